Background: an optimization exercise with open tools, aiming at small area. Do not read the settings as production practice. Where RTL was checked, it was by simulation tests only, not by an equivalence proof against the original. The runs stand in the order in which they began. Some may have run side by side, so a run need not build on the results above it, and the first need not be the original design. The series may have gaps, and a smaller design here may also do less where the tests do not look. For runs 3 to 5, only the layout was checked, not whether the RTL still works. No activity file was given, so power comes from the tool's default toggle rates.

==> design/flow/design.v <==
module vga_sync(
   input iCLK,  
   input iRST,  
   input [9:0] iRed,
   input [9:0] iGreen,
   input [9:0] iBlue,
   output [9:0] px,
   output [9:0] py,
   output  [9:0] VGA_R,
   output  [9:0] VGA_G,
   output  [9:0] VGA_B,
   output reg VGA_H_SYNC,
   output reg VGA_V_SYNC,
   output VGA_BLANK
);
assign	VGA_BLANK	=	VGA_H_SYNC & VGA_V_SYNC;
reg [9:0] h_count, v_count;
assign px = h_count;
assign py = v_count;
parameter H_SYNC_TOTAL = 800;
parameter H_PIXELS =     640;
parameter H_SYNC_START = 659;
parameter H_SYNC_WIDTH =  96;
always@(posedge iCLK)
begin
   if(iRST)
   begin
      h_count <= 10'h000;
      VGA_H_SYNC <= 1'b0;
   end
   else
   begin
      if (h_count < H_SYNC_TOTAL-1) h_count <= h_count + 1'b1;
      else h_count <= 10'h0000;
      if (h_count >= H_SYNC_START && 
	h_count < H_SYNC_START+H_SYNC_WIDTH) VGA_H_SYNC <= 1'b0;
      else VGA_H_SYNC <= 1'b1;
   end
end
parameter V_SYNC_TOTAL = 525;
parameter V_PIXELS     = 480;
parameter V_SYNC_START = 493;
parameter V_SYNC_WIDTH =   2;
parameter H_START = 699;
always @(posedge iCLK)
begin
   if (iRST)
   begin
      v_count <= 10'h0000;
      VGA_V_SYNC <= 1'b0;
   end
   else if (h_count == H_START)
   begin
      if (v_count < V_SYNC_TOTAL-1) v_count <= v_count + 1'b1;
      else v_count <= 10'h0000;
      if (v_count >= V_SYNC_START && 
		v_count < V_SYNC_START+V_SYNC_WIDTH) VGA_V_SYNC <= 1'b0;
      else VGA_V_SYNC <= 1'b1;
   end
end
wire video_h_on = (h_count<H_PIXELS);
wire video_v_on = (v_count<V_PIXELS);
wire video_on = video_h_on & video_v_on;
assign VGA_R = (video_on? iRed: 10'h000);
assign VGA_G = (video_on? iGreen: 10'h000);
assign VGA_B = (video_on? iBlue: 10'h000);
endmodule
module Spaceship(
input clk,
input [9:0] px,
input [9:0] py,
input clk_60hz,  
input left, 
input right,
input reset,
input [3:0] bullets,
output reg pixel,
output [9:0]shipXOut);
reg [9:0] shipX;
wire [9:0] shipY = 10'd240;
assign shipXOut = shipX + 10'd16;
always @(posedge clk) begin
	if(reset)begin
		shipX <= 10'd320;
	end else if (clk_60hz) begin
		if(left && (shipX > 10'd30)) begin
			shipX <= shipX - 10'd3;
		end
		else if(right && (shipX < 10'd628)) begin
			shipX <= shipX + 10'd3;
		end
	end
end
always @(*) begin
	if( (py==shipY) && px>=(shipX+10) && px<=(shipX+22))
		pixel=1'b1;
	else if( (py == (shipY+1)) && px>=(shipX+6) && px<=(shipX+26) )
		pixel=1'b1;
	else if( (py == (shipY+2)) && px>=(shipX+4) && px<=(shipX+28))
		pixel=1'b1;
	else if( (py == (shipY+3)) && px>=(shipX+2) && px<=(shipX+30))
		pixel=1'b1;
	else if( (py == (shipY+4)) && px>=(shipX+2) && px<=(shipX+30))
		pixel=1'b1;
	else if( (py == (shipY+5)) && px>=(shipX+2) && px<=(shipX+30))
		pixel=1'b1;
	else if( (py == (shipY+6)) && px>=(shipX+2) && px<=(shipX+30))
		pixel=1'b1;
	else if( (py == (shipY+7)) && px>=(shipX+2) && px<=(shipX+30))
		pixel=1'b1;
	else if( (py == (shipY+8)) && px>=(shipX+2) && px<=(shipX+30))
		pixel=1'b1;
	else if( (py == (shipY+9)) && px>=(shipX+4) && px<=(shipX+28))
		pixel=1'b1;
	else if( (py == (shipY+10)) && px>=(shipX+6) && px<=(shipX+26))
		pixel=1'b1;
	else if( (py == (shipY+11)) && px>=(shipX+10) && px<=(shipX+22))
		pixel=1'b1;
	else
		pixel=1'b0;
	if( py>=(shipY+4) && py<=(shipY+8) && px>=(shipX+11) && px<=(shipX+12) )
		pixel = ~bullets[0];
	if( py>=(shipY+4) && py<=(shipY+8) && px>=(shipX+14) && px<=(shipX+15) )
		pixel = ~bullets[1];	
	if( py>=(shipY+4) && py<=(shipY+8) && px>=(shipX+17) && px<=(shipX+18) )
		pixel = ~bullets[2];
	if( py>=(shipY+4) && py<=(shipY+8) && px>=(shipX+20) && px<=(shipX+21) )
		pixel = ~bullets[3];
end
endmodule
module Bullet(
input clk,
input [9:0] px,
input [9:0] py,
input clk_60hz,  
input start_bullet,
input direction,  
input reset,
input [9:0]shipX,
output reg pixel,
output reg inUse
); 
reg [9:0] bulletX;
reg [9:0] bulletY;
reg bullet_direction;
always @(posedge clk) begin
	if (reset) begin
		inUse <= 1'b0;
	end else if (clk_60hz) begin
		if (~inUse && start_bullet) begin
			inUse <= 1'b1;
			bullet_direction <= direction;
			bulletX <= shipX;
			bulletY <= 10'd240;
		end else if (inUse) begin
			if(bullet_direction == 1'b1)
				bulletY <= bulletY - 10'd6;
			else if (bullet_direction == 1'b0)
				bulletY <= bulletY + 10'd6;
		end
	end	
end
always @(*) begin
	pixel = 1'b0;
	if (inUse) begin
		if((px-2)<bulletX && (px+2)>bulletX && (py-6)<bulletY && (py+6)>bulletY ) begin
				pixel = 1'b1;
		end
	end
end
endmodule
module Bullet_Man(
input clk,
input rst,
input [9:0] px,
input [9:0] py,
input clk_60hz,  
input [9:0]shipX,
input shootUp,
input shootDown,
input [3:0]reset,
output [3:0] inUse,
output [3:0]pixel
);
wire direction;
assign direction = shootUp;
wire shoot = (shootUp || shootDown);
reg [3:0] fire;
reg prvCycleShoot;
Bullet B0(
	.clk(clk),
	.px(px),
	.py(py),
	.clk_60hz(clk_60hz),
	.direction(direction),
	.start_bullet(fire[0]),
	.reset(reset[0]),
	.shipX(shipX),
	.pixel(pixel[0]),
	.inUse(inUse[0])
);
Bullet B1(
	.clk(clk),
	.px(px),
	.py(py),
	.clk_60hz(clk_60hz),
	.direction(direction),
	.start_bullet(fire[1]),
	.reset(reset[1]),
	.shipX(shipX),
	.pixel(pixel[1]),
	.inUse(inUse[1])
);
Bullet B2(
	.clk(clk),
	.px(px),
	.py(py),
	.clk_60hz(clk_60hz),
	.direction(direction),
	.start_bullet(fire[2]),
	.reset(reset[2]),
	.shipX(shipX),
	.pixel(pixel[2]),
	.inUse(inUse[2])
);
Bullet B3(
	.clk(clk),
	.px(px),
	.py(py),
	.clk_60hz(clk_60hz),
	.direction(direction),
	.start_bullet(fire[3]),
	.reset(reset[3]),
	.shipX(shipX),
	.pixel(pixel[3]),
	.inUse(inUse[3])
);
always @ (posedge clk) begin
	if (rst) begin
		fire <= 4'b0000;
		prvCycleShoot <= 1'b0;
	end else if (clk_60hz) begin
		fire <= 4'b0000;
		if (~prvCycleShoot) begin
			if (shoot) begin
				prvCycleShoot <= 1'b1;
				if (~inUse[0])
					fire[0] <= 1'b1;
				else if (~inUse[1])
					fire[1] <= 1'b1;
				else if (~inUse[2])
					fire[2] <= 1'b1;
				else if (~inUse[3])
					fire[3] <= 1'b1;
			end
		end else if (~shoot)
			prvCycleShoot <= 1'b0;
	end
end
endmodule
module Rocks(
input clk,
input [9:0] px,
input [9:0] py,
input [9:0] initialX,
input [9:0] initialY,
input [2:0] dirX,
input [2:0] dirY,
input start,
input reset,
input clk60hz,
output reg pixel,
output reg inUse);
reg [9:0] rockX, rockY;
reg [2:0] rockDirX, rockDirY;
always @ (posedge clk) begin
	if (reset) begin
		inUse <= 1'b0;
	end else if (clk60hz) begin
		if (~inUse) begin
			if (start) begin
				inUse <= 1'b1;
				rockX <= initialX;
				rockY <= initialY;
				rockDirX <= dirX;
				rockDirY <= dirY;
			end
		end else begin
			if (rockDirX[2] == 1'b0) begin
					rockX <= rockX + rockDirX[1:0];
			end else begin
					rockX <= rockX - rockDirX[1:0];
			end
			if (rockDirY[2] == 1'b0) begin
				rockY <= rockY + rockDirY[1:0];
			end else begin
				rockY <= rockY - rockDirY[1:0];
			end
		end
	end
end
always @(*) begin
	pixel = 1'b0;
	if (inUse) begin
		if((px-12)<rockX && (px+12)>rockX && (py-10)<rockY&& (py+10)>rockY )
			pixel=1'b1;
		else if((px-10)<rockX && (px+10)>rockX && (py-12)<rockY&& (py+12)>rockY )
			pixel=1'b1;
	end
end
endmodule
module fib_16bit (clk, rst, en, Q);
	 input clk, rst, en;
	 output [15:0] Q;
	 reg [15:0]SEED;
	 always @(posedge clk) begin
	  if (rst)
	   SEED <= 16'b0011010100101001;
	  else if (en)
	   SEED<={SEED[14:0],SEED[10]^ (SEED[12]^  (SEED[13]^SEED[15]))};
	 end
	 assign Q = SEED;
endmodule
module randomDir(in, out);
	input [15:0] in;
	output [2:0] out;
	assign out[0] = ~in[1] | in[0];
	assign out[1] = in[1];
	assign out[2] = in[2];
endmodule
module Clk2sec( input clk, input rst, input clk60hz, output reg q);
	reg [6:0] counter;
	always @ (posedge clk) begin
		if (rst) begin
			counter <= 7'b0000000;
			q <= 1'b0;
		end else if (clk60hz) begin
			counter <= counter + 1;
			if (counter == 120) begin
				q <= 1;
				counter <=0;
			end
			else q <= 0;
		end
	end
endmodule
module rand_coordinates(A, B, X, Y);
	input [15:0] A, B;
	output [9:0] X, Y;
	wire [9:0] Xedge, Yedge;
	assign Xedge = (A[10]? 10'd0 : 10'd640);
	assign Yedge = (A[10]? 10'd0 : 10'd480);
	assign X = (A[11]? A[9:0] : Xedge);
	assign Y = (A[11]? Yedge : B[9:0]);
endmodule
module Rocks_Man(
input clk,
input rst,
input [9:0] px,
input [9:0] py,
input clk60hz,  
input [3:0] reset,
output [3:0] pixel
);
	wire [3:0] rocks_in_use;
	wire [15:0] randomA, randomB;
	fib_16bit ra(clk, rst, clk60hz, randomA);
	fib_16bit rb(clk, rst, clk60hz, randomB);
	wire [9:0] randomX, randomY;
	rand_coordinates rc(randomA, randomB, randomX, randomY);
	wire [2:0] ranDirX;
	wire [2:0] ranDirY;
	randomDir rdx({6'd0, randomX}, ranDirX);
	randomDir rdy({6'd0, randomY}, ranDirY);
	wire spawn;
	reg spawn_d;
	reg [3:0] fire;
	Clk2sec c2s(clk, rst, clk60hz, spawn);
	always @ (posedge clk) begin
		if (rst) begin
			spawn_d <= 1'b0;
			fire <= 4'd0;
		end else begin
			spawn_d <= spawn;
			if (spawn & ~spawn_d) begin
				fire <= 4'd0;
				if (rocks_in_use[0] == 1'b0)
					fire[0] <= 1'b1;
				else if (rocks_in_use[1] == 1'b0)
					fire[1] <= 1'b1;
				else if (rocks_in_use[2] == 1'b0)
					fire[2] <= 1'b1;
				else if (rocks_in_use[3] == 1'b0)
					fire[3] <= 1'b1;
			end
		end
	end
	Rocks r0(
	.clk(clk),
	.px(px),
	.py(py),
	.initialX(randomX),
	.initialY(randomY),
	.dirX(ranDirX),
	.dirY(ranDirY),
	.start(fire[0]),
	.reset(reset[0]),
	.clk60hz(clk60hz),
	.pixel(pixel[0]),
	.inUse(rocks_in_use[0]));
	Rocks r1(
	.clk(clk),
	.px(px),
	.py(py),
	.initialX(randomX),
	.initialY(randomY),
	.dirX(ranDirX),
	.dirY(ranDirY),
	.start(fire[1]),
	.reset(reset[1]),
	.clk60hz(clk60hz),
	.pixel(pixel[1]),
	.inUse(rocks_in_use[1]));
	Rocks r2(
	.clk(clk),
	.px(px),
	.py(py),
	.initialX(randomX),
	.initialY(randomY),
	.dirX(ranDirX),
	.dirY(ranDirY),
	.start(fire[2]),
	.reset(reset[2]),
	.clk60hz(clk60hz),
	.pixel(pixel[2]),
	.inUse(rocks_in_use[2]));
	Rocks r3(
	.clk(clk),
	.px(px),
	.py(py),
	.initialX(randomX),
	.initialY(randomY),
	.dirX(ranDirX),
	.dirY(ranDirY),
	.start(fire[3]),
	.reset(reset[3]),
	.clk60hz(clk60hz),
	.pixel(pixel[3]),
	.inUse(rocks_in_use[3]));
endmodule
module collision_detector(
	input clk,
	input rst,
	input [9:0] px,
	input [9:0] py,
	input [8:0] pixels,  
	input reset_game,
	output reg [8:0]reset,  
	output reg game_over,  
	output reg [15:0] score,
	output reg [1:0] lives
	);
	wire space_ship = pixels[0];
	wire bullets = |pixels[4:1];
	wire rocks = |pixels[8:5];
	always @ (posedge clk) begin
		if (rst || reset_game) begin
			game_over <= 1'b0;
			reset <= 9'b111111111;  
			score <= 16'b0;
			lives <= 2'd3;
		end else if (px[0]) begin
			reset <= 9'b0; 
			if ((px > 10'd660) || (py > 10'd500)) begin
				reset <= pixels;
			end else begin
				if (bullets && rocks) begin
					score <= score + 16'b1;
					reset <= pixels;
				end else if (space_ship && rocks) begin
					lives <= lives - 2'b1;
					reset <= pixels;
					if (lives == 2'd0) begin
						game_over <= 1'b1;
						end
				end
			end
		end
	end
endmodule
module Astroids(
  input clk,             
  input rst,             
  input tick,            
  input [3:0] KEY,       
  input reset_game,      
  output VGA_HS,							 
  output VGA_VS,							 
  output VGA_BLANK,						 
  output [9:0] VGA_R,   						 
  output [9:0] VGA_G,	 						 
  output [9:0] VGA_B,   						 
  output [15:0] score,
  output reg [15:0] high_score,
  output [1:0] lives,
  output game_over
);
wire [9:0]	mVGA_R;
wire [9:0]	mVGA_G;
wire [9:0]	mVGA_B;
wire [9:0]	mCoord_X;
wire [9:0]	mCoord_Y;
wire [9:0]shipX;
wire [8:0]BW;
wire sample_clk = tick;
wire [8:0] reset;
wire [15:0] current_score;
wire [3:0] bullets;  
reg game_over_d;
assign score = current_score;
always @ (posedge clk) begin
	if (rst) begin
		high_score <= 16'd0;
		game_over_d <= 1'b0;
	end else begin
		game_over_d <= game_over;
		if (game_over && !game_over_d && (high_score < current_score))
			high_score <= current_score;
	end
end
Spaceship c1(
	.clk(clk),
	.px(mCoord_X),
	.py(mCoord_Y),
	.clk_60hz(sample_clk),
	.left(~KEY[3]),
	.right(~KEY[2]),
	.reset(reset[0]),
	.bullets(bullets),
	.pixel(BW[0]),
	.shipXOut(shipX)
);
Bullet_Man Bm1(
	.clk(clk),
	.rst(rst),
	.px(mCoord_X),
	.py(mCoord_Y),
	.clk_60hz(sample_clk),
	.shipX(shipX),
	.shootUp(~KEY[1]),
	.shootDown(~KEY[0]),
	.reset(reset[4:1]),
	.inUse(bullets),
	.pixel(BW[4:1])
);
Rocks_Man Rm1(
	.clk(clk),
	.rst(rst),
	.px(mCoord_X),
	.py(mCoord_Y),
	.clk60hz(sample_clk),
	.reset(reset[8:5]),
	.pixel(BW[8:5])
);
collision_detector cd1(
	.clk(clk),
	.rst(rst),
	.px(mCoord_X),
	.py(mCoord_Y),
	.pixels(BW),  
	.reset_game(reset_game),
	.reset(reset),  
	.game_over(game_over),  
	.score(current_score),
	.lives(lives)
);
wire pixel = |BW;
assign mVGA_R = (game_over?  10'h3ff :(pixel? 10'h3ff : 10'h000));
assign mVGA_G = (game_over?  10'h300 :(pixel? 10'h3ff : 10'h000));
assign mVGA_B = (game_over?  10'h300 :(pixel? 10'h3ff : 10'h000));
vga_sync u1(
   .iCLK(clk),
   .iRST(rst),	
   .iRed(mVGA_R),
   .iGreen(mVGA_G),
   .iBlue(mVGA_B),
   .px(mCoord_X),
   .py(mCoord_Y),
   .VGA_R(VGA_R),
   .VGA_G(VGA_G),
   .VGA_B(VGA_B),
   .VGA_H_SYNC(VGA_HS),
   .VGA_V_SYNC(VGA_VS),
   .VGA_BLANK(VGA_BLANK)
);
endmodule
==> design/flow/run.sh <==
#!/bin/bash
# synth_recipe.tcl (not shown) runs the flow's synth.tcl, then flattens the netlist and writes it again
# the make line also repeats each setting of config.mk as NAME=value (left out here)
make -C /OpenROAD-flow-scripts/flow DESIGN_CONFIG=/design/flow/config.mk WORK_HOME=/design/flow/orfs CLKGATE_MAP_FILE= SYNTH_SCRIPT=/design/flow/synth_recipe.tcl finish
==> design/flow/config.mk <==
export PLATFORM = sky130hd
export DESIGN_NAME = Astroids
export DESIGN_NICKNAME = Astroids
export VERILOG_FILES = /design/flow/design.v
export SDC_FILE = /design/flow/constraint.sdc
export NUM_CORES = 4
export LEC_CHECK = 0
export CAP_MARGIN = 20
export CORE_MARGIN = 2
export CORE_UTILIZATION = 40
export PLACE_DENSITY = 0.6
export SLEW_MARGIN = 20
==> design/flow/constraint.sdc <==
create_clock -name core_clock -period 12.0 [get_ports {clk}]
set_input_delay 2.4000 -clock core_clock [delete_from_list [all_inputs] [get_ports {clk}]]
set_output_delay 2.4000 -clock core_clock [all_outputs]
set_load 0.01 [all_outputs]
==> metrics.cfg, run 1 <==
[grt]
grt_use_total_pct = 23.5
grt_first_pass_wirelength_um = 157000
antenna_found_initial = 2
grt_max_degree = 53
grt-ovfl-total = 0
grt_pass1_vias = 26900

[sta]
rsz0062_at_grt = false
setup_viol = 0
fin_skew_ns = 0.0218
min_period_ns = 9.50
setup_tns_ns = 0
setup_ws_ns = 2.50
worst_slew_pin_slew_ns = 1.12
hold_violations = 0
final_max_slew_viol_count = 0
min_period_over_period_pct = 79.2
fmax_mhz = 105
slew_headroom_pct = 24.6

[synth]
synth-edff-count = 184
yosys-top-cells-count = ha_1 (704), inv_1 (337), nor2_1 (312)
async_flop_share_pct = 0
syn-cell-area_sq_um = 33200
synth_top_area_share_pct = 26.6
ys_seq_elements = 319
synth_ff_type = edfxtp_1
yosysMostFrequentCell = ha_1
synth_top_area_cell = ha_1
syn_inst = 3777
synth_cell_types = 92
synth-seq-area-share_pct = 24.8
ys_warn_count = 10
avgSynthCellArea_sq_um = 8.78
netlist_top_cells_area = ha_1 (27%), edfxtp_1 (17%), dfxtp_1 (8.1%)
synth_nets = 4502

[drt]
wl_per_cell_um = 20.8
routed_wirelength_um = 102000
ant_nets = 0
vias = 27900
viasPerCell = 5.69
drc = 0
first_iter_violations = 2143
drt_pass1_iterations = 5

[cts]
clkLatencyLatePin_ns = 0.58
ctsResizeCount = 0
clock_sinks = 319
post_cts_buffers = 0
htree_levels = 2
cts_hold_buf = 0
cts_buffer_depth = 3
cts_root_buf = clkbuf_16
cts_tree = built
clk_pin_slew_worst_paths_ns = 0.06
numCtsBuffers = 39

[placement]
place.gp.congestion = 0.957
dp_cells = 4832
hpwl_um = 78600
portBuffers = 75
dp_slack_ns = 3.22

[flow_run]
drv_cap = 0

[floorplanning]
start_util_pct = 40.4
die_area_sq_um = 85200
core_sq_um = 82100
die_h_um = 292
rows = 105
die_width_um = 292
pin_count = 76

[final_layout]
nets = 4528
finalNonFillerCells = 4905
area_growth_pct = 9.55
fin_util_pct = 44.2
layout-drive-gt1-share_pct = 4.28

[critical_path]
crit_type = reg -> out
crit_fanout = 17
cp.arrival_ns = 7.10
r2r_setup_slack_ns = 5.80
start_kind = flip-flop
cp.required_ns = 9.60
cp-end-kind = output pin

[power_and_ir_drop]
p_clk_share_pct = 47.2
p_leak_nw = 15.9
ir_drop_mv = 0.0875
switching_share_pct = 25.1
totalPowerFinal_mw = 2.72
combPwrFrac_pct = 9.2
p_int_mw = 2.04
pwr-share-seq_pct = 43.6
power_density_nw_per_um2 = 74.8
p_sw_mw = 0.682

[run_status]
outcome = complete, no violations

[worst_hold_path]
holdCritPathClass = reg -> reg

-- path summary, 6_finish.rpt --
path	from	depth (start not counted)	to
worst max-delay path	u1.v_count[3]	16	VGA_G[3]
worst min-delay path	cd1.reset[3]	1	Bm1.B2.inUse
worst max register to register	u1.v_count[3]	15	cd1.reset[0]
worst min register to register	cd1.reset[3]	1	Bm1.B2.inUse
-- cells by family after synthesis --
logic type / after synthesis / synth area share (%)
DFF: 319 / 24.8
and+or+nand+nor: 1040 / 15.7
xor gates and xnor gates: 282 / 7.45
AOI/OAI and AO/OA: 870 / 16.7
muxes: 73 / 2.21
adders and majority gates: 717 / 27.3
buffers and inverters: 476 / 5.85
-- power by group through the flow --
stage	Combinational (mW)	Clock [mW]	Sequential [mW]
floorplan	0.173	0	1.20
global placement	0.244	0	1.21
detailed placement	0.247	0	1.21
CTS	0.248	1.31	1.18
global route	0.279	1.35	1.19
finish	0.250	1.28	1.18
-- cells in the final DEF, fill, tap and decap left out, drive strengths merged, types with 14 or more instances in the layout --
cell type,instances
o21ai,228
a2111oi,20
nand4,75
a21oi,255
nor4,28
a211oi,37
nand2,248
ha,704
nor3,48
xnor2,182
mux2i,72
a21o,64
nand3b,25
edfxtp,184
nor2b,45
o21a,47
nand3,95
o211ai,33
and3,19
clkdlybuf4s50,73
or3,25
a31oi,17
dfxtp,135
o2111ai,15
o21bai,30
buf,45
nor2,313
clkbuf,52
inv,345
nand2b,38
a22oi,14
xor2,100
-- worst max-delay path: stages, from the launching register on --
cell,delay [ns]
dfxtp_1,0.77
inv_1,0.27
ha_1,0.34
a21oi_2,0.33
xor2_1,0.59
inv_1,0.28
ha_1,0.36
a21o_1,0.16
a221o_1,0.28
a2111oi_0,0.92
a21oi_1,0.08
a22o_1,0.25
nand4bb_4,0.23
or2_1,0.30
or3_1,0.46
and3b_1,0.35
clkdlybuf4s50_1,0.55
-- layer usage --
metal / vias up / GRT usage [%] / routed length (um)
met5: - / 0 / 0
met4: 0 / 7.00 / 3050
met3: 187 / 3.54 / 6810
met2: 883 / 38.1 / 45400
met1: 13100 / 32.2 / 46500
li1: 13700 / - / -
-- flip-flops by register name, summed over array words and instances, names as in the netlist, 16 cells and up --
| register | cells |
|---|---|
| Rm1.ra.SEED | 16 |
| Rm1.rb.SEED | 16 |
| cd1.score | 16 |
| high_score | 16 |
-- area by class of cell --
cell class | instances | area, sq um
Antenna cell | 1 | 2.50
Timing Repair Buffer | 118 | 1070
Sequential cell | 319 | 8230
Inverter | 343 | 1290
Multi-Input combinational cell | 2982 | 23000
Clock buffer | 52 | 1130
Tap cell | 1070 | 1340
Clock inverter | 20 | 250
Fill cell | 8003 | 45800
-- per-stage QoR --
step / hold WS (ns) / area (sq um)
finish: 0.411 / 36300
global route: 0.424 / 36300
CTS: 0.415 / 36300
detailed placement: 0.406 / 34900
global placement: 0.395 / 34900
floorplan: 0.393 / 33200
==> run 2: changes to the inputs <==
==> design/flow/design.v (replaced) <==
module vga_sync(
   input iCLK,  
   input iRST,  
   input iPix,   
   input iOver,  
   output [9:0] px,
   output [9:0] py,
   output  [9:0] VGA_R,
   output  [9:0] VGA_G,
   output  [9:0] VGA_B,
   output reg VGA_H_SYNC,
   output reg VGA_V_SYNC,
   output VGA_BLANK
);
assign	VGA_BLANK	=	VGA_H_SYNC & VGA_V_SYNC;
reg [9:0] h_count, v_count;
assign px = h_count;
assign py = v_count;
wire h_end = (h_count == 10'd799);
wire v_step = (h_count == 10'd699);
always @(posedge iCLK) begin
   if (iRST) begin
      h_count <= 10'd0;
      VGA_H_SYNC <= 1'b0;
   end else begin
      h_count <= h_end ? 10'd0 : h_count + 1'b1;
      VGA_H_SYNC <= ~(h_count >= 10'd659 && h_count <= 10'd754);
   end
end
always @(posedge iCLK) begin
   if (iRST) begin
      v_count <= 10'd0;
      VGA_V_SYNC <= 1'b0;
   end else if (v_step) begin
      v_count <= (v_count == 10'd524) ? 10'd0 : v_count + 1'b1;
      VGA_V_SYNC <= ~(v_count == 10'd493 || v_count == 10'd494);
   end
end
wire video_on = (h_count < 10'd640) & (v_count < 10'd480);
wire hi = video_on & (iOver | iPix);
wire lo = video_on & ~iOver & iPix;
assign VGA_R = {10{hi}};
assign VGA_G = {{2{hi}}, {8{lo}}};
assign VGA_B = {{2{hi}}, {8{lo}}};
endmodule
module Spaceship(
input clk,
input [9:0] px,
input [9:0] py,
input clk_60hz,  
input left,
input right,
input reset,
input [3:0] bullets,
output reg pixel,
output [9:0] shipXOut);
function [9:0] add10;
	input [9:0] a, b;
	input cin;
	integer i;
	reg c;
	begin
		c = cin;
		for (i = 0; i < 10; i = i + 1) begin
			add10[i] = a[i] ^ b[i] ^ c;
			c = (a[i] & b[i]) | (c & (a[i] ^ b[i]));
		end
	end
endfunction
reg [9:0] shipX;
assign shipXOut = shipX;
always @(posedge clk) begin
	if (reset)
		shipX <= 10'd320;
	else if (clk_60hz) begin
		if (left && (shipX != 10'd29))
			shipX <= add10(shipX, 10'h3fc, 1'b1);
		else if (right && (shipX != 10'd629))
			shipX <= add10(shipX, 10'd3, 1'b0);
	end
end
wire [9:0] dx = add10(px, ~shipX, 1'b1);
wire [4:0] x = dx[4:0];
wire in_x = (dx[9:5] == 5'd0);
wire in_y = (py[9:4] == 6'd15) && (py[3:0] <= 4'd11);
wire [3:0] y = py[3:0];
always @(*) begin
	case (y)
	4'd0, 4'd11: pixel = (x >= 5'd10) && (x <= 5'd22);
	4'd1, 4'd10: pixel = (x >= 5'd6) && (x <= 5'd26);
	4'd2, 4'd9:  pixel = (x >= 5'd4) && (x <= 5'd28);
	default:     pixel = (x >= 5'd2) && (x <= 5'd30);
	endcase
	if (y >= 4'd4 && y <= 4'd8) begin
		if (x == 5'd11 || x == 5'd12) pixel = ~bullets[0];
		if (x == 5'd14 || x == 5'd15) pixel = ~bullets[1];
		if (x == 5'd17 || x == 5'd18) pixel = ~bullets[2];
		if (x == 5'd20 || x == 5'd21) pixel = ~bullets[3];
	end
	pixel = pixel & in_x & in_y;
end
endmodule
module Bullet(
input clk,
input [9:0] pxb,  
input [9:0] pyb,  
input py_ge6,
input clk_60hz,  
input start_bullet,
input direction,  
input reset,
input [9:0] shipX,
output pixel,
output reg inUse
);
function [9:0] add10;
	input [9:0] a, b;
	input cin;
	integer i;
	reg c;
	begin
		c = cin;
		for (i = 0; i < 10; i = i + 1) begin
			add10[i] = a[i] ^ b[i] ^ c;
			c = (a[i] & b[i]) | (c & (a[i] ^ b[i]));
		end
	end
endfunction
reg [9:0] bx;
reg [8:0] by;
reg bullet_direction;
always @(posedge clk) begin
	if (reset)
		inUse <= 1'b0;
	else if (clk_60hz && ~inUse && start_bullet)
		inUse <= 1'b1;
end
always @(posedge clk) begin
	if (clk_60hz) begin
		if (inUse)
			by <= bnext;
		else begin
			bullet_direction <= direction;
			bx <= shipX;
			by <= 9'd120;
		end
	end
end
wire [9:0] ex = add10(pxb, ~bx, 1'b1);                
wire [9:0] ey = add10(pyb, ~{by, 1'b0}, 1'b1);
wire [9:0] bsum = add10({1'b0, by}, bullet_direction ? 10'h3fc : 10'd3, bullet_direction);
wire [8:0] bnext = bsum[8:0];        
assign pixel = inUse & py_ge6 & (ex <= 10'd2) & (ey <= 10'd10);
endmodule
module Bullet_Man(
input clk,
input rst,
input [9:0] px,
input [9:0] py,
input clk_60hz,  
input [9:0]shipX,
input shootUp,
input shootDown,
input [3:0]reset,
output [3:0] inUse,
output [3:0]pixel
);
wire direction = shootUp;
wire shoot = (shootUp || shootDown);
reg [3:0] fire;
reg prvCycleShoot;
wire [9:0] pxb = px - 10'd15;
wire [9:0] pyb = py + 10'd5;
wire py_ge6 = (py >= 10'd6);
Bullet B0(.clk(clk), .pxb(pxb), .pyb(pyb), .py_ge6(py_ge6), .clk_60hz(clk_60hz),
	.direction(direction), .start_bullet(fire[0]), .reset(reset[0]), .shipX(shipX),
	.pixel(pixel[0]), .inUse(inUse[0]));
Bullet B1(.clk(clk), .pxb(pxb), .pyb(pyb), .py_ge6(py_ge6), .clk_60hz(clk_60hz),
	.direction(direction), .start_bullet(fire[1]), .reset(reset[1]), .shipX(shipX),
	.pixel(pixel[1]), .inUse(inUse[1]));
Bullet B2(.clk(clk), .pxb(pxb), .pyb(pyb), .py_ge6(py_ge6), .clk_60hz(clk_60hz),
	.direction(direction), .start_bullet(fire[2]), .reset(reset[2]), .shipX(shipX),
	.pixel(pixel[2]), .inUse(inUse[2]));
Bullet B3(.clk(clk), .pxb(pxb), .pyb(pyb), .py_ge6(py_ge6), .clk_60hz(clk_60hz),
	.direction(direction), .start_bullet(fire[3]), .reset(reset[3]), .shipX(shipX),
	.pixel(pixel[3]), .inUse(inUse[3]));
always @ (posedge clk) begin
	if (rst) begin
		fire <= 4'b0000;
		prvCycleShoot <= 1'b0;
	end else if (clk_60hz) begin
		fire <= 4'b0000;
		if (~prvCycleShoot) begin
			if (shoot) begin
				prvCycleShoot <= 1'b1;
				if (~inUse[0])
					fire[0] <= 1'b1;
				else if (~inUse[1])
					fire[1] <= 1'b1;
				else if (~inUse[2])
					fire[2] <= 1'b1;
				else if (~inUse[3])
					fire[3] <= 1'b1;
			end
		end else if (~shoot)
			prvCycleShoot <= 1'b0;
	end
end
endmodule
module Rocks(
input clk,
input [9:0] pxr,  
input [9:0] pyr,  
input px_ge10, px_ge12, py_ge10, py_ge12,
input [9:0] initialX,
input [9:0] initialY,
input [2:0] dirX,
input [2:0] dirY,
input start,
input reset,
input clk60hz,
output pixel,
output reg inUse);
function [9:0] add10;
	input [9:0] a, b;
	input cin;
	integer i;
	reg c;
	begin
		c = cin;
		for (i = 0; i < 10; i = i + 1) begin
			add10[i] = a[i] ^ b[i] ^ c;
			c = (a[i] & b[i]) | (c & (a[i] ^ b[i]));
		end
	end
endfunction
reg [9:0] rockX, rockY;
reg [2:0] rockDirX, rockDirY;
always @(posedge clk) begin
	if (reset)
		inUse <= 1'b0;
	else if (clk60hz && start)
		inUse <= 1'b1;
end
always @(posedge clk) begin
	if (clk60hz) begin
		if (inUse) begin
			rockX <= add10(rockX, {{7{rockDirX[2]}}, rockDirX}, 1'b0);
			rockY <= add10(rockY, {{7{rockDirY[2]}}, rockDirY}, 1'b0);
		end else begin
			rockX <= initialX;
			rockY <= initialY;
			rockDirX <= dirX;
			rockDirY <= dirY;
		end
	end
end
wire [9:0] ex = add10(pxr, ~rockX, 1'b1);
wire [9:0] ey = add10(pyr, ~rockY, 1'b1);
wire ex_hi = (ex[9:5] == 5'd0);
wire ey_hi = (ey[9:5] == 5'd0);
wire box1 = px_ge12 & py_ge10 & ex_hi & ey_hi & (ex[4:0] <= 5'd22) & (ey[4:0] >= 5'd2) & (ey[4:0] <= 5'd20);
wire box2 = px_ge10 & py_ge12 & ex_hi & ey_hi & (ey[4:0] <= 5'd22) & (ex[4:0] >= 5'd2) & (ex[4:0] <= 5'd20);
assign pixel = inUse & (box1 | box2);
endmodule
module fib_16bit (clk, rst, en, Q);
	input clk, rst, en;
	output [15:0] Q;
	reg [15:0]SEED;
	always @(posedge clk) begin
		if (rst)
			SEED <= 16'b0011010100101001;
		else if (en)
			SEED<={SEED[14:0],SEED[10]^ (SEED[12]^  (SEED[13]^SEED[15]))};
	end
	assign Q = SEED;
endmodule
module randomDir(in, out);
	input [2:0] in;
	output [2:0] out;
	wire [1:0] mag = {in[1], ~in[1] | in[0]};
	assign out = in[2] ? (3'd0 - {1'b0, mag}) : {1'b0, mag};
endmodule
module Clk2sec( input clk, input rst, input clk60hz, output reg q);
	reg [6:0] counter;
	always @ (posedge clk) begin
		if (rst) begin
			counter <= 7'd0;
			q <= 1'b0;
		end else begin
			q <= clk60hz && (counter == 7'd120);
			if (clk60hz)
				counter <= (counter == 7'd120) ? 7'd0 : counter + 1'b1;
		end
	end
endmodule
module Rocks_Man(
input clk,
input rst,
input [9:0] px,
input [9:0] py,
input clk60hz,  
input [3:0] reset,
output [3:0] pixel
);
	wire [3:0] rocks_in_use;
	wire [15:0] randomA;
	fib_16bit ra(clk, rst, clk60hz, randomA);
	wire [9:0] randomX = randomA[11] ? randomA[9:0] : (randomA[10] ? 10'd0 : 10'd640);
	wire [9:0] randomY = randomA[11] ? (randomA[10] ? 10'd0 : 10'd480) : randomA[9:0];
	wire [2:0] ranDirX;
	wire [2:0] ranDirY;
	randomDir rdx(randomX[2:0], ranDirX);
	randomDir rdy(randomY[2:0], ranDirY);
	wire spawn;
	reg [3:0] fire;
	Clk2sec c2s(clk, rst, clk60hz, spawn);
	always @ (posedge clk) begin
		if (rst)
			fire <= 4'd0;
		else if (spawn) begin
			fire <= 4'd0;
			if (rocks_in_use[0] == 1'b0)
				fire[0] <= 1'b1;
			else if (rocks_in_use[1] == 1'b0)
				fire[1] <= 1'b1;
			else if (rocks_in_use[2] == 1'b0)
				fire[2] <= 1'b1;
			else if (rocks_in_use[3] == 1'b0)
				fire[3] <= 1'b1;
		end
	end
	wire [9:0] pxr = px + 10'd11;
	wire [9:0] pyr = py + 10'd11;
	wire px_ge10 = (px >= 10'd10);
	wire px_ge12 = (px >= 10'd12);
	wire py_ge10 = (py >= 10'd10);
	wire py_ge12 = (py >= 10'd12);
	Rocks r0(.clk(clk), .pxr(pxr), .pyr(pyr), .px_ge10(px_ge10), .px_ge12(px_ge12),
		.py_ge10(py_ge10), .py_ge12(py_ge12), .initialX(randomX), .initialY(randomY),
		.dirX(ranDirX), .dirY(ranDirY), .start(fire[0]), .reset(reset[0]),
		.clk60hz(clk60hz), .pixel(pixel[0]), .inUse(rocks_in_use[0]));
	Rocks r1(.clk(clk), .pxr(pxr), .pyr(pyr), .px_ge10(px_ge10), .px_ge12(px_ge12),
		.py_ge10(py_ge10), .py_ge12(py_ge12), .initialX(randomX), .initialY(randomY),
		.dirX(ranDirX), .dirY(ranDirY), .start(fire[1]), .reset(reset[1]),
		.clk60hz(clk60hz), .pixel(pixel[1]), .inUse(rocks_in_use[1]));
	Rocks r2(.clk(clk), .pxr(pxr), .pyr(pyr), .px_ge10(px_ge10), .px_ge12(px_ge12),
		.py_ge10(py_ge10), .py_ge12(py_ge12), .initialX(randomX), .initialY(randomY),
		.dirX(ranDirX), .dirY(ranDirY), .start(fire[2]), .reset(reset[2]),
		.clk60hz(clk60hz), .pixel(pixel[2]), .inUse(rocks_in_use[2]));
	Rocks r3(.clk(clk), .pxr(pxr), .pyr(pyr), .px_ge10(px_ge10), .px_ge12(px_ge12),
		.py_ge10(py_ge10), .py_ge12(py_ge12), .initialX(randomX), .initialY(randomY),
		.dirX(ranDirX), .dirY(ranDirY), .start(fire[3]), .reset(reset[3]),
		.clk60hz(clk60hz), .pixel(pixel[3]), .inUse(rocks_in_use[3]));
endmodule
module collision_detector(
	input clk,
	input rst,
	input [9:0] px,
	input [9:0] py,
	input [8:0] pixels,  
	input reset_game,
	output reg [8:0]reset,  
	output reg game_over,  
	output reg [15:0] score,
	output reg [1:0] lives
	);
	wire space_ship = pixels[0];
	wire bullets = |pixels[4:1];
	wire rocks = |pixels[8:5];
	always @ (posedge clk) begin
		if (rst || reset_game) begin
			game_over <= 1'b0;
			reset <= 9'b111111111;  
			score <= 16'b0;
			lives <= 2'd3;
		end else if (px[0]) begin
			reset <= 9'b0; 
			if ((px > 10'd660) || (py > 10'd500)) begin
				reset <= pixels;
			end else begin
				if (bullets && rocks) begin
					score <= score + 16'b1;
					reset <= pixels;
				end else if (space_ship && rocks) begin
					lives <= lives - 2'b1;
					reset <= pixels;
					if (lives == 2'd0) begin
						game_over <= 1'b1;
						end
				end
			end
		end
	end
endmodule
module Astroids(
  input clk,             
  input rst,             
  input tick,            
  input [3:0] KEY,       
  input reset_game,      
  output VGA_HS,							 
  output VGA_VS,							 
  output VGA_BLANK,						 
  output [9:0] VGA_R,   						 
  output [9:0] VGA_G,	 						 
  output [9:0] VGA_B,   						 
  output [15:0] score,
  output reg [15:0] high_score,
  output [1:0] lives,
  output game_over
);
wire [9:0]	mCoord_X;
wire [9:0]	mCoord_Y;
wire [9:0] shipX;
wire [8:0] BW;
wire [8:0] reset;
wire [15:0] current_score;
wire [3:0] bullets;
reg game_over_d;
assign score = current_score;
always @ (posedge clk) begin
	if (rst) begin
		high_score <= 16'd0;
		game_over_d <= 1'b0;
	end else begin
		game_over_d <= game_over;
		if (game_over && !game_over_d && (high_score < current_score))
			high_score <= current_score;
	end
end
Spaceship c1(
	.clk(clk),
	.px(mCoord_X),
	.py(mCoord_Y),
	.clk_60hz(tick),
	.left(~KEY[3]),
	.right(~KEY[2]),
	.reset(reset[0]),
	.bullets(bullets),
	.pixel(BW[0]),
	.shipXOut(shipX)
);
Bullet_Man Bm1(
	.clk(clk),
	.rst(rst),
	.px(mCoord_X),
	.py(mCoord_Y),
	.clk_60hz(tick),
	.shipX(shipX),
	.shootUp(~KEY[1]),
	.shootDown(~KEY[0]),
	.reset(reset[4:1]),
	.inUse(bullets),
	.pixel(BW[4:1])
);
Rocks_Man Rm1(
	.clk(clk),
	.rst(rst),
	.px(mCoord_X),
	.py(mCoord_Y),
	.clk60hz(tick),
	.reset(reset[8:5]),
	.pixel(BW[8:5])
);
collision_detector cd1(
	.clk(clk),
	.rst(rst),
	.px(mCoord_X),
	.py(mCoord_Y),
	.pixels(BW),
	.reset_game(reset_game),
	.reset(reset),
	.game_over(game_over),
	.score(current_score),
	.lives(lives)
);
vga_sync u1(
   .iCLK(clk),
   .iRST(rst),
   .iPix(|BW),
   .iOver(game_over),
   .px(mCoord_X),
   .py(mCoord_Y),
   .VGA_R(VGA_R),
   .VGA_G(VGA_G),
   .VGA_B(VGA_B),
   .VGA_H_SYNC(VGA_HS),
   .VGA_V_SYNC(VGA_VS),
   .VGA_BLANK(VGA_BLANK)
);
endmodule
==> metrics.cfg, run 2 <==
[run_status]
outcome = complete, no violations

[synth]
synth_top_area_cell = edfxtp_1
synth_nets = 2175
yosys-top-cells-count = inv_1 (230), fa_1 (224), edfxtp_1 (184)
async_flop_share_pct = 0
netlist_top_cells_area = edfxtp_1 (27%), fa_1 (22%), dfxtp_1 (12%)
synth_top_area_share_pct = 27.2
synth-edff-count = 184
synth-seq-area-share_pct = 38.8
ys_seq_elements = 302
synth_ff_type = edfxtp_1
avgSynthCellArea_sq_um = 10.9
ys_warn_count = 10
synth_cell_types = 71
syn_inst = 1874
yosysMostFrequentCell = inv_1
syn-cell-area_sq_um = 20300

[drt]
viasPerCell = 5.16
first_iter_violations = 976
drt_pass1_iterations = 5
vias = 13400
ant_nets = 0
wl_per_cell_um = 18.9
drc = 0
routed_wirelength_um = 49100

[final_layout]
layout-drive-gt1-share_pct = 4.63
final_cell_mix = inv_1 (230), fa_1 (224), edfxtp_1 (184)
fin_util_pct = 45.3
finish.instance_area_sq_um = 22700
reg.largest.list = Rm1.ra.SEED x16, cd1.score x16, high_score x16
area_growth_pct = 11.6
final_common_cell = inv_1
nets = 2197
diodes = 0

[sta]
min_period_ns = 10.85
setup_tns_ns = 0
min_period_over_period_pct = 90.5
setup_ws_ns = 1.15
hold_violations = 0
slew_headroom_pct = 30.3
final_max_slew_viol_count = 0
fin_skew_ns = 0.0233
setup_viol = 0
worst_slew_pin_slew_ns = 1.04
fmax_mhz = 92.1
rsz0062_at_grt = false

[flow_run]
drv_cap = 0

[worst_hold_path]
min_delay_path_depth = 1
holdCritPathClass = reg -> reg

[floorplanning]
rows = 82
core_sq_um = 50200
pin_count = 76
start_util_pct = 40.5
die_area_sq_um = 52700
die_width_um = 230
die_h_um = 230

[placement]
dpl_cell_area_sq_um = 21500
portBuffers = 75
place.gp.congestion = 0.877
dp_slack_ns = 1.29
hpwl_um = 37500

[cts]
numCtsBuffers = 35
htree_levels = 2
clk_pin_slew_worst_paths_ns = 0.06
cts_tree = built
clock_sinks = 302
post_cts_buffers = 0
cts_root_buf = clkbuf_16
cts_buffer_depth = 3
ctsResizeCount = 0
cts_hold_buf = 0
clkLatencyLatePin_ns = 0.54

[grt]
antenna_found_initial = 0
grt_use_total_pct = 19.2
grt_pass1_vias = 13800
grt_max_degree = 68
grt_first_pass_wirelength_um = 79300
grt-ovfl-total = 0

[power_and_ir_drop]
ir_drop_mv = 0.0915
totalPowerFinal_mw = 2.66
p_leak_nw = 8.77
power_density_nw_per_um2 = 117

[critical_path]
start_kind = flip-flop
cp.required_ns = 9.60
cp-end-kind = output pin
crit_fanout = 17
cp.arrival_ns = 8.45
ff2ff_path_depth = 22
crit_type = reg -> out

[run 2: changes by cell type in the layout (fill, tap and decap cells not counted), sizes merged, moves of 63 or more]
cell,change
fa,+211
xor2,-66
a21oi,-210
ha,-635
inv,-115
nand2,-77
nor2,-182
o21ai,-117
xnor2,-104
nand3,-63
[run 2: kinds of logic (layout without fill, tap and decap cells)]
group                    after synthesis  count (layout)  synth area share, %
AO/OA/AOI/OAI                        246             246                 7.26
XOR/XNOR                             116             116                 5.27
adder cells (fa/ha/maj)              293             293                 26.3
buffers and inverters                334             382                 6.86
flip-flops                           302             302                 38.8
multiplexers                          55              55                 2.71
AND/OR/NAND/NOR                      528             528                 12.8
[run 2: layout make-up]
type                       instances  area, sq um
fill                            4660        27500
multi-input combinational       1238        11100
sequential                       302         7890
clock buffer                      53         1040
inverter                         231          867
timing repair buffer              88          845
tap                              672          841
clock inverter                    10          131
[run 2: stage by stage]
step / hold slack (ns) / std cells
4_1_cts: 0.425 / 2594
3_3_place_gp: 0.416 / 2531
2_1_floorplan: 0.393 / 1874
5_1_grt: 0.425 / 2594
6_report: 0.427 / 2594
3_5_place_dp: 0.415 / 2531
[run 2: per-layer routing]
| layer | global-route usage, % | routed length [um] |
|---|---|---|
| met1 | 26.2 | 21400 |
| met3 | 2.37 | 2280 |
| met5 | 0 | 0 |
| met4 | 5.07 | 1220 |
| met2 | 32.3 | 24200 |
[run 2: worst max-delay path, cell delays in order (launching register included)]
cell,delay (ns)
dfxtp_1,0.80
inv_1,0.44
ha_1,0.84
inv_1,0.18
fa_1,0.45
fa_1,0.39
fa_1,0.38
inv_1,0.09
fa_1,0.16
inv_1,0.05
fa_1,0.38
fa_1,0.39
fa_1,0.36
inv_1,0.08
fa_1,0.39
nand4bb_1,0.18
nor4_1,0.33
o211ai_1,0.15
nor3_1,0.17
or4_1,0.19
nor3_1,0.15
a211oi_2,0.66
clkdlybuf4s50_1,0.68
[run 2: where the power goes]
part | internal (mW) | switching (mW)
Clock | 0.662 | 0.441
Combinational | 0.151 | 0.207
Sequential | 1.15 | 0.0510
[run 2: final timing paths]
path	end	slack (ns)	startpoint
worst max-delay path	VGA_B[8]	1.15	u1.h_count[0]
worst min-delay path	Bm1.B1.inUse	0.43	cd1.reset[2]
worst max register to register	cd1.score[11]	4.37	u1.h_count[0]
worst min register to register	Bm1.B1.inUse	0.43	cd1.reset[2]
==> run 3: changes to the inputs <==
==> design/flow/design.v (replaced) <==
module vga_sync(
   input iCLK,  
   input iRST,  
   input iPix,   
   input iOver,  
   output [9:0] px,
   output [9:0] py,
   output [9:0] px_next,  
   output [9:0] py_next,
   output h_end, v_step, v_wrap,
   output reg [8:0] cx,  
   output reg [1:0] rx,
   output  [9:0] VGA_R,
   output  [9:0] VGA_G,
   output  [9:0] VGA_B,
   output reg VGA_H_SYNC,
   output reg VGA_V_SYNC,
   output VGA_BLANK
);
assign	VGA_BLANK	=	VGA_H_SYNC & VGA_V_SYNC;
reg [9:0] h_count, v_count;
assign px = h_count;
assign py = v_count;
assign h_end = (h_count >= 10'd799);
assign v_step = (h_count == 10'd699);
assign v_wrap = v_step & (v_count >= 10'd524);
assign px_next = h_end ? 10'd0 : add10(h_count, 10'd1, 1'b0);
assign py_next = v_step ? (v_wrap ? 10'd0 : add10(v_count, 10'd1, 1'b0)) : v_count;
always @(posedge iCLK) begin
   if (iRST) begin
      h_count <= 10'd0;
      VGA_H_SYNC <= 1'b0;
   end else begin
      h_count <= px_next;
      VGA_H_SYNC <= ~(h_count >= 10'd659 && h_count <= 10'd754);
   end
end
always @(posedge iCLK) begin
   if (iRST || h_end) begin
      cx <= 9'd0;
      rx <= 2'd1;
   end else if (rx == 2'd2) begin
      cx <= cx_inc[8:0];
      rx <= 2'd0;
   end else
      rx <= {rx[0], ~rx[0]};
end
wire [9:0] cx_inc = add10({1'b0, cx}, 10'd1, 1'b0);
always @(posedge iCLK) begin
   if (iRST) begin
      v_count <= 10'd0;
      VGA_V_SYNC <= 1'b0;
   end else if (v_step) begin
      v_count <= py_next;
      VGA_V_SYNC <= ~(v_count == 10'd493 || v_count == 10'd494);
   end
end
function [9:0] add10;
	input [9:0] a, b;
	input cin;
	integer i;
	reg c;
	begin
		c = cin;
		for (i = 0; i < 10; i = i + 1) begin
			add10[i] = a[i] ^ b[i] ^ c;
			c = (a[i] & b[i]) | (c & (a[i] ^ b[i]));
		end
	end
endfunction
wire video_on = (h_count < 10'd640) & (v_count < 10'd480);
wire hi = video_on & (iOver | iPix);
wire lo = video_on & ~iOver & iPix;
assign VGA_R = {10{hi}};
assign VGA_G = {{2{hi}}, {8{lo}}};
assign VGA_B = {{2{hi}}, {8{lo}}};
endmodule
module Spaceship(
input clk,
input [8:0] cx,  
input [1:0] rx,
input [9:0] py,
input clk_60hz,  
input left,
input right,
input reset,
input [3:0] bullets,
output reg pixel,
output reg [7:0] shipK);
function [8:0] add9;
	input [8:0] a, b;
	input cin;
	integer i;
	reg c;
	begin
		c = cin;
		for (i = 0; i < 9; i = i + 1) begin
			add9[i] = a[i] ^ b[i] ^ c;
			c = (a[i] & b[i]) | (c & (a[i] ^ b[i]));
		end
	end
endfunction
function [7:0] updn8;
	input [7:0] a;
	input dn;
	integer i;
	reg c;
	begin
		c = 1'b1;
		for (i = 0; i < 8; i = i + 1) begin
			updn8[i] = a[i] ^ c;
			c = c & (a[i] ^ dn);
		end
	end
endfunction
wire go_left = left && (shipK != 8'd15);
wire go_right = right && (shipK != 8'd215);
always @(posedge clk) begin
	if (reset)
		shipK <= 8'd112;
	else if (clk_60hz && (go_left || go_right))
		shipK <= updn8(shipK, go_left);
end
wire [8:0] d = add9(cx, ~{1'b0, shipK}, 1'b1);
wire in_x = ((d[8:3] == 6'd0) && (d[2:0] <= 3'd5)) || ((d[8:3] == 6'h3f) && (d[2:0] >= 3'd3));
wire [5:0] idx = {d[3:0], rx};
wire [63:0] T0 = 64'h7600000000000377;
wire [63:0] T1 = 64'h7770000000007777;
wire [63:0] T2 = 64'h7776000000037777;
wire [63:0] T3 = 64'h7777400000177777;
wire [63:0] H0 = 64'h1400000000000000;
wire [63:0] H1 = 64'h4000000000000001;
wire [63:0] H2 = 64'h0000000000000014;
wire [63:0] H3 = 64'h0000000000000140;
wire in_y = (py[9:4] == 6'd15) && (py[3:0] <= 4'd11);
wire [3:0] y = py[3:0];
always @(*) begin
	case (y)
	4'd0, 4'd11: pixel = T0[idx];
	4'd1, 4'd10: pixel = T1[idx];
	4'd2, 4'd9:  pixel = T2[idx];
	default:     pixel = T3[idx];
	endcase
	if (y >= 4'd4 && y <= 4'd8) begin
		if (H0[idx]) pixel = ~bullets[0];
		if (H1[idx]) pixel = ~bullets[1];
		if (H2[idx]) pixel = ~bullets[2];
		if (H3[idx]) pixel = ~bullets[3];
	end
	pixel = pixel & in_x & in_y;
end
endmodule
module Bullet(
input clk,
input [8:0] cx,  
input [9:0] pyb,  
input py_ge6,
input clk_60hz,  
input start_bullet,
input direction,  
input reset,
input [7:0] shipK,
output pixel,
output reg inUse
);
function [9:0] add10;
	input [9:0] a, b;
	input cin;
	integer i;
	reg c;
	begin
		c = cin;
		for (i = 0; i < 10; i = i + 1) begin
			add10[i] = a[i] ^ b[i] ^ c;
			c = (a[i] & b[i]) | (c & (a[i] ^ b[i]));
		end
	end
endfunction
reg [7:0] bk;
reg [8:0] by;
reg bullet_direction;
always @(posedge clk) begin
	if (reset)
		inUse <= 1'b0;
	else if (clk_60hz && ~inUse && start_bullet)
		inUse <= 1'b1;
end
wire [9:0] bsum = add10({1'b0, by}, bullet_direction ? 10'h3fc : 10'd3, bullet_direction);
always @(posedge clk) begin
	if (clk_60hz) begin
		if (inUse)
			by <= bsum[8:0];
		else begin
			bullet_direction <= direction;
			bk <= shipK;
			by <= 9'd120;
		end
	end
end
wire [9:0] ey = add10(pyb, ~{by, 1'b0}, 1'b1);
assign pixel = inUse & py_ge6 & (cx == {1'b0, bk}) & (ey <= 10'd10);
endmodule
module Bullet_Man(
input clk,
input rst,
input [8:0] cx,  
input [9:0] py,
input clk_60hz,  
input [7:0] shipK,
input shootUp,
input shootDown,
input [3:0]reset,
output [3:0] inUse,
output [3:0]pixel
);
wire direction = shootUp;
wire shoot = (shootUp || shootDown);
reg [3:0] fire;
reg prvCycleShoot;
wire [9:0] pyb = py + 10'd5;
wire py_ge6 = (py >= 10'd6);
Bullet B0(.clk(clk), .cx(cx), .pyb(pyb), .py_ge6(py_ge6), .clk_60hz(clk_60hz),
	.direction(direction), .start_bullet(fire[0]), .reset(reset[0]), .shipK(shipK),
	.pixel(pixel[0]), .inUse(inUse[0]));
Bullet B1(.clk(clk), .cx(cx), .pyb(pyb), .py_ge6(py_ge6), .clk_60hz(clk_60hz),
	.direction(direction), .start_bullet(fire[1]), .reset(reset[1]), .shipK(shipK),
	.pixel(pixel[1]), .inUse(inUse[1]));
Bullet B2(.clk(clk), .cx(cx), .pyb(pyb), .py_ge6(py_ge6), .clk_60hz(clk_60hz),
	.direction(direction), .start_bullet(fire[2]), .reset(reset[2]), .shipK(shipK),
	.pixel(pixel[2]), .inUse(inUse[2]));
Bullet B3(.clk(clk), .cx(cx), .pyb(pyb), .py_ge6(py_ge6), .clk_60hz(clk_60hz),
	.direction(direction), .start_bullet(fire[3]), .reset(reset[3]), .shipK(shipK),
	.pixel(pixel[3]), .inUse(inUse[3]));
always @ (posedge clk) begin
	if (rst) begin
		fire <= 4'b0000;
		prvCycleShoot <= 1'b0;
	end else if (clk_60hz) begin
		fire <= 4'b0000;
		if (~prvCycleShoot) begin
			if (shoot) begin
				prvCycleShoot <= 1'b1;
				if (~inUse[0])
					fire[0] <= 1'b1;
				else if (~inUse[1])
					fire[1] <= 1'b1;
				else if (~inUse[2])
					fire[2] <= 1'b1;
				else if (~inUse[3])
					fire[3] <= 1'b1;
			end
		end else if (~shoot)
			prvCycleShoot <= 1'b0;
	end
end
endmodule
module Rocks(
input clk,
input [9:0] initialX,
input [9:0] initialY,
input [2:0] dirX,
input [2:0] dirY,
input start,
input reset,
input clk60hz,
input hwrap, vstep, vwrap,
input px_ge10, px_ge12, py_ge10, py_ge12,
output pixel,
output reg inUse);
function [9:0] add10;
	input [9:0] a, b;
	integer i;
	reg c;
	begin
		c = 1'b0;
		for (i = 0; i < 10; i = i + 1) begin
			add10[i] = a[i] ^ b[i] ^ c;
			c = (a[i] & b[i]) | (c & (a[i] ^ b[i]));
		end
	end
endfunction
reg [9:0] relX, relY;
reg [2:0] stepX, stepY;
always @(posedge clk) begin
	if (reset)
		inUse <= 1'b0;
	else if (clk60hz && start)
		inUse <= 1'b1;
end
wire [2:0] kx = clk60hz ? stepX : 3'b111;
wire [9:0] bx = {hwrap ? {4'b1100, ~kx[2]} : {5{kx[2]}}, {2{kx[2]}}, kx};
wire [2:0] sy = clk60hz ? stepY : 3'b000;
wire [2:0] sym = sy - 3'd1;
wire [3:0] syw = {sy[2], sy} + 4'd12;
wire [9:0] by = vwrap ? {6'b100000, syw} :
                vstep ? {{7{sym[2]}}, sym} : {{7{sy[2]}}, sy};
always @(posedge clk) begin
	if (inUse) begin
		relX <= add10(relX, bx);
		relY <= add10(relY, by);
	end else begin
		relX <= initialX;
		relY <= initialY;
	end
	if (clk60hz && !inUse) begin
		stepX <= dirX;
		stepY <= dirY;
	end
end
wire x_hi = (relX[9:5] == 5'd0);
wire y_hi = (relY[9:5] == 5'd0);
wire x_a = x_hi & (relX[4:0] <= 5'd22);
wire x_b = x_hi & (relX[4:0] >= 5'd2) & (relX[4:0] <= 5'd20);
wire y_a = y_hi & (relY[4:0] <= 5'd22);
wire y_b = y_hi & (relY[4:0] >= 5'd2) & (relY[4:0] <= 5'd20);
assign pixel = inUse & ((px_ge12 & py_ge10 & x_a & y_b) | (px_ge10 & py_ge12 & x_b & y_a));
endmodule
module fib_16bit (clk, rst, en, Q);
	input clk, rst, en;
	output [15:0] Q;
	reg [15:0]SEED;
	always @(posedge clk) begin
		if (rst)
			SEED <= 16'b0011010100101001;
		else if (en)
			SEED<={SEED[14:0],SEED[10]^ (SEED[12]^  (SEED[13]^SEED[15]))};
	end
	assign Q = SEED;
endmodule
module randomDir(in, out);
	input [2:0] in;
	output [2:0] out;
	wire [1:0] mag = {in[1], ~in[1] | in[0]};
	assign out = in[2] ? (3'd0 - {1'b0, mag}) : {1'b0, mag};
endmodule
module Clk2sec( input clk, input rst, input clk60hz, output reg q);
	reg [6:0] counter;
	always @ (posedge clk) begin
		if (rst) begin
			counter <= 7'd0;
			q <= 1'b0;
		end else begin
			q <= clk60hz && (counter == 7'd120);
			if (clk60hz)
				counter <= (counter == 7'd120) ? 7'd0 : counter + 1'b1;
		end
	end
endmodule
module Rocks_Man(
input clk,
input rst,
input [9:0] px,
input [9:0] py,
input [9:0] px_next,  
input [9:0] py_next,
input hwrap, vstep, vwrap,
input clk60hz,  
input [3:0] reset,
output [3:0] pixel
);
function [9:0] add10;
	input [9:0] a, b;
	input cin;
	integer i;
	reg c;
	begin
		c = cin;
		for (i = 0; i < 10; i = i + 1) begin
			add10[i] = a[i] ^ b[i] ^ c;
			c = (a[i] & b[i]) | (c & (a[i] ^ b[i]));
		end
	end
endfunction
	wire [3:0] rocks_in_use;
	wire [15:0] randomA;
	fib_16bit ra(clk, rst, clk60hz, randomA);
	wire [9:0] randomX = randomA[11] ? randomA[9:0] : (randomA[10] ? 10'd0 : 10'd640);
	wire [9:0] randomY = randomA[11] ? (randomA[10] ? 10'd0 : 10'd480) : randomA[9:0];
	wire [2:0] ranDirX;
	wire [2:0] ranDirY;
	randomDir rdx(randomX[2:0], ranDirX);
	randomDir rdy(randomY[2:0], ranDirY);
	wire [2:0] ranDirXm = ranDirX - 3'd1;
	wire [9:0] relX0 = add10(add10(randomX, 10'd12, 1'b0), ~px_next, 1'b0);
	wire [9:0] relY0 = add10(add10(randomY, 10'd12, 1'b0), ~py_next, 1'b0);
	wire spawn;
	reg [3:0] fire;
	Clk2sec c2s(clk, rst, clk60hz, spawn);
	always @ (posedge clk) begin
		if (rst)
			fire <= 4'd0;
		else if (spawn) begin
			fire <= 4'd0;
			if (rocks_in_use[0] == 1'b0)
				fire[0] <= 1'b1;
			else if (rocks_in_use[1] == 1'b0)
				fire[1] <= 1'b1;
			else if (rocks_in_use[2] == 1'b0)
				fire[2] <= 1'b1;
			else if (rocks_in_use[3] == 1'b0)
				fire[3] <= 1'b1;
		end
	end
	wire px_ge10 = (px >= 10'd10);
	wire px_ge12 = (px >= 10'd12);
	wire py_ge10 = (py >= 10'd10);
	wire py_ge12 = (py >= 10'd12);
	genvar gi;
	generate
		for (gi = 0; gi < 4; gi = gi + 1) begin : rk
			Rocks r(.clk(clk), .initialX(relX0), .initialY(relY0),
				.dirX(ranDirXm), .dirY(ranDirY), .start(fire[gi]), .reset(reset[gi]),
				.clk60hz(clk60hz), .hwrap(hwrap), .vstep(vstep), .vwrap(vwrap),
				.px_ge10(px_ge10), .px_ge12(px_ge12), .py_ge10(py_ge10), .py_ge12(py_ge12),
				.pixel(pixel[gi]), .inUse(rocks_in_use[gi]));
		end
	endgenerate
endmodule
module collision_detector(
	input clk,
	input rst,
	input [9:0] px,
	input [9:0] py,
	input [8:0] pixels,  
	input reset_game,
	output reg [8:0]reset,  
	output reg game_over,  
	output reg [15:0] score,
	output reg [1:0] lives
	);
	wire space_ship = pixels[0];
	wire bullets = |pixels[4:1];
	wire rocks = |pixels[8:5];
	always @ (posedge clk) begin
		if (rst || reset_game) begin
			game_over <= 1'b0;
			reset <= 9'b111111111;  
			score <= 16'b0;
			lives <= 2'd3;
		end else if (px[0]) begin
			reset <= 9'b0; 
			if ((px > 10'd660) || (py > 10'd500)) begin
				reset <= pixels;
			end else begin
				if (bullets && rocks) begin
					score <= score + 16'b1;
					reset <= pixels;
				end else if (space_ship && rocks) begin
					lives <= lives - 2'b1;
					reset <= pixels;
					if (lives == 2'd0) begin
						game_over <= 1'b1;
						end
				end
			end
		end
	end
endmodule
module Astroids(
  input clk,             
  input rst,             
  input tick,            
  input [3:0] KEY,       
  input reset_game,      
  output VGA_HS,							 
  output VGA_VS,							 
  output VGA_BLANK,						 
  output [9:0] VGA_R,   						 
  output [9:0] VGA_G,	 						 
  output [9:0] VGA_B,   						 
  output [15:0] score,
  output reg [15:0] high_score,
  output [1:0] lives,
  output game_over
);
wire [9:0]	mCoord_X;
wire [9:0]	mCoord_Y;
wire [7:0] shipK;
wire [8:0] cx;
wire [1:0] rx;
wire [9:0] px_next, py_next;
wire hwrap, vstep, vwrap;
wire [8:0] BW;
wire [8:0] reset;
wire [15:0] current_score;
wire [3:0] bullets;
reg game_over_d;
assign score = current_score;
always @ (posedge clk) begin
	if (rst) begin
		high_score <= 16'd0;
		game_over_d <= 1'b0;
	end else begin
		game_over_d <= game_over;
		if (game_over && !game_over_d && (high_score < current_score))
			high_score <= current_score;
	end
end
Spaceship c1(
	.clk(clk),
	.cx(cx),
	.rx(rx),
	.py(mCoord_Y),
	.clk_60hz(tick),
	.left(~KEY[3]),
	.right(~KEY[2]),
	.reset(reset[0]),
	.bullets(bullets),
	.pixel(BW[0]),
	.shipK(shipK)
);
Bullet_Man Bm1(
	.clk(clk),
	.rst(rst),
	.cx(cx),
	.py(mCoord_Y),
	.clk_60hz(tick),
	.shipK(shipK),
	.shootUp(~KEY[1]),
	.shootDown(~KEY[0]),
	.reset(reset[4:1]),
	.inUse(bullets),
	.pixel(BW[4:1])
);
Rocks_Man Rm1(
	.clk(clk),
	.rst(rst),
	.px(mCoord_X),
	.py(mCoord_Y),
	.px_next(px_next),
	.py_next(py_next),
	.hwrap(hwrap),
	.vstep(vstep),
	.vwrap(vwrap),
	.clk60hz(tick),
	.reset(reset[8:5]),
	.pixel(BW[8:5])
);
collision_detector cd1(
	.clk(clk),
	.rst(rst),
	.px(mCoord_X),
	.py(mCoord_Y),
	.pixels(BW),
	.reset_game(reset_game),
	.reset(reset),
	.game_over(game_over),
	.score(current_score),
	.lives(lives)
);
vga_sync u1(
   .iCLK(clk),
   .iRST(rst),
   .iPix(|BW),
   .iOver(game_over),
   .px(mCoord_X),
   .py(mCoord_Y),
   .px_next(px_next),
   .py_next(py_next),
   .h_end(hwrap),
   .v_step(vstep),
   .v_wrap(vwrap),
   .cx(cx),
   .rx(rx),
   .VGA_R(VGA_R),
   .VGA_G(VGA_G),
   .VGA_B(VGA_B),
   .VGA_H_SYNC(VGA_HS),
   .VGA_V_SYNC(VGA_VS),
   .VGA_BLANK(VGA_BLANK)
);
endmodule
--- a/design/flow/config.mk
+++ b/design/flow/config.mk
@@ -7,6 +7,8 @@
 export LEC_CHECK = 0
 export CAP_MARGIN = 20
 export CORE_MARGIN = 2
-export CORE_UTILIZATION = 40
-export PLACE_DENSITY = 0.6
+export CORE_UTILIZATION = 65
+export CTS_BUF_LIST = sky130_fd_sc_hd__clkbuf_4
+export CTS_CLUSTER_SIZE = 30
+export PLACE_DENSITY = 0.8
 export SLEW_MARGIN = 20
==> metrics.cfg, run 3 <==
[power_and_ir_drop]
p_sw_mw = 0.724
power_density_nw_per_um2 = 124
combPwrFrac_pct = 15.7
pwr-share-seq_pct = 47.4
p_clk_share_pct = 36.9
ir_drop_mv = 0.106
p_leak_nw = 8.08
switching_share_pct = 28.9
p_int_mw = 1.78

[synth]
synth-edff-count = 96
synth_top_area_share_pct = 22.5
ys_warn_count = 10
synth_top_area_cell = dfxtp_1
avgSynthCellArea_sq_um = 10.2
synth_nets = 2040
syn_inst = 1799
yosys-top-cells-count = dfxtp_1 (207), inv_1 (177), nor2_1 (155)
yosysMostFrequentCell = dfxtp_1
async_flop_share_pct = 0
netlist_top_cells_area = dfxtp_1 (22%), edfxtp_1 (16%), fa_1 (16%)
synth-seq-area-share_pct = 38.1
synth_cell_types = 82
ys_seq_elements = 303
syn-cell-area_sq_um = 18400
synth_ff_type = dfxtp_1

[final_layout]
area_growth_pct = 9.68
multi_input_area_sq_um = 10200
reg.largest.list = Rm1.rk.r.relX x40, Rm1.rk.r.relY x40
fin_util_pct = 72.5
nets = 2094
nFillCells = 2032
final_cell_mix = dfxtp_1 (207), inv_1 (177), nor2_1 (154)
layout-drive-gt1-share_pct = 10.2
final_common_cell = dfxtp_1
regArea_sq_um = 7030

[grt]
grt_use_total_pct = 28.7
antenna_found_initial = 1
grt_pass1_vias = 13300
grt-ovfl-total = 0
grt_max_degree = 65
grt_first_pass_wirelength_um = 66300

[sta]
final_max_slew_viol_count = 0
hold_violations = 0
min_period_over_period_pct = 81.0
min_period_ns = 9.72
setup_tns_ns = 0
setup_viol = 0
rsz0062_at_grt = false
fin_skew_ns = 0.0542
slew_headroom_pct = 26.1
fmax_mhz = 103
worst_slew_pin_slew_ns = 1.10

[critical_path]
cp.arrival_ns = 7.32
crit_family = adder cells
crit_path_frequent_cell = fa_1
cp-end-kind = output pin
ff2ff_path_depth = 22
start_kind = flip-flop
cp.required_ns = 9.60
crit_chain = inv_1, ha_1, inv_1, ha_1, inv_1, fa_1, fa_1, fa_1, fa_1, fa_1, fa_1, or4_1, a211oi_1, nand4_1, o22ai_1, nor2_1, nand2b_1, nor2_1, a21oi_1, clkdlybuf4s50_1
crit_fanout = 14
path_buf_inv = 4
max_stage_delay_ns = 0.71
critPathSlowestCell = a21oi_1
crit_type = reg -> out
crit_cells = 20

[placement]
portBuffers = 75
hpwl_um = 30400
place.gp.congestion = 0.870

[drt]
ant_nets = 0
drc = 0
vias = 13100
routed_wirelength_um = 40800
first_iter_violations = 969
wl_per_cell_um = 17.8
viasPerCell = 5.72
drt_pass1_iterations = 5

[floorplanning]
die_area_sq_um = 29700
die_h_um = 172
rows = 61
die_width_um = 172
start_util_pct = 66.1
core_sq_um = 27900
pin_count = 76

[cts]
cts_buffer_depth = 3
clk_pin_slew_worst_paths_ns = 0.07
ctsResizeCount = 0
clkLatencyLatePin_ns = 0.73
post_cts_buffers = 0
cts_hold_buf = 0
numCtsBuffers = 81
cts_root_buf = clkbuf_4
cts_tree = built
clock_sinks = 303
htree_levels = 3

[run_status]
outcome = complete, no violations

[worst_hold_path]
holdCritPathClass = reg -> reg
min_delay_path_depth = 1

[flow_run]
drv_cap = 0

==> run 3: changes by cell type in the layout (fill, tap and decap cells not counted), moves of 57 or more <==
cell / previous run / this run
a21oi_1: 44 / 106
edfxtp_1: 184 / 96
fa_1: 224 / 143
dfxtp_1: 118 / 207
o21ai_0: 110 / 50
clkbuf_4: 0 / 120
nand2_1: 171 / 114
==> run 3: final timing paths <==
check	from	endpoint	slack [ns]
min reg2reg	cd1.reset[8]	Rm1.rk[3].r.inUse	0.36
max reg2reg	u1.h_count[0]	Rm1.rk[3].r.relY[9]	4.92
min	cd1.reset[8]	Rm1.rk[3].r.inUse	0.36
max	u1.v_count[0]	VGA_R[8]	2.28
==> run 3: cell families (layout without fill, tap and decap cells) <==
family	count (synthesis)	in the layout	synth area share [%]
adder cells (fa/ha/maj)	234	234	21.7
AO/OA/AOI/OAI	271	271	9.44
XOR/XNOR	107	107	5.39
other	0	1	0
buffers and inverters	289	405	6.70
flip-flops	303	303	38.1
AND/OR/NAND/NOR	523	523	14.6
multiplexers	72	72	4.06
==> run 3: power by group through the flow <==
stage               Sequential [mW]  Clock (mW)  Combinational (mW)
global route                   1.19       0.996               0.449
floorplan                      1.19           0               0.296
global placement               1.20           0               0.365
CTS                            1.18       0.941               0.394
finish                         1.18       0.923               0.393
detailed placement             1.21           0               0.390
==> run 3: per-layer routing <==
metal | vias to the layer above | GRT usage (%) | wire length [um]
li1 | 6222 | - | -
met1 | 6383 | 38.2 | 17700
met2 | 411 | 47.0 | 19500
met3 | 96 | 5.45 | 2540
met4 | 0 | 10.8 | 1170
met5 | - | 0 | 0
==> run 3: per-stage QoR <==
step / worst slack [ns] / area [sq um] / power (mW) / cells / hold WS, ns
2_1_floorplan: 3.86 / 18400 / 1.48 / 1799 / 0.387
3_3_place_gp: 3.06 / 19100 / 1.57 / 2148 / 0.396
3_5_place_dp: 2.63 / 19100 / 1.60 / 2148 / 0.398
4_1_cts: 1.93 / 20200 / 2.52 / 2293 / 0.351
5_1_grt: 1.74 / 20200 / 2.64 / 2294 / 0.385
6_report: 2.28 / 20200 / 2.50 / 2294 / 0.365
==> run 3: area by class of cell <==
class / count / share of cell area, %
Tap cell: 378 / 2.34
Inverter: 177 / 3.29
Timing Repair Buffer: 83 / 3.98
Multi-Input combinational cell: 1207 / 50.4
Clock inverter: 25 / 0.706
Sequential cell: 303 / 34.8
Clock buffer: 120 / 4.46
Antenna cell: 1 / 0.0124
==> run 4: changes to the inputs <==
--- a/design/flow/config.mk
+++ b/design/flow/config.mk
@@ -8,7 +8,8 @@
 export CAP_MARGIN = 20
 export CORE_MARGIN = 2
 export CORE_UTILIZATION = 65
-export CTS_BUF_LIST = sky130_fd_sc_hd__clkbuf_4
-export CTS_CLUSTER_SIZE = 30
+export CTS_BUF_LIST = sky130_fd_sc_hd__clkbuf_8
+export CTS_CLUSTER_DIAMETER = 60
+export CTS_CLUSTER_SIZE = 20
 export PLACE_DENSITY = 0.8
 export SLEW_MARGIN = 20
==> metrics.cfg, run 4 <==
[run_status]
outcome = complete, no violations

[sta]
final_max_slew_viol_count = 0
worst_slew_pin_slew_ns = 1.19
slew_headroom_pct = 20.2
rsz0062_at_grt = false
fmax_mhz = 103
min_period_over_period_pct = 81.1
fin_skew_ns = 0.0235
hold_violations = 0
setup_tns_ns = 0
min_period_ns = 9.73
setup_viol = 0

[cts]
cts_root_buf = clkbuf_8
clock_sinks = 303
clkLatencyLatePin_ns = 0.64
cts_hold_buf = 0
htree_levels = 1
numCtsBuffers = 31
ctsResizeCount = 0
cts_buffer_depth = 3
clk_pin_slew_worst_paths_ns = 0.10
post_cts_buffers = 0
cts_tree = built

[critical_path]
crit_type = reg -> out
crit_fanout = 14
cp.required_ns = 9.60
crit_chain = inv_1, ha_1, inv_1, ha_1, inv_1, fa_1, fa_1, fa_1, fa_1, fa_1, fa_1, or4_1, a211oi_1, nand4_1, o22ai_1, nor2_1, nand2b_1, nor2_1, a21oi_1, clkdlybuf4s50_1
cp-end-kind = output pin
cp.arrival_ns = 7.33
start_kind = flip-flop
crit_path_frequent_cell = fa_1
critPathSlowestCell = a21oi_1
max_stage_delay_ns = 0.71

[drt]
wl_per_cell_um = 18.3
drt_pass1_iterations = 5
viasPerCell = 5.78
drc = 0
first_iter_violations = 955
vias = 12700
routed_wirelength_um = 40400
ant_nets = 0

[synth]
yosysMostFrequentCell = dfxtp_1
synth-edff-count = 96
ys_seq_elements = 303
synth_top_area_cell = dfxtp_1
syn-cell-area_sq_um = 18400
syn_inst = 1799
synth_cell_types = 82
synth-seq-area-share_pct = 38.1
netlist_top_cells_area = dfxtp_1 (22%), edfxtp_1 (16%), fa_1 (16%)
synth_top_area_share_pct = 22.5
ys_warn_count = 10
yosys-top-cells-count = dfxtp_1 (207), inv_1 (177), nor2_1 (155)
avgSynthCellArea_sq_um = 10.2
synth_ff_type = dfxtp_1
async_flop_share_pct = 0
synth_nets = 2040

[floorplanning]
start_util_pct = 66.1
die_area_sq_um = 29700
die_width_um = 172
pin_count = 76
rows = 61
core_sq_um = 27900
die_h_um = 172

[placement]
portBuffers = 75
hpwl_um = 30400
place.gp.congestion = 0.870

[final_layout]
layout-drive-gt1-share_pct = 6.84
final_cell_mix = dfxtp_1 (207), inv_1 (177), nor2_1 (154)
area_growth_pct = 8.29
nets = 2044
final_common_cell = dfxtp_1
diodes = 0
reg.largest.list = Rm1.rk.r.relX x40, Rm1.rk.r.relY x40

[grt]
grt_first_pass_wirelength_um = 65100
grt-ovfl-total = 0
grt_use_total_pct = 28.0
grt_pass1_vias = 12800
antenna_found_initial = 0
grt_max_degree = 65

[power_and_ir_drop]
p_leak_nw = 7.85
totalPowerFinal_mw = 2.37
ir_drop_mv = 0.126
power_density_nw_per_um2 = 119

[worst_hold_path]
holdCritPathClass = reg -> reg

[flow_run]
drv_cap = 0

[run 4: changes by cell type in the layout (fill, tap and decap cells not counted), moves of 3 or more]
cell / delta
clkinv_1: -17
clkinv_8: +10
clkinv_2: -3
inv_6: +6
clkbuf_8: +31
inv_8: +5
clkbuf_4: -120
[run 4: worst paths after layout]
kind / from / to / slack, ns / depth (start not counted)
setup / recovery: u1.v_count[0] / VGA_R[8] / 2.27 / 20
hold reg to reg: cd1.reset[3] / Bm1.B2.inUse / 0.42 / 1
setup reg to reg: u1.h_count[0] / Rm1.rk[3].r.relY[9] / 4.92 / 22
hold / removal: cd1.reset[3] / Bm1.B2.inUse / 0.42 / 1
[run 4: area by class of cell]
class	instances	area, sq um
tap	378	473
clock inverter	27	363
timing repair buffer	83	803
fill	2044	7910
multi-input combinational	1207	10200
inverter	177	664
clock buffer	31	427
sequential	303	7030
[run 4: critical path, delay by kind of cell (launching register included)]
family	cells	cell delay [ns]
adder cells (fa/ha/maj)	8	2.84
AO/OA/AOI/OAI	3	1.33
buffers and inverters	4	1.02
AND/OR/NAND/NOR	5	0.99
flip-flops	1	0.52
[run 4: logic make-up after synthesis]
group,after synthesis,synth area share [%]
simple gates,523,14.6
flops,303,38.1
buf+inv,289,6.70
compound gates,271,9.44
fa+ha+maj,234,21.7
xor+xnor,107,5.39
mux,72,4.06
[run 4: metrics by stage]
step	std cells	hold WS, ns	area, sq um	worst slack [ns]	util, %
6_report	2206	0.418	19900	2.27	71.6
5_1_grt	2206	0.433	19900	1.82	71.6
4_1_cts	2206	0.409	19900	1.96	71.5
3_5_place_dp	2148	0.398	19100	2.63	68.7
3_3_place_gp	2148	0.396	19100	3.06	68.7
2_1_floorplan	1799	0.387	18400	3.86	-
[run 4: report_power, final]
group / switching, mW / internal (mW) / leakage (nW) / total (mW)
registers: 0.0586 / 1.13 / 2.58 / 1.18
clock network: 0.477 / 0.316 / 0.389 / 0.792
logic: 0.224 / 0.168 / 4.88 / 0.392
[run 4: layer usage]
metal  share of wire [%]  vias to the layer above  global-route usage (%)  routed length [um]
met5                   0                        -                       0                   0
met4                 2.5                        0                    7.96                1030
met3                 6.0                       69                    3.91                2430
met2                  48                      382                    46.7               19300
met1                  44                     6220                    38.5               17600
li1                    -                     6075                       -                   -
==> run 5: changes to the inputs <==
--- a/design/flow/config.mk
+++ b/design/flow/config.mk
@@ -8,8 +8,8 @@
 export CAP_MARGIN = 20
 export CORE_MARGIN = 2
 export CORE_UTILIZATION = 65
-export CTS_BUF_LIST = sky130_fd_sc_hd__clkbuf_8
-export CTS_CLUSTER_DIAMETER = 60
-export CTS_CLUSTER_SIZE = 20
+export CTS_BUF_LIST = sky130_fd_sc_hd__clkbuf_16
+export CTS_CLUSTER_DIAMETER = 100
+export CTS_CLUSTER_SIZE = 30
 export PLACE_DENSITY = 0.8
 export SLEW_MARGIN = 20
==> metrics.cfg, run 5 <==
[run_status]
outcome = complete, no violations

[placement]
place.gp.congestion = 0.870
portBuffers = 75
hpwl_um = 30400
dp_cells = 2148
dp_slack_ns = 2.63

[sta]
min_period_over_period_pct = 80.1
worst_hold_slack_ns = 0.406
fmax_mhz = 104
worst_slew_pin_slew_ns = 1.09
min_period_ns = 9.61
final_max_slew_viol_count = 0
hold_violations = 0
setup_ws_ns = 2.39
fin_skew_ns = 0.0205
setup_viol = 0
slew_headroom_pct = 26.8
rsz0062_at_grt = false
setup_tns_ns = 0

[grt]
antenna_found_initial = 0
grt_first_pass_wirelength_um = 64400
grt_max_degree = 65
grt_pass1_vias = 12600
grt_use_total_pct = 27.6
grt-ovfl-total = 0

[cts]
clock_sinks = 303
numCtsBuffers = 14
cts_tree = built
post_cts_buffers = 0
cts_hold_buf = 0
clk_pin_slew_worst_paths_ns = 0.12
ctsResizeCount = 0
clkLatencyLatePin_ns = 0.52
htree_levels = 1
cts_buffer_depth = 3
cts_root_buf = clkbuf_16

[floorplanning]
rows = 61
die_width_um = 172
die_h_um = 172
core_sq_um = 27900
start_util_pct = 66.1
pin_count = 76
die_area_sq_um = 29700

[synth]
syn-cell-area_sq_um = 18400
synth-edff-count = 96
yosys-top-cells-count = dfxtp_1 (207), inv_1 (177), nor2_1 (155)
synth-seq-area-share_pct = 38.1
avgSynthCellArea_sq_um = 10.2
synth_top_area_share_pct = 22.5
netlist_top_cells_area = dfxtp_1 (22%), edfxtp_1 (16%), fa_1 (16%)
yosysMostFrequentCell = dfxtp_1
synth_ff_type = dfxtp_1
synth_top_area_cell = dfxtp_1
async_flop_share_pct = 0
synth_cell_types = 82
synth_nets = 2040
syn_inst = 1799
ys_seq_elements = 303
ys_warn_count = 10

[drt]
wl_met3_um = 2270
ant_nets = 0
wl_per_cell_um = 18.4
drc = 0
vias = 12700
viasPerCell = 5.84
routed.top_layer = met4
drt_pass1_iterations = 5
routed_wirelength_um = 40000
wl_met2_um = 19100
first_iter_violations = 1049
met1Wirelength_um = 17700

[power_and_ir_drop]
p_sw_mw = 0.621
p_leak_nw = 7.70
combPwrFrac_pct = 18.0
p_int_mw = 1.55
switching_share_pct = 28.6
p_clk_share_pct = 27.4
pwr-share-seq_pct = 54.5
ir_drop_mv = 0.129
power_density_nw_per_um2 = 111

[final_layout]
nets = 2027
final_cell_mix = dfxtp_1 (207), inv_1 (182), nor2_1 (154)
diodes = 0
reg.largest.list = Rm1.rk.r.relX x40, Rm1.rk.r.relY x40
final_common_cell = dfxtp_1
area_growth_pct = 6.44
finalNonFillerCells = 2171
layout-drive-gt1-share_pct = 4.74

[critical_path]
cp.required_ns = 9.60
cp-end-kind = output pin
crit_type = reg -> out
ff2ff_path_depth = 22
start_kind = flip-flop
crit_fanout = 14
cp.arrival_ns = 7.21

[worst_hold_path]
min_delay_path_depth = 1
holdCritPathClass = reg -> reg

[flow_run]
drv_cap = 0

==> run 5: cell counts after synthesis <==
No cell type changed its count.
==> run 5: critical path, cell delays in order (launching register included) <==
cell and delay, ns:
dfxtp_1 0.52, inv_1 0.11, ha_1 0.30, inv_1 0.16, ha_1 0.17, inv_1 0.04, fa_1 0.38, fa_1 0.39
fa_1 0.38, fa_1 0.39, fa_1 0.39, fa_1 0.43, or4_1 0.41, a211oi_1 0.45, nand4_1 0.18, o22ai_1 0.16
nor2_1 0.12, nand2b_1 0.15, nor2_1 0.12, a21oi_1 0.71, clkdlybuf4s50_1 0.70
==> run 5: cell type report <==
| cell class | count | area, sq um |
|---|---|---|
| clock buffer | 15 | 375 |
| clock inverter | 8 | 73.8 |
| fill | 2079 | 8250 |
| inverter | 177 | 664 |
| multi-input combinational | 1207 | 10200 |
| sequential | 303 | 7030 |
| tap | 378 | 473 |
| timing repair buffer | 83 | 803 |
==> run 5: metal layers <==
layer	up-vias	global-route usage (%)
li1	6017	-
met1	6221	38.8
met2	383	45.6
met3	65	3.09
met4	0	8.04
met5	-	0
==> run 5: cell families after synthesis <==
logic type | synth area share [%]
xor gates and xnor gates | 5.39
AOI/OAI and AO/OA | 9.44
DFF | 38.1
adders and majority gates | 21.7
buffers and inverters | 6.70
and+or+nand+nor | 14.6
muxes | 4.06
==> run 5: final timing paths <==
check,startpoint,endpoint,slack [ns]
max,u1.v_count[0],VGA_R[4],2.39
min,cd1.reset[3],Bm1.B2.inUse,0.41
max reg2reg,u1.h_count[0],Rm1.rk[3].r.relY[9],4.86
min reg2reg,cd1.reset[3],Bm1.B2.inUse,0.41
==> run 5: power groups by stage <==
stage | Sequential, mW | Clock (mW) | Combinational (mW)
after CTS | 1.18 | 0.604 | 0.393
after detailed placement | 1.21 | 0 | 0.390
final | 1.18 | 0.595 | 0.392
after floorplan | 1.19 | 0 | 0.296
after global routing | 1.19 | 0.632 | 0.448
after global placement | 1.20 | 0 | 0.365
==> run 5: metrics by stage <==
step                      instance area [sq um]  power, mW  utilization (%)
after floorplan                           18400       1.48                -
after global placement                    19100       1.57             68.7
after detailed placement                  19100       1.60             68.7
after CTS                                 19600       2.18             70.3
after global routing                      19600       2.27             70.4
final                                     19600       2.17             70.4
==> run 6: changes to the inputs <==
--- a/design/flow/design.v
+++ b/design/flow/design.v
@@ -177,7 +177,7 @@
 	end
 endfunction
 reg [7:0] bk;
-reg [8:0] by;
+reg [8:0] nby;
 reg bullet_direction;
 always @(posedge clk) begin
 	if (reset)
@@ -185,19 +185,19 @@
 	else if (clk_60hz && ~inUse && start_bullet)
 		inUse <= 1'b1;
 end
-wire [9:0] bsum = add10({1'b0, by}, bullet_direction ? 10'h3fc : 10'd3, bullet_direction);
+wire [9:0] bsum = add10({1'b0, nby}, bullet_direction ? 10'd3 : 10'h3fc, ~bullet_direction);
 always @(posedge clk) begin
 	if (clk_60hz) begin
 		if (inUse)
-			by <= bsum[8:0];
+			nby <= bsum[8:0];
 		else begin
 			bullet_direction <= direction;
 			bk <= shipK;
-			by <= 9'd120;
+			nby <= ~9'd120;
 		end
 	end
 end
-wire [9:0] ey = add10(pyb, ~{by, 1'b0}, 1'b1);
+wire [9:0] ey = add10(pyb, {nby, 1'b1}, 1'b1);
 assign pixel = inUse & py_ge6 & (cx == {1'b0, bk}) & (ey <= 10'd10);
 endmodule
 module Bullet_Man(
@@ -335,14 +335,15 @@
 endmodule
 module Clk2sec( input clk, input rst, input clk60hz, output reg q);
 	reg [6:0] counter;
+	wire last = (counter == 7'h7f);
 	always @ (posedge clk) begin
 		if (rst) begin
-			counter <= 7'd0;
+			counter <= 7'h01;
 			q <= 1'b0;
 		end else begin
-			q <= clk60hz && (counter == 7'd120);
+			q <= clk60hz && last;
 			if (clk60hz)
-				counter <= (counter == 7'd120) ? 7'd0 : counter + 1'b1;
+				counter <= last ? 7'h01 : {counter[5:0], counter[6] ^ counter[5]};
 		end
 	end
 endmodule
==> design/flow/flow/run.sh (new file) <==
#!/bin/bash
# The standard layout (standard.sh: standard synthesis, floorplan, place,
# CTS, route), with two changes:
#  - port buffers are sky130_fd_sc_hd__buf_1 instead of the larger cell that
#    buffer_ports picks by default (every port still gets its own buffer);
#  - the clock tree uses clkbuf_8 leaf buffers on clusters of up to 16 flops
#    and inserts no dummy loads.
# standard.sh's full output goes to standard.log; ORFS's per-step logs are in
# orfs/logs/.
set -euo pipefail
export BUFFER_PORTS_ARGS="-buffer_cell sky130_fd_sc_hd__buf_1"
export CTS_ARGS="-sink_clustering_enable -repair_clock_nets -dont_use_dummy_load -sink_clustering_size 16 -sink_clustering_max_diameter 50 -buf_list sky130_fd_sc_hd__clkbuf_8"
bash standard.sh > standard.log 2>&1
==> design/flow/standard.sh (new file) <==
#!/bin/bash
# synth_recipe.tcl (not shown) runs the flow's synth.tcl, then flattens the netlist and writes it again
# the make line also repeats each setting of config.mk as NAME=value (left out here)
make -C /OpenROAD-flow-scripts/flow DESIGN_CONFIG=/design/flow/config.mk WORK_HOME=/design/flow/orfs CLKGATE_MAP_FILE= SYNTH_SCRIPT=/design/flow/synth_recipe.tcl "${@:-finish}"
--- a/design/flow/config.mk
+++ b/design/flow/config.mk
@@ -8,8 +8,5 @@
 export CAP_MARGIN = 20
 export CORE_MARGIN = 2
 export CORE_UTILIZATION = 65
-export CTS_BUF_LIST = sky130_fd_sc_hd__clkbuf_16
-export CTS_CLUSTER_DIAMETER = 100
-export CTS_CLUSTER_SIZE = 30
 export PLACE_DENSITY = 0.8
 export SLEW_MARGIN = 20
removed: design/flow/run.sh
==> metrics.cfg, run 6 <==
[drt]
met1Wirelength_um = 16800
routed_wirelength_um = 39100
vias = 12800
drt_pass1_iterations = 6
wl_met2_um = 18600
viasPerCell = 5.81
first_iter_violations = 808
ant_nets = 0
wl_per_cell_um = 17.8
wl_met3_um = 2480
routed.top_layer = met4
drc = 0

[placement]
place.gp.congestion = 0.900
portBuffers = 75
hpwl_um = 29700

[critical_path]
start_kind = flip-flop
cp.arrival_ns = 7.00
ff2ff_path_depth = 19
r2r_setup_slack_ns = 5.40
r2r-end = cd1.score[9]
crit_path_frequent_cell = fa_1
critPathLaunch = u1.v_count[0]
cp-end-kind = output pin
crit_fanout = 16
crit_chain = inv_1, ha_1, inv_1, ha_1, fa_1, fa_1, fa_1, fa_1, fa_1, fa_1, inv_1, fa_1, a2111oi_0, nor4b_1, nor4_2, nor2b_1, nand2_1, and3b_1, buf_1
cp.required_ns = 9.60
max_stage_delay_ns = 0.77
critPathSlowestCell = a2111oi_0
r2r_start = u1.v_count[0]
crit_end = VGA_G[2]
crit_type = reg -> out

[synth]
synth-edff-count = 96
synth_nets = 2045
synth_top_area_cell = dfxtp_1
syn-cell-area_sq_um = 18200
synth_top_area_share_pct = 22.8
netlist_top_cells_area = dfxtp_1 (23%), edfxtp_1 (16%), fa_1 (16%)
ys_warn_count = 10
syn_inst = 1806
synth_cell_types = 70
yosysMostFrequentCell = dfxtp_1
async_flop_share_pct = 0
ys_seq_elements = 303
avgSynthCellArea_sq_um = 10.1
synth_ff_type = dfxtp_1
yosys-top-cells-count = dfxtp_1 (207), inv_1 (194), nor2_1 (158)
synth-seq-area-share_pct = 38.6

[sta]
setup_viol = 0
setup_tns_ns = 0
fin_skew_ns = 0.0669
min_period_over_period_pct = 78.3
rsz0062_at_grt = false
worst_slew_pin_slew_ns = 1.06
hold_violations = 0
fmax_mhz = 106
slew_headroom_pct = 29.2
min_period_ns = 9.40
final_max_slew_viol_count = 0

[cts]
cts_hold_buf = 0
numCtsBuffers = 34
post_cts_buffers = 0
ctsResizeCount = 0
clk_pin_slew_worst_paths_ns = 0.07
clkLatencyLatePin_ns = 0.56
cts_root_buf = clkbuf_8
clock_sinks = 303
cts_buffer_depth = 3
htree_levels = 2
cts_tree = built

[floorplanning]
start_util_pct = 65.7
die_width_um = 171
die_area_sq_um = 29400
core_sq_um = 27700
pin_count = 76
rows = 61
die_h_um = 171

[final_layout]
diodes = 0
layout-drive-gt1-share_pct = 5.10
fin_util_pct = 68.6
final_cell_mix = dfxtp_1 (207), inv_1 (194), nor2_1 (158)
reg.largest.list = Rm1.rk.r.relX x40, Rm1.rk.r.relY x40
nFillCells = 2090
nets = 2064
final_common_cell = dfxtp_1
area_growth_pct = 4.36

[power_and_ir_drop]
ir_drop_mv = 0.152
p_leak_nw = 7.50
totalPowerFinal_mw = 2.16
power_density_nw_per_um2 = 114

[grt]
grt_use_total_pct = 27.8
antenna_found_initial = 0
grt-ovfl-total = 0
grt_first_pass_wirelength_um = 63700
grt_pass1_vias = 12800
grt_max_degree = 74

[worst_hold_path]
hp-start = cd1.reset[4]
holdCritPathClass = reg -> reg

[flow_run]
drv_cap = 0

[run_status]
outcome = complete, no violations

-- run 6: changes by cell type in the layout (fill, tap and decap cells not counted), sizes merged, moves of 9 or more --
| cell | previous run | this run |
|---|---|---|
| mux2i | 51 | 42 |
| a21oi | 114 | 137 |
| clkdlybuf4s50 | 73 | 0 |
| nor4 | 45 | 31 |
| nand2b | 44 | 24 |
| inv | 184 | 196 |
| nor2b | 10 | 45 |
| and2 | 46 | 24 |
| or3 | 9 | 18 |
| buf | 10 | 83 |
| clkbuf | 15 | 36 |
-- run 6: how the worst min path moves through the flow --
stage	endpoint	depth (start not counted)
floorplan	Bm1.B0.inUse	1
global placement	Bm1.B2.inUse	1
detailed placement	Bm1.B3.inUse	1
CTS	Bm1.B3.inUse	1
global route	Bm1.B3.inUse	1
finish	Bm1.B3.inUse	1
-- run 6: cell type report --
class	count	area, sq um	area share (%)
flip-flops and latches	303	7030	37.0
repair buffers	85	362	1.90
multi-input cells	1205	9940	52.3
well taps	378	473	2.49
inverters	196	736	3.87
clock buffers	34	468	2.46
-- run 6: layer usage --
metal | vias to the layer above | GRT usage (%)
met5 | - | 0
met4 | 0 | 10.1
met2 | 425 | 46.0
met1 | 6231 | 37.4
met3 | 93 | 4.16
li1 | 6028 | -
-- run 6: stage by stage --
stage	cell area (sq um)	instances	worst slack, ns	hold WS (ns)
final	19000	2201	2.60	0.387
after global routing	19000	2201	2.24	0.405
after CTS	19000	2201	2.65	0.388
after detailed placement	18500	2167	3.21	0.409
after global placement	18500	2167	3.60	0.400
after floorplan	18200	1806	4.14	0.393
-- run 6: power breakdown --
group | internal, mW | switching, mW
sequential | 1.12 | 0.0545
clock | 0.253 | 0.347
combinational | 0.161 | 0.221
total | 1.54 | 0.623
-- run 6: cells by family (layout without fill, tap and decap cells) --
kind of cell	count (synthesis)	count (layout)	synth area share, %
and+or+nand+nor	534	534	14.8
xor gates and xnor gates	105	105	5.35
AOI/OAI and AO/OA	268	268	8.72
muxes	67	67	3.85
buffers and inverters	298	315	6.89
adders and majority gates	231	231	21.8
DFF	303	303	38.6
-- run 6: worst max-delay path: cells and delay by family (launching register included) --
family | cells | cell delay (ns)
flip-flops | 1 | 0.49
buffers and inverters | 4 | 0.53
AND/OR/NAND/NOR | 5 | 1.39
AO/OA/AOI/OAI | 1 | 0.77
adder cells (fa/ha/maj) | 9 | 3.28
==> run 7: changes to the inputs <==
--- a/design/flow/design.v
+++ b/design/flow/design.v
@@ -258,8 +258,8 @@
 input clk,
 input [9:0] initialX,
 input [9:0] initialY,
-input [2:0] dirX,
-input [2:0] dirY,
+input dirSelX,
+input [2:0] dir,
 input start,
 input reset,
 input clk60hz,
@@ -280,14 +280,17 @@
 	end
 endfunction
 reg [9:0] relX, relY;
-reg [2:0] stepX, stepY;
+reg stepSelX;
+reg [2:0] step;
+wire [2:0] stepX = stepSelX ? step : 3'd1;
+wire [2:0] stepY = stepSelX ? 3'd1 : step;
 always @(posedge clk) begin
 	if (reset)
 		inUse <= 1'b0;
 	else if (clk60hz && start)
 		inUse <= 1'b1;
 end
-wire [2:0] kx = clk60hz ? stepX : 3'b111;
+wire [2:0] kx = clk60hz ? stepX - 3'd1 : 3'b111;
 wire [9:0] bx = {hwrap ? {4'b1100, ~kx[2]} : {5{kx[2]}}, {2{kx[2]}}, kx};
 wire [2:0] sy = clk60hz ? stepY : 3'b000;
 wire [2:0] sym = sy - 3'd1;
@@ -303,8 +306,8 @@
 		relY <= initialY;
 	end
 	if (clk60hz && !inUse) begin
-		stepX <= dirX;
-		stepY <= dirY;
+		stepSelX <= dirSelX;
+		step <= dir;
 	end
 end
 wire x_hi = (relX[9:5] == 5'd0);
@@ -377,11 +380,8 @@
 	fib_16bit ra(clk, rst, clk60hz, randomA);
 	wire [9:0] randomX = randomA[11] ? randomA[9:0] : (randomA[10] ? 10'd0 : 10'd640);
 	wire [9:0] randomY = randomA[11] ? (randomA[10] ? 10'd0 : 10'd480) : randomA[9:0];
-	wire [2:0] ranDirX;
-	wire [2:0] ranDirY;
-	randomDir rdx(randomX[2:0], ranDirX);
-	randomDir rdy(randomY[2:0], ranDirY);
-	wire [2:0] ranDirXm = ranDirX - 3'd1;
+	wire [2:0] ranDir;
+	randomDir rd(randomA[2:0], ranDir);
 	wire [9:0] relX0 = add10(add10(randomX, 10'd12, 1'b0), ~px_next, 1'b0);
 	wire [9:0] relY0 = add10(add10(randomY, 10'd12, 1'b0), ~py_next, 1'b0);
 	wire spawn;
@@ -410,7 +410,7 @@
 	generate
 		for (gi = 0; gi < 4; gi = gi + 1) begin : rk
 			Rocks r(.clk(clk), .initialX(relX0), .initialY(relY0),
-				.dirX(ranDirXm), .dirY(ranDirY), .start(fire[gi]), .reset(reset[gi]),
+				.dirSelX(randomA[11]), .dir(ranDir), .start(fire[gi]), .reset(reset[gi]),
 				.clk60hz(clk60hz), .hwrap(hwrap), .vstep(vstep), .vwrap(vwrap),
 				.px_ge10(px_ge10), .px_ge12(px_ge12), .py_ge10(py_ge10), .py_ge12(py_ge12),
 				.pixel(pixel[gi]), .inUse(rocks_in_use[gi]));
==> design/flow/flow/run.sh (replaced) <==
#!/bin/bash
# The standard layout (standard.sh: standard synthesis, floorplan, place,
# CTS, route), with two changes:
#  - port buffers are sky130_fd_sc_hd__buf_1 instead of the larger cell that
#    buffer_ports picks by default (every port still gets its own buffer);
#  - the clock tree uses clkbuf_4 buffers on clusters of up to 8 flops
#    and inserts no dummy loads.
# standard.sh's full output goes to standard.log; ORFS's per-step logs are in
# orfs/logs/.
set -euo pipefail
export BUFFER_PORTS_ARGS="-buffer_cell sky130_fd_sc_hd__buf_1"
export CTS_ARGS="-sink_clustering_enable -repair_clock_nets -dont_use_dummy_load -sink_clustering_size 8 -sink_clustering_max_diameter 35 -buf_list sky130_fd_sc_hd__clkbuf_4"
bash standard.sh > standard.log 2>&1
--- a/design/flow/config.mk
+++ b/design/flow/config.mk
@@ -7,6 +7,6 @@
 export LEC_CHECK = 0
 export CAP_MARGIN = 20
 export CORE_MARGIN = 2
-export CORE_UTILIZATION = 65
-export PLACE_DENSITY = 0.8
+export CORE_UTILIZATION = 75
+export PLACE_DENSITY = 0.88
 export SLEW_MARGIN = 20
==> metrics.cfg, run 7 <==
[run_status]
outcome = complete, no violations

[synth]
netlist_top_cells_area = dfxtp_1 (23%), fa_1 (16%), edfxtp_1 (15%)
ys_warn_count = 10
async_flop_share_pct = 0
synth_cell_types = 74
yosysMostFrequentCell = dfxtp_1
synth_nets = 2053
syn-cell-area_sq_um = 18000
ys_seq_elements = 295
yosys-top-cells-count = dfxtp_1 (207), inv_1 (185), nor2_1 (167)
synth_top_area_cell = dfxtp_1
syn_inst = 1810
synth-edff-count = 88
synth-seq-area-share_pct = 37.6
avgSynthCellArea_sq_um = 9.97
synth_ff_type = dfxtp_1
synth_top_area_share_pct = 23.0

[cts]
cts_hold_buf = 0
clock_sinks = 295
htree_levels = 2
ctsResizeCount = 0
numCtsBuffers = 51
clk_pin_slew_worst_paths_ns = 0.09
clkLatencyLatePin_ns = 0.73
cts_buffer_depth = 3
post_cts_buffers = 0
cts_tree = built
cts_root_buf = clkbuf_4

[sta]
final_max_slew_viol_count = 0
min_period_ns = 9.00
setup_viol = 0
rsz0062_at_grt = false
slew_headroom_pct = 31.4
setup_tns_ns = 0
hold_violations = 0
worst_slew_pin_slew_ns = 1.03
worst_hold_slack_ns = 0.410
min_period_over_period_pct = 75.0
fmax_mhz = 111
fin_skew_ns = 0.119

[critical_path]
start_kind = flip-flop
crit_type = reg -> out
cp.arrival_ns = 6.60
crit_fanout = 25
cp.required_ns = 9.60
cp-end-kind = output pin
r2r_start = u1.h_count[9]
critPathLaunch = u1.v_count[0]

[floorplanning]
rows = 56
start_util_pct = 76.7
core_sq_um = 23500
pin_count = 76
die_area_sq_um = 25300
die_h_um = 159
die_width_um = 159

[final_layout]
final_common_cell = dfxtp_1
finish.instance_area_sq_um = 18700
nets = 2082
fin_util_pct = 79.3
area_growth_pct = 3.49
layout-drive-gt1-share_pct = 5.93
reg.largest.list = Rm1.rk.r.relX x40, Rm1.rk.r.relY x40
final_cell_mix = dfxtp_1 (207), inv_1 (185), nor2_1 (166)

[grt]
grt_pass1_vias = 13400
grt-ovfl-total = 0
grt_first_pass_wirelength_um = 65800
antenna_found_initial = 1
grt_max_degree = 68
grt_use_total_pct = 32.1

[flow_run]
drv_cap = 0

[drt]
routed_wirelength_um = 39500
drt_pass1_iterations = 6
viasPerCell = 6.04
drc = 0
first_iter_violations = 1086
ant_nets = 0
wl_per_cell_um = 18.3
vias = 13000

[power_and_ir_drop]
ir_drop_mv = 0.0952
totalPowerFinal_mw = 2.06
power_density_nw_per_um2 = 110
p_leak_nw = 7.47

[placement]
dpl_cell_area_sq_um = 18300
hpwl_um = 29600
portBuffers = 75
place.gp.congestion = 0.893

[worst_hold_path]
holdCritPathClass = reg -> reg
hp-start = cd1.reset[1]

## run 7: changes by cell type after synthesis, sizes merged, moves of 11 or more
cell	change
nand2	+36
or3	-15
a21oi	-14
o21ai	-14
nor2	+11
nor2b	-11
## run 7: where the power goes
| group | switching, mW | internal, mW | leakage, nW |
|---|---|---|---|
| sequential | 0.0595 | 1.09 | 2.48 |
| combinational | 0.223 | 0.159 | 4.75 |
| clock | 0.335 | 0.194 | 0.235 |
| total | 0.617 | 1.45 | 7.47 |
## run 7: per-stage QoR
stage          instances  setup WS [ns]
2_1_floorplan       1810           4.11
3_3_place_gp        2104           3.89
3_5_place_dp        2105           3.67
4_1_cts             2156           2.99
5_1_grt             2157           2.56
6_report            2157           3.00
## run 7: path summary, 6_finish.rpt
kind / end / slack, ns / cells after the start
worst min-delay path: Bm1.B0.inUse / 0.41 / 1
worst max register to register: Rm1.rk[1].r.relY[9] / 5.63 / 24
worst max-delay path: VGA_G[3] / 3.00 / 20
worst min register to register: Bm1.B0.inUse / 0.41 / 1
## run 7: per-layer routing
metal	vias to the layer above	global-route usage, %	routed length (um)
met3	118	4.98	2860
met4	0	15.0	1770
met1	6276	41.6	15700
met2	554	53.6	19200
met5	-	0	0
li1	6077	-	-
## run 7: critical path: stages (launching register included)
cell and delay, ns:
dfxtp_1 0.53, inv_1 0.13, ha_1 0.33, inv_1 0.09, ha_1 0.20, fa_1 0.38
fa_1 0.39, fa_1 0.39, fa_1 0.40, fa_1 0.39, fa_1 0.36, inv_1 0.07
fa_1 0.39, and4b_1 0.26, o2111ai_1 0.19, nor4_4 0.32, nor4_4 0.08, buf_4 0.24
nand3_1 0.15, and3b_1 0.44, buf_1 0.20
## run 7: cell families after synthesis
family          Yosys count  synth area share (%)
buf+inv                 295                  6.86
flops                   295                  37.6
fa+ha+maj               235                  22.2
compound gates          259                  8.68
mux                      68                  3.90
simple gates            550                  15.4
xor+xnor                108                  5.35
## run 7: final cells by class
| class | instances | area (sq um) |
|---|---|---|
| Multi-Input combinational cell | 1220 | 10000 |
| Sequential cell | 295 | 6790 |
| Fill cell | 1502 | 4870 |
| Inverter | 186 | 698 |
| Tap cell | 319 | 399 |
| Clock buffer | 51 | 383 |
| Timing Repair Buffer | 85 | 369 |
| Antenna cell | 1 | 2.50 |
==> run 8: changes to the inputs <==
--- a/design/flow/flow/run.sh
+++ b/design/flow/flow/run.sh
@@ -10,4 +10,5 @@
 set -euo pipefail
 export BUFFER_PORTS_ARGS="-buffer_cell sky130_fd_sc_hd__buf_1"
 export CTS_ARGS="-sink_clustering_enable -repair_clock_nets -dont_use_dummy_load -sink_clustering_size 8 -sink_clustering_max_diameter 35 -buf_list sky130_fd_sc_hd__clkbuf_4"
+export RECOVER_POWER=100
 bash standard.sh > standard.log 2>&1
==> metrics.cfg, run 8 <==
[drt]
routed_wirelength_um = 39500
vias = 13000
ant_nets = 0
met1Wirelength_um = 15700
viasPerCell = 6.02
drc = 0
wl_met3_um = 2960
drt_pass1_iterations = 6
wl_met2_um = 19100
routed.top_layer = met4
first_iter_violations = 1137
wl_per_cell_um = 18.3

[flow_run]
drv_cap = 4

[worst_hold_path]
min_delay_path_depth = 1
holdCritPathClass = reg -> reg
hp-start = cd1.reset[1]

[run_status]
so_faults = max-capacitance violations, max-slew violations
outcome = failed layout checks

[placement]
place.gp.congestion = 0.893
dpl_cell_area_sq_um = 18300
portBuffers = 75
dp_slack_ns = 3.67
dp_cells = 2105
hpwl_um = 29600

[cts]
clock_sinks = 295
htree_levels = 2
clkLatencyLatePin_ns = 0.73
ctsResizeCount = 0
post_cts_buffers = 0
cts_root_buf = clkbuf_4
cts_buffer_depth = 3
cts_tree = built
cts_hold_buf = 0
clk_pin_slew_worst_paths_ns = 0.10
numCtsBuffers = 51

[critical_path]
cp.arrival_ns = 10.64
crit_type = in -> reg
cp.required_ns = 12.54
crit_fanout = 46
r2r_start = u1.v_count[0]
start_kind = primary input
crit_chain = clkbuf_1, clkbuf_1, o21ai_0, ha_1, nor2_1, a31oi_1, fa_1, fa_1, fa_1, fa_1, fa_1, fa_1, inv_1, fa_1, inv_1, fa_1, xor2_1, xnor2_1, a21oi_1
cp-end-kind = flip-flop
critPathLaunch = tick
ff2ff_path_depth = 23
critPathSlowestCell = clkbuf_1
max_stage_delay_ns = 1.75
crit_path_frequent_cell = fa_1

[power_and_ir_drop]
switching_share_pct = 29.9
p_leak_nw = 7.42
pwr-share-seq_pct = 55.9
p_clk_share_pct = 25.6
power_density_nw_per_um2 = 111
p_sw_mw = 0.618
combPwrFrac_pct = 18.5
ir_drop_mv = 0.0955
p_int_mw = 1.45

[synth]
netlist_top_cells_area = dfxtp_1 (23%), fa_1 (16%), edfxtp_1 (15%)
synth_nets = 2053
synth_top_area_share_pct = 23.0
yosysMostFrequentCell = dfxtp_1
async_flop_share_pct = 0
syn_inst = 1810
synth_top_area_cell = dfxtp_1
avgSynthCellArea_sq_um = 9.97
ys_warn_count = 10
syn-cell-area_sq_um = 18000
synth_cell_types = 74
yosys-top-cells-count = dfxtp_1 (207), inv_1 (185), nor2_1 (167)
synth-seq-area-share_pct = 37.6
synth_ff_type = dfxtp_1
ys_seq_elements = 295
synth-edff-count = 88

[sta]
setup_ws_ns = 1.90
setup_tns_ns = 0
min_period_ns = 10.10
setup_viol = 0
worst_slew_pin_slew_ns = 3.32
slew_headroom_pct = -121
rsz0062_at_grt = false
min_period_over_period_pct = 84.1
fmax_mhz = 99.0
fin_skew_ns = 0.113
final_max_slew_viol_count = 185
hold_violations = 0

[grt]
antenna_found_initial = 1
grt-ovfl-total = 0
grt_use_total_pct = 32.1
grt_first_pass_wirelength_um = 65800
grt_pass1_vias = 13400
grt_max_degree = 68

[final_layout]
nets = 2082
reg.largest.list = Rm1.rk.r.relX x40, Rm1.rk.r.relY x40
finalNonFillerCells = 2157
final_cell_mix = dfxtp_1 (207), inv_1 (185), nor2_1 (166)
fin_util_pct = 79.0
finish.instance_area_sq_um = 18600
area_growth_pct = 3.04
layout-drive-gt1-share_pct = 5.12
final_common_cell = dfxtp_1

[floorplanning]
pin_count = 76
core_sq_um = 23500
die_h_um = 159
die_area_sq_um = 25300
start_util_pct = 76.7
rows = 56
die_width_um = 159

run 8: final cells by class:
| class | instances | area (sq um) |
|---|---|---|
| Fill cell | 1523 | 4950 |
| Clock buffer | 51 | 383 |
| Antenna cell | 1 | 2.50 |
| Timing Repair Buffer | 85 | 347 |
| Sequential cell | 295 | 6790 |
| Inverter | 186 | 698 |
| Tap cell | 319 | 399 |
| Multi-Input combinational cell | 1220 | 9980 |
run 8: cell families (layout without fill, tap and decap cells):
group	after synthesis	after routing	share of synthesized area (%)
xor+xnor	108	108	5.35
fa+ha+maj	235	235	22.2
simple gates	550	550	15.4
flops	295	295	37.6
mux	68	68	3.90
other cells	0	1	0
buf+inv	295	322	6.86
compound gates	259	259	8.68
run 8: routing by layer:
metal,GRT usage (%),vias to the layer above
met4,15.0,0
met2,53.6,556
met1,41.6,6229
li1,-,6075
met5,0,-
met3,4.98,116
run 8: worst paths after layout:
path,end,slack (ns)
max,Rm1.rk[1].r.relY[9],1.90
min,Bm1.B0.inUse,0.40
max reg2reg,cd1.reset[8],5.55
min reg2reg,Bm1.B0.inUse,0.40
run 8: power by group through the flow:
stage | registers [mW] | clock network (mW) | logic (mW)
2_1_floorplan | 1.15 | 0 | 0.282
3_3_place_gp | 1.17 | 0 | 0.347
3_5_place_dp | 1.17 | 0 | 0.376
4_1_cts | 1.15 | 0.533 | 0.381
5_1_grt | 1.16 | 0.576 | 0.439
6_report | 1.15 | 0.529 | 0.382
run 8: metrics by stage:
stage          hold WS (ns)  total power [mW]
2_1_floorplan         0.393              1.44
3_3_place_gp          0.405              1.52
6_report              0.401              2.06
4_1_cts               0.405              2.07
5_1_grt               0.434              2.18
3_5_place_dp          0.411              1.55
run 8: worst max-delay path, delay by kind of cell:
kind	cells	cell delay [ns]
buffers and inverters	4	3.34
AND/OR/NAND/NOR	1	0.10
adder cells (fa/ha/maj)	9	3.75
AO/OA/AOI/OAI	3	0.69
XOR/XNOR	2	0.33
==> run 9: changes to the inputs <==
--- a/design/flow/flow/run.sh
+++ b/design/flow/flow/run.sh
@@ -9,6 +9,5 @@
 # orfs/logs/.
 set -euo pipefail
 export BUFFER_PORTS_ARGS="-buffer_cell sky130_fd_sc_hd__buf_1"
-export CTS_ARGS="-sink_clustering_enable -repair_clock_nets -dont_use_dummy_load -sink_clustering_size 8 -sink_clustering_max_diameter 35 -buf_list sky130_fd_sc_hd__clkbuf_4"
-export RECOVER_POWER=100
+export CTS_ARGS="-sink_clustering_enable -repair_clock_nets -dont_use_dummy_load -sink_clustering_size 5 -sink_clustering_max_diameter 25 -buf_list sky130_fd_sc_hd__clkbuf_2"
 bash standard.sh > standard.log 2>&1
==> metrics.cfg, run 9 <==
[run_status]
outcome = complete, no violations

[cts]
htree_levels = 3
clock_sinks = 295
post_cts_buffers = 0
cts_tree = built
clkLatencyLatePin_ns = 0.91
cts_root_buf = clkbuf_2
cts_hold_buf = 0
ctsResizeCount = 0
clk_pin_slew_worst_paths_ns = 0.09
numCtsBuffers = 81
cts_buffer_depth = 3

[placement]
hpwl_um = 29600
dp_slack_ns = 3.67
place.gp.congestion = 0.893
portBuffers = 75

[critical_path]
crit_path_frequent_cell = fa_1
start_kind = flip-flop
r2r-end = Rm1.rk[1].r.relY[9]
crit_type = reg -> out
cp.arrival_ns = 6.71
r2r_setup_slack_ns = 5.57
cp.required_ns = 9.60
r2r_start = u1.h_count[0]
cp-end-kind = output pin
max_stage_delay_ns = 0.54
crit_fanout = 25
critPathSlowestCell = dfxtp_1
ff2ff_path_depth = 25
crit_chain = inv_1, ha_1, inv_1, ha_1, fa_1, fa_1, fa_1, fa_1, fa_1, fa_1, inv_1, fa_1, and4b_1, o2111ai_1, nor4_4, nor4_4, buf_4, nand3_1, and3b_1, buf_1

[sta]
min_period_ns = 9.11
setup_tns_ns = 0
min_period_over_period_pct = 76.0
worst_slew_pin_slew_ns = 1.03
fmax_mhz = 110
fin_skew_ns = 0.154
slew_headroom_pct = 31.6
rsz0062_at_grt = false
setup_viol = 0
hold_violations = 0
setup_ws_ns = 2.89
final_max_slew_viol_count = 0

[floorplanning]
start_util_pct = 76.7
die_width_um = 159
core_sq_um = 23500
die_h_um = 159
rows = 56
pin_count = 76
die_area_sq_um = 25300

[synth]
yosys-top-cells-count = dfxtp_1 (207), inv_1 (185), nor2_1 (167)
synth_top_area_share_pct = 23.0
avgSynthCellArea_sq_um = 9.97
syn_inst = 1810
async_flop_share_pct = 0
yosysMostFrequentCell = dfxtp_1
synth_top_area_cell = dfxtp_1
synth_cell_types = 74
ys_seq_elements = 295
syn-cell-area_sq_um = 18000
synth-edff-count = 88
netlist_top_cells_area = dfxtp_1 (23%), fa_1 (16%), edfxtp_1 (15%)
synth-seq-area-share_pct = 37.6
synth_nets = 2053
ys_warn_count = 10
synth_ff_type = dfxtp_1

[worst_hold_path]
holdCritPathClass = reg -> reg
holdPathEnd = Bm1.B3.inUse
hp-start = cd1.reset[4]
min_delay_path_depth = 1

[grt]
grt_use_total_pct = 32.2
grt_pass1_vias = 13700
antenna_found_initial = 1
grt_max_degree = 68
grt-ovfl-total = 0
grt_first_pass_wirelength_um = 66000

[flow_run]
drv_cap = 0

[final_layout]
layout-drive-gt1-share_pct = 7.45
final_cell_mix = dfxtp_1 (207), inv_1 (185), nor2_1 (166)
final_common_cell = dfxtp_1
nets = 2112
fin_util_pct = 79.4
reg.largest.list = Rm1.rk.r.relX x40, Rm1.rk.r.relY x40
area_growth_pct = 3.62

[power_and_ir_drop]
p_leak_nw = 7.57
power_density_nw_per_um2 = 111
totalPowerFinal_mw = 2.08
ir_drop_mv = 0.0969

[drt]
drc = 0
wl_per_cell_um = 18.1
ant_nets = 0
first_iter_violations = 1102
vias = 13100
drt_pass1_iterations = 6
routed_wirelength_um = 39600
viasPerCell = 6.00

-- run 9: cell counts after synthesis --
No cell type changed its count.
-- run 9: logic make-up after synthesis --
logic type      after synthesis  share of synthesized area [%]
xor+xnor                    108                           5.35
mux                          68                           3.90
simple gates                550                           15.4
buf+inv                     295                           6.86
flops                       295                           37.6
fa+ha+maj                   235                           22.2
compound gates              259                           8.68
-- run 9: layout make-up --
| class | instances | area (sq um) |
|---|---|---|
| inverter | 186 | 698 |
| sequential | 295 | 6790 |
| timing repair buffer | 85 | 369 |
| clock buffer | 81 | 405 |
| multi-input combinational | 1220 | 10000 |
| fill | 1514 | 4840 |
| tap | 319 | 399 |
| antenna | 1 | 2.50 |
-- run 9: through the flow --
stage	hold slack (ns)	std cells	area (sq um)
2_1_floorplan	0.393	1810	18000
3_3_place_gp	0.405	2104	18300
3_5_place_dp	0.411	2105	18300
4_1_cts	0.428	2186	18700
5_1_grt	0.433	2187	18700
6_report	0.428	2187	18700
-- run 9: worst max-delay path, delay by kind of cell (launching register included) --
kind	cells	cell delay, ns
flip-flops	1	0.54
AO/OA/AOI/OAI	1	0.19
adder cells (fa/ha/maj)	9	3.23
AND/OR/NAND/NOR	5	1.23
buffers and inverters	5	0.74
-- run 9: where the power goes --
part / internal [mW] / leakage, nW / switching [mW]
clock: 0.175 / 0.336 / 0.368
combinational: 0.159 / 4.75 / 0.223
sequential: 1.09 / 2.48 / 0.0592
-- run 9: how the worst max path moves through the flow --
stage / startpoint / cells after the start / slack [ns] / to
after floorplan: u1.v_count[0] / 21 / 4.11 / VGA_B[0]
after global placement: u1.v_count[0] / 20 / 3.89 / VGA_B[1]
after detailed placement: u1.v_count[0] / 20 / 3.67 / VGA_G[3]
after CTS: u1.v_count[0] / 20 / 2.84 / VGA_G[3]
after global routing: u1.v_count[0] / 20 / 2.43 / VGA_B[1]
final: u1.v_count[0] / 20 / 2.89 / VGA_G[3]
-- run 9: metal layers --
layer	routed length [um]	part of all wire (%)	track usage, %
met2	19000	48	52.8
met4	2110	5.3	17.8
met1	15500	39	40.9
met5	0	0	0
met3	2950	7.5	5.78
==> run 10: changes to the inputs <==
--- a/design/flow/flow/run.sh
+++ b/design/flow/flow/run.sh
@@ -9,5 +9,5 @@
 # orfs/logs/.
 set -euo pipefail
 export BUFFER_PORTS_ARGS="-buffer_cell sky130_fd_sc_hd__buf_1"
-export CTS_ARGS="-sink_clustering_enable -repair_clock_nets -dont_use_dummy_load -sink_clustering_size 5 -sink_clustering_max_diameter 25 -buf_list sky130_fd_sc_hd__clkbuf_2"
+export CTS_ARGS="-sink_clustering_enable -repair_clock_nets -dont_use_dummy_load -sink_clustering_size 10 -sink_clustering_max_diameter 30 -buf_list sky130_fd_sc_hd__clkbuf_4"
 bash standard.sh > standard.log 2>&1
==> metrics.cfg, run 10 <==
[final_layout]
final_cell_mix = dfxtp_1 (207), inv_1 (185), nor2_1 (166)
area_growth_pct = 3.74
nets = 2088
layout-drive-gt1-share_pct = 6.24
final_common_cell = dfxtp_1
reg.largest.list = Rm1.rk.r.relX x40, Rm1.rk.r.relY x40
nFillCells = 1500
multi_input_area_sq_um = 10000
regArea_sq_um = 6790
finalNonFillerCells = 2163

[sta]
min_period_ns = 8.98
slew_headroom_pct = 31.3
min_period_over_period_pct = 74.8
setup_tns_ns = 0
setup_viol = 0
final_max_slew_viol_count = 0
fin_skew_ns = 0.119
hold_violations = 0
worst_hold_slack_ns = 0.422
rsz0062_at_grt = false
worst_slew_pin_slew_ns = 1.03
fmax_mhz = 111

[critical_path]
cp.arrival_ns = 6.58
crit_path_frequent_cell = fa_1
crit_chain = inv_1, ha_1, inv_1, ha_1, fa_1, fa_1, fa_1, fa_1, fa_1, fa_1, inv_1, fa_1, and4b_1, o2111ai_1, nor4_4, nor4_4, buf_4, nand3_1, and3b_1, buf_1
crit_type = reg -> out
critPathSlowestCell = dfxtp_1
start_kind = flip-flop
cp-end-kind = output pin
path_buf_inv = 5
crit_fanout = 25
cp.required_ns = 9.60
crit_family = adder cells
max_stage_delay_ns = 0.53

[floorplanning]
start_util_pct = 76.7
core_sq_um = 23500
pin_count = 76
die_area_sq_um = 25300
die_width_um = 159
rows = 56
die_h_um = 159

[cts]
cts_buffer_depth = 3
cts_hold_buf = 0
numCtsBuffers = 57
cts_root_buf = clkbuf_4
clk_pin_slew_worst_paths_ns = 0.07
cts_tree = built
post_cts_buffers = 0
htree_levels = 2
clkLatencyLatePin_ns = 0.74
ctsResizeCount = 0
clock_sinks = 295

[placement]
portBuffers = 75
place.gp.congestion = 0.893
dp_cells = 2105
hpwl_um = 29600

[synth]
synth-seq-area-share_pct = 37.6
syn_inst = 1810
yosys-top-cells-count = dfxtp_1 (207), inv_1 (185), nor2_1 (167)
ys_seq_elements = 295
yosysMostFrequentCell = dfxtp_1
synth_top_area_share_pct = 23.0
synth_top_area_cell = dfxtp_1
ys_warn_count = 10
synth_ff_type = dfxtp_1
synth_cell_types = 74
async_flop_share_pct = 0
avgSynthCellArea_sq_um = 9.97
netlist_top_cells_area = dfxtp_1 (23%), fa_1 (16%), edfxtp_1 (15%)
synth_nets = 2053
syn-cell-area_sq_um = 18000
synth-edff-count = 88

[run_status]
outcome = complete, no violations

[worst_hold_path]
holdCritPathClass = reg -> reg

[power_and_ir_drop]
power_density_nw_per_um2 = 112
p_leak_nw = 7.49
ir_drop_mv = 0.101

[drt]
wl_per_cell_um = 18.4
ant_nets = 0
drt_pass1_iterations = 6
drc = 0
routed_wirelength_um = 39700
viasPerCell = 6.03
first_iter_violations = 1021
vias = 13000

[grt]
grt-ovfl-total = 0
grt_max_degree = 68
grt_pass1_vias = 13500
antenna_found_initial = 1
grt_use_total_pct = 32.1
grt_first_pass_wirelength_um = 65900

[flow_run]
drv_cap = 0

-- run 10: final timing paths --
check,startpoint,to,slack (ns),cells past startpoint
setup / recovery,u1.v_count[0],VGA_G[3],3.02,20
hold reg to reg,cd1.reset[4],Bm1.B3.inUse,0.42,1
hold / removal,cd1.reset[4],Bm1.B3.inUse,0.42,1
setup reg to reg,u1.h_count[0],Rm1.rk[3].r.relY[9],5.68,25
-- run 10: layer usage --
layer / track usage (%) / up-vias / part of all wire, %
met5: 0 / - / 0
met4: 16.0 / 0 / 4.9
met3: 4.77 / 151 / 6.7
met2: 53.2 / 531 / 48
met1: 41.6 / 6283 / 40
li1: - / 6075 / -
-- run 10: layout make-up --
cell class,count,area share (%)
flip-flops and latches,295,36.2
multi-input cells,1220,53.6
clock buffers,57,2.29
repair buffers,85,1.97
inverters,186,3.73
well taps,319,2.13
diodes,1,0.0134
-- run 10: cells by family after synthesis --
group           share of synthesized area [%]
xor+xnor                                 5.35
buf+inv                                  6.86
compound gates                           8.68
simple gates                             15.4
mux                                      3.90
flops                                    37.6
fa+ha+maj                                22.2
-- run 10: per-stage QoR --
| step | power, mW | worst slack, ns | instance area, sq um | utilization [%] |
|---|---|---|---|---|
| 2_1_floorplan | 1.44 | 4.11 | 18000 | - |
| 3_3_place_gp | 1.52 | 3.89 | 18300 | 77.6 |
| 3_5_place_dp | 1.55 | 3.67 | 18300 | 77.7 |
| 4_1_cts | 2.10 | 3.01 | 18700 | 79.5 |
| 5_1_grt | 2.21 | 2.61 | 18700 | 79.5 |
| 6_report | 2.09 | 3.02 | 18700 | 79.5 |
-- run 10: report_power, final --
| group | switching, mW | total [mW] | internal (mW) |
|---|---|---|---|
| combinational | 0.224 | 0.383 | 0.159 |
| sequential | 0.0595 | 1.15 | 1.09 |
| clock | 0.343 | 0.558 | 0.215 |
| total | 0.626 | 2.09 | 1.47 |

## port drivers added, routing unchanged
The results above use ideal ports. As a check the final layouts listed here were re-extracted and re-timed, cells and wires unchanged.
Step 1 (the two cells are an assumption about what drives the block):
set clk [get_ports {clk}]
set_driving_cell -lib_cell sky130_fd_sc_hd__clkbuf_16 $clk
set_driving_cell -lib_cell sky130_fd_sc_hd__buf_2 [delete_from_list [all_inputs] $clk]
Step 2 also shifts input and output timing later by t, the mid clock arrival at the registers, as if the neighbouring blocks saw the same clock.
a / b / c = ideal ports / drivers / drivers and shift; a / b = the first two.
| run | t, ns | slack for setup (ns) | worst slew at a driven data input, ns |
|---|---|---|---|
| run 1 | 0.639 | 2.500 / 2.430 / 3.069 | 0.04 |
| run 2 | 0.584 | 1.146 / 1.091 / 1.675 | 0.05 |
| run 3 | 0.746 | 2.285 / 2.236 / 2.982 | 0.06 |
| run 4 | 0.669 | 2.267 / 2.220 / 2.890 | 0.05 |
| run 5 | 0.556 | 2.389 / 2.339 / 2.895 | 0.07 |
| run 6 | 0.571 | 2.604 / 2.556 / 3.126 | 0.04 |
| run 7 | 0.714 | 2.999 / 2.953 / 3.667 | 0.04 |
| run 8 | 0.717 | 1.903 / 1.897 / 1.180 | 0.04 |
| run 9 | 0.877 | 2.885 / 2.838 / 3.709 | 0.04 |
| run 10 | 0.728 | 3.020 / 2.968 / 3.695 | 0.04 |
The setup slack of run 8, which loses most, moves by -0.006 ns with the drivers and by -0.723 ns with both steps.
